From an optimization exercise on the open Yosys and OpenROAD flow, aimed at small area; shortcuts taken in it are not production practice.
At most, simulation tests tie the RTL to the original design; equivalence was not proved.
Order is by start time. A run may have started before the one above it ended, and the first run may already hold edits.
The series may have gaps, and a smaller design here may also do less where the tests do not look.
Function not checked in run 1: the RTL went through the layout flow alone.
In runs 8 to 14, 16 and 17 the design's own scripts or RTL, not TritonCTS, make the clock network.
The clock port is modelled as an ideal driver, which makes a skipped or thinned clock tree look cheaper than it is; a real chip needs a root buffer or a tree.

==> flow/design.v <==
module counter_1000(clk,rst,clkout,statechange);
input clk,rst;
output clkout;
output [1:0] statechange;
reg clkout;
reg [9:0] flag1;
reg [1:0] statechange;
always @(posedge clk) 
begin   
    if(rst)
        begin
            flag1<=0;
            clkout<=1'b1;
        end
	else if(flag1<500) 
		begin
			flag1<=flag1+1;
			clkout<=1'b1;
		end 
	else if(flag1<1000)
		begin
			flag1<=flag1+1;
			clkout<=1'b0;
        end
    else if(flag1==1000)
        begin
            flag1<=0;
            clkout<=1'b1;
		end
end
always @(posedge clk)
begin 
    if(rst)
        statechange <= 0;
    else if(flag1==1000)
    begin
        if(statechange<3)
            statechange <= statechange + 1;
        else
            statechange <= 0;
    end
end
endmodule
module TrigSignal(clk_1m,rst,trig);
input clk_1m,rst;
output trig;
reg trig;
reg [16:0]flag1;
always @(posedge clk_1m) 
begin   
    if(rst)
        begin
            flag1<=0;
            trig<=1'b0;
        end
	else if(flag1<15) 
		begin
			flag1<=flag1+1;
			trig<=1'b1;
		end 
	else if(flag1<100000)
		begin
			flag1<=flag1+1;
			trig<=1'b0;
        end
    else if(flag1==100000)
        begin
            flag1<=0;
            trig<=1'b0;
		end
end
endmodule 
module PosCounter(clk_1m,rst,echo,dis_count);
input clk_1m,rst,echo;
output [19:0] dis_count;
reg [19:0] dis_count;
reg [19:0] count;
reg [19:0] countfinal;
always@(posedge clk_1m)
begin 
    if(rst)
    begin
        dis_count <= 0;
        count <= 0;
        countfinal <= 0;
    end
    else if(echo == 1'b1)
    begin
        count <= count+1;
        countfinal <= count;
    end
    else 
    begin
        dis_count <= countfinal *120 >> 6;
        count <= 0;
    end
end 
endmodule  
module Showdigit(in,LED_activating_counter,out1,out2);
input [19:0] in;
input [1:0] LED_activating_counter;
output reg [6:0] out1;
output reg [3:0] out2;
reg [3:0] outnumber;
always @(*)
begin
    case(LED_activating_counter)
    2'b00: 
    begin
        out2 = 4'b0111; 
        outnumber = (in / 10000)%10; 
    end
    2'b01: 
    begin
        out2 = 4'b1011; 
        outnumber = (in / 1000)%10; 
    end
    2'b10: 
    begin
        out2 = 4'b1101; 
        outnumber = ((in / 100)%10); 
    end
    2'b11: 
    begin
        out2 = 4'b1110; 
        outnumber = ((in / 10)%10); 
    end
    default: begin out2 = 4'b1111; outnumber = 4'b0000; end
    endcase
end
always@(*)
begin
    case(outnumber)
    4'b0000: out1 = 7'b0000001;  
    4'b0001: out1 = 7'b1001111;  
    4'b0010: out1 = 7'b0010010;  
    4'b0011: out1 = 7'b0000110;  
    4'b0100: out1 = 7'b1001100;  
    4'b0101: out1 = 7'b0100100;  
    4'b0110: out1 = 7'b0100000;  
    4'b0111: out1 = 7'b0001111;  
    4'b1000: out1 = 7'b0000000;  
    4'b1001: out1 = 7'b0000100;  
    default: out1 = 7'b0000001;  
    endcase
end
endmodule  
module Top(clk, rst, Trig, Echo, distance, sel);
input clk, rst, Echo;
output Trig;
output [6:0] distance;
output [3:0] sel;
wire [19:0] dis;
wire [1:0] state;
wire clk_1k;
counter_1000 u3(.clk(clk), .rst(rst), .clkout(clk_1k), .statechange(state));
TrigSignal u1(.clk_1m(clk), .rst(rst), .trig(Trig));
PosCounter u2(.clk_1m(clk), .rst(rst), .echo(Echo), .dis_count(dis));
Showdigit u4(.in(dis),.LED_activating_counter(state),.out1(distance[6:0]),.out2(sel[3:0]));
endmodule  
==> flow/run.sh <==
#!/bin/bash
# synth_recipe.tcl (not shown) runs the flow's synth.tcl, then flattens the netlist and writes it again
# the make line also repeats each setting of config.mk as NAME=value (left out here)
make -C /OpenROAD-flow-scripts/flow DESIGN_CONFIG=/design/flow/config.mk WORK_HOME=/design/flow/orfs CLKGATE_MAP_FILE= SYNTH_SCRIPT=/design/flow/synth_recipe.tcl finish
==> flow/config.mk <==
export PLATFORM = sky130hd
export DESIGN_NAME = Top
export DESIGN_NICKNAME = Top
export VERILOG_FILES = /design/flow/design.v
export SDC_FILE = /design/flow/constraint.sdc
export NUM_CORES = 4
export LEC_CHECK = 0
export CAP_MARGIN = 20
export CORE_MARGIN = 2
export CORE_UTILIZATION = 40
export PLACE_DENSITY = 0.6
export SLEW_MARGIN = 20
==> flow/constraint.sdc <==
create_clock -name core_clock -period 1000.0 [get_ports {clk}]
set_input_delay 200.0000 -clock core_clock [delete_from_list [all_inputs] [get_ports {clk}]]
set_output_delay 200.0000 -clock core_clock [all_outputs]
set_load 0.01 [all_outputs]
==> results of run 1 <==
-- metal layers --
metal | up-vias | GRT usage | routed length (µm)
met4 | 0 | 0.0574 | 1970
met2 | 783 | 0.372 | 38600
met3 | 120 | 0.0262 | 4730
li1 | 15200 | - | -
met5 | - | 0 | 0
met1 | 14300 | 0.325 | 42200
-- kinds of logic (layout without fill, tap and decap cells) --
group,after synthesis,count (layout),synth area share
simple gates,1636,1636,0.283
xor+xnor,232,232,0.0710
fa+ha+maj,370,370,0.171
other cells,1,11,0.000131
mux,126,126,0.0465
buf+inv,298,209,0.0410
compound gates,1318,1318,0.325
flops,90,90,0.0628
-- worst max-delay path: cells and delay by family, from the launching register on --
| kind | cells | cell delay (ns) |
|---|---|---|
| muxes | 8 | 2.22 |
| adders and majority gates | 32 | 10.21 |
| AOI/OAI and AO/OA | 245 | 54.99 |
| and+or+nand+nor | 109 | 27.66 |
| buffers and inverters | 31 | 5.75 |
| DFF | 1 | 0.38 |
-- through the flow --
| step | hold slack, ns | setup WS [ns] | util | area (µm²) |
|---|---|---|---|---|
| 2_1_floorplan | 0.425 | 707.48 | - | 28800 |
| 3_3_place_gp | 0.442 | 702.31 | 0.418 | 29800 |
| 3_5_place_dp | 0.448 | 700.32 | 0.418 | 29800 |
| 4_1_cts | 0.469 | 699.52 | 0.422 | 30100 |
| 5_1_grt | 0.490 | 689.74 | 0.422 | 30100 |
| 6_report | 0.463 | 698.25 | 0.422 | 30100 |
-- how the worst max path moves through the flow --
stage | end | depth (start not counted)
after global routing | distance[1] | 428
after global placement | distance[1] | 418
after CTS | distance[1] | 423
after detailed placement | distance[1] | 424
after floorplan | distance[1] | 449
final | distance[1] | 425
-- synth_stat cells, types with 25 or more instances --
master    instances  share of area
nand3_1         125          0.022
o21bai_1         30         0.0078
nand2b_1         38         0.0083
a21o_1           56          0.015
a31oi_1          45         0.0098
o31ai_1         135          0.035
nor4_1           26         0.0057
o21ai_0         166          0.029
o211ai_1         46          0.012
or2_2            37         0.0081
a211oi_1         47          0.012
dfxtp_1          90          0.063
and3_1           44         0.0096
and2_1           39         0.0085
nor2b_1          25         0.0054
o21a_1          177          0.046
a21oi_1         282          0.049
nor3_1          242          0.042
mux2i_1          79          0.028
mux2_2           40          0.016
or3_1            57          0.012
xnor2_1         146          0.045
clkbuf_1        123          0.016
fa_1             37          0.026
nand2_1         376          0.049
inv_1           130          0.017
nor2_1          441          0.058
xor2_1           85          0.026
nand4_1          61          0.013
ha_1            329           0.14
-- area by class of cell --
cell class	count	share of cell area
sequential	90	0.0599
clock inverter	5	0.00158
timing repair buffer	61	0.0161
multi-input combinational	3693	0.858
inverter	132	0.0166
tap	950	0.0395
clock buffer	11	0.00807
-- sequential cells by signal, summed over array words and instances (netlist names) --
signal / flops
u2.count: 20
u2.dis_count: 20
u2.countfinal: 20
u3.statechange: 2
u3.flag1: 10
u1.flag1: 17
u1.trig: 1
==> summary.md, run 1 <==
| Metric | Value |
|---|---|
| Status | timing/DRC/antenna clean |
| Vias in the first global route | 27900 |
| Initial antenna violation count | 0 |
| Initial Util | 0.403 |
| Die X | 272 µm |
| Asr flop ratio synth | 0 |
| Critical Path AT | 101.75 ns |
| Synth Register Bits | 90 |
| Num ports | 15 |
| Largest stage delay, worst path | 0.80 ns |
| Relative slew slack | 0.297 |
| # H-tree levels | 3 |
| First-pass GRT wire length | 145000 µm |
| Commonest cells after routing, fill and taps aside | nor2_1 (440), nand2_1 (376), ha_1 (329) |
| Final GP Congestion | slightly above 0.9 |
| Routed Antenna Nets | 0 |
| Largest net degree at the start of global routing | 67 |
| Critical hold path startpoint | u2.count[0]$_SDFF_PP0_ |
| Row count | 98 |
| HPWL Detailed | 68500 µm |
| Core box area | 71200 µm² |
| Final hold vios | 0 |
| CP endpoint kind | output pin |
| Clock buffer depth | 2 |
| Area of the die | ~74000 µm² |
| Setup Buffers After CTS | 0 |
| TritonCTS clock tree | yes |
| Final Max Tran Viols | 0 |
| # diodes | 0 |
| CP max-delay cell | and3_1 |
| Syn. warnings | 4 |
| Tcrit/Tclk final | 0.302 |
| Layout cells sized above 1 | 0.0611 |
| Hold Path Class | reg2reg |
| Filler cell count | 7397 |
| Register area share after synthesis | 0.0628 |
| Critical Path Start Type | flop |
| Drt wl/cell | 17.7 µm |
| DRC | 0 |
| Commonest non-fill, non-tap cell in the layout | nor2_1 |
| Number of library cell types mapped by synthesis | 131 |
| R2R depth | 27 |
| Worst Hold Path EP | u2.count[0]$_SDFF_PP0_ |
| Netlist Area Pre-Place | 28700 µm² |
| Area delta synth->final | 4.76% |
| DRC marker count from the first detailed-route iteration | roughly 2400 |
| Clock transition at path regs | around 0.090 ns |
| First-pass DRT Iterations | 6 |
| Tot GR Track Use | 0.231 |
| Critical Path RT | 800.00 ns |
| Most common flop cell mapped by yosys | dfxtp_1 |
| Root buffer cell | clkbuf_16 |
| Port bufs | 14 |
| Reg-to-reg endpoint | u2.dis_count[19]$_SDFFE_PP0N_ |
| Kind of critical path | reg2out |
| Number of flops mapped to enable cells by yosys | 0 |
| Vias | 30500 |
| Min cycle time layout | 301.75 ns |
| Vias per cell | roughly 6.2 |
| Crit path top cell by count | o21a_1 |
| Die Y | ~270 µm |
| Post-Place Cells | 4926 |
| Setup_tns | 0 ns |
| Final setup viols | 0 |
| Worst-skew pair later-pin latency | 0.37 ns |
| Flop-to-flop setup slack | 994.59 ns |
| Worst Max-Slew Pin Slew | 1.05 ns |
| Cts repair resizes | 0 |
| Max-Cap Viols | 0 |
| Avg Inst Size Synth | 7.05 µm² |
| Crit Reg-Reg Startpoint | u2.countfinal[1]$_SDFFE_PP0P_ |
| CTS Sinks | 90 |
| Routed wire length | roughly 88000 µm |
| Launch point of the worst path | u3.statechange[0]$_SDFFE_PP0P_ |
| Syn Inst Count | 4071 |
| CTS Buf Count | 9 |
| Max FO, Critical Path | 30 |
| Total gr overflow | 0 |
| FF/Latch Area | 1800 µm² |
| Fmax | 3.31 MHz |
| Clock skew | 0.0161 ns |
| Hold Buf Count CTS | 0 |
| Fin cells | 4942 |
| RSZ-0062 raised after global routing | false |
| Hold depth | 1 |
| Final #Nets | between 4000 and 5000 |
| Area of the multi-input gates | 25800 µm² |
Power of run 1 is not shown: the default activity estimate is doubtful for this run.
==> run 2, diff against run 1 <==
==> flow/design.v (replaced) <==
module counter_1000(clk,rst,statechange);
input clk,rst;
output reg [1:0] statechange;
reg [9:0] flag1;
wire last = &flag1[9:5] & flag1[3];
always @(posedge clk)
begin
    if (rst | last)
        flag1 <= 10'd0;
    else
        flag1 <= flag1 + 1'b1;
end
always @(posedge clk)
begin
    if (rst)
        statechange <= 2'd0;
    else if (last)
        statechange <= statechange + 1'b1;
end
endmodule
module TrigSignal(clk_1m,rst,trig);
input clk_1m,rst;
output trig;
reg [16:0] flag1;
wire last = flag1[16] & flag1[15] & flag1[10] & flag1[9] & flag1[7] & flag1[5];
always @(posedge clk_1m)
begin
    if (rst | last)
        flag1 <= 17'd0;
    else
        flag1 <= flag1 + 1'b1;
end
assign trig = ~(|flag1[16:4]) & (|flag1[3:0]);
endmodule
module PosCounter(clk_1m,rst,echo,dis_count);
input clk_1m,rst,echo;
output reg [15:0] dis_count;
reg [3:0] c16;
reg w;
reg [3:0] d1, d2, d3, d4, hk;
wire idle = d1[3] & d1[1];
wire e0 = ~w & hk[3] & hk[1] & d4[2] & d3[3] & d2[2] & d2[0] & (&d1[2:0]) & c16[3];
wire e1 = w & hk[3] & hk[0] & d4[0] & (&d3[2:0]) & d2[2] & d2[0] & c16[0];
wire ez = e0 | e1;
wire [31:0] ctab = 32'h21088420;
wire cy1 = ctab[{w, c16}];
wire cy2 = cy1 & d1[3] & d1[0];
wire cy3 = cy2 & d2[3] & d2[0];
wire cy4 = cy3 & d3[3] & d3[0];
wire cy5 = cy4 & d4[3] & d4[0];
always @(posedge clk_1m)
begin
    if (rst | ~echo)
    begin
        c16 <= 4'hf; w <= 1'b1;
        d1 <= 4'hf; d2 <= 4'hf; d3 <= 4'hf; d4 <= 4'hf; hk <= 4'hf;
    end
    else
    begin
        c16 <= c16 + 1'b1;
        w <= e0 | (w & ~e1);
        d1 <= ez ? 4'd0 : cy1 ? (cy2 ? 4'd0 : d1 + 1'b1) : d1;
        d2 <= ez ? 4'd0 : cy2 ? (cy3 ? 4'd0 : d2 + 1'b1) : d2;
        d3 <= ez ? 4'd0 : cy3 ? (cy4 ? 4'd0 : d3 + 1'b1) : d3;
        d4 <= ez ? 4'd0 : cy4 ? (cy5 ? 4'd0 : d4 + 1'b1) : d4;
        hk <= ez ? 4'd0 : hk + cy5;
    end
end
always @(posedge clk_1m)
begin
    if (rst)
        dis_count <= 16'd0;
    else if (~echo & ~idle)
        dis_count <= {d4, d3, d2, d1};
end
endmodule  
module Showdigit(in,LED_activating_counter,out1,out2);
input [15:0] in;
input [1:0] LED_activating_counter;
output reg [6:0] out1;
output reg [3:0] out2;
reg [3:0] outnumber;
always @(*)
begin
    case(LED_activating_counter)
    2'b00: begin out2 = 4'b0111; outnumber = in[15:12]; end
    2'b01: begin out2 = 4'b1011; outnumber = in[11:8]; end
    2'b10: begin out2 = 4'b1101; outnumber = in[7:4]; end
    default: begin out2 = 4'b1110; outnumber = in[3:0]; end
    endcase
end
always@(*)
begin
    case(outnumber)
    4'b0000: out1 = 7'b0000001;  
    4'b0001: out1 = 7'b1001111;  
    4'b0010: out1 = 7'b0010010;  
    4'b0011: out1 = 7'b0000110;  
    4'b0100: out1 = 7'b1001100;  
    4'b0101: out1 = 7'b0100100;  
    4'b0110: out1 = 7'b0100000;  
    4'b0111: out1 = 7'b0001111;  
    4'b1000: out1 = 7'b0000000;  
    4'b1001: out1 = 7'b0000100;  
    default: out1 = 7'b0000001;
    endcase
end
endmodule  
module Top(clk, rst, Trig, Echo, distance, sel);
input clk, rst, Echo;
output Trig;
output [6:0] distance;
output [3:0] sel;
wire [15:0] dis;
wire [1:0] state;
counter_1000 u3(.clk(clk), .rst(rst), .statechange(state));
TrigSignal u1(.clk_1m(clk), .rst(rst), .trig(Trig));
PosCounter u2(.clk_1m(clk), .rst(rst), .echo(Echo), .dis_count(dis));
Showdigit u4(.in(dis),.LED_activating_counter(state),.out1(distance[6:0]),.out2(sel[3:0]));
endmodule  
==> summary.md, run 2 <==
| Metric | Value |
|---|---|
| Final setup viols | 0 (unchanged) |
| HPWL Detailed | 4910 µm (-93%) |
| Critical Path AT | 2.75 ns (-99.00 ns) |
| Initial antenna violation count | 0 (unchanged) |
| Area contributors post-synth | dfxtp_1 (42%), ha_1 (9.0%), nor2_1 (5.8%) |
| Largest stage delay, worst path | 0.56 ns (-0.24 ns) |
| Final GP Congestion | 0.817 (-11%) |
| Netlist Area Pre-Place | 3340 µm² (-88%) |
| Cell family with most CP delay | buffers and inverters |
| Routed wire length | 6790 µm (-92%) |
| Most frequent cells after synthesis | dfxtp_1 (70), nor2_1 (52), nand2_1 (51) |
| DRC | 0 (unchanged) |
| Avg Inst Size Synth | 8.53 µm² (+21%) |
| Count leader, synth | dfxtp_1 |
| Vias in the first global route | 2498 (-91%) |
| Status | timing/DRC/antenna clean |
| DRC marker count from the first detailed-route iteration | 94 (-96%) |
| Commonest non-fill, non-tap cell in the layout | dfxtp_1 |
| # H-tree levels | 3 (unchanged) |
| Clock skew | 0.0177 ns (+0.00158 ns) |
| First-pass GRT wire length | 11700 µm (-92%) |
| Number of library cell types mapped by synthesis | 43 (-67%) |
| Hold Buf Count CTS | 0 (unchanged) |
| Asr flop ratio synth | 0 (unchanged) |
| Clock transition at path regs | 0.07 ns (-0.02 ns) |
| CTS Buf Count | 9 (unchanged) |
| # diodes | 0 (unchanged) |
| RSZ-0062 raised after global routing | false |
| Top cell type's share of synthesized area | 0.419 (+0.276) |
| Core box area | 8180 µm² (-89%) |
| Port bufs | 14 (unchanged) |
| Fmax | 4.93 MHz (+49%) |
| Buf/Inv on CP | 3 (-90%) |
| Clock buffer depth | 2 (unchanged) |
| CTS Sinks | 70 (-22%) |
| Hold Path Class | reg2reg |
| FF/Latch Area | 1400 µm² (-22%) |
| Largest net degree at the start of global routing | 25 (-63%) |
| CP endpoint kind | output pin |
| Critical Path RT | 800.00 ns (about the same) |
| Critical-path cell list | inv_1, ha_1, a222oi_1, a21oi_1, inv_1, ha_1, mux2i_1, o22ai_1, clkdlybuf4s50_1 |
| Die Y | 95.4 µm (-65%) |
| Top flop regs | u1.flag1 x17, u2.dis_count x16, u3.flag1 x10 |
| Worst-skew pair later-pin latency | 0.34 ns (-0.03 ns) |
| Setup Buffers After CTS | 0 (unchanged) |
| Area of the die | 9110 µm² (-88%) |
| Worst Max-Slew Pin Slew | 0.976 ns (-0.0753 ns) |
| Relative slew slack | 0.349 (+0.0519) |
| Synth Register Bits | 70 (-22%) |
| Reg with most FFs | u1.flag1 |
| Vias per cell | 5.17 (-16%) |
| Max FO, Critical Path | 5 (-83%) |
| Placed cell area | 3600 µm² (-88%) |
| Final hold vios | 0 (unchanged) |
| Syn. warnings | 4 (unchanged) |
| Num ports | 15 (unchanged) |
| Layout cells sized above 1 | 0.0601 (-0.00103) |
| Setup_tns | 0 ns (unchanged) |
| Tcrit/Tclk final | 0.203 (-0.0990) |
| Final #Nets | 438 (-90%) |
| Max-Cap Viols | 0 (unchanged) |
| Row count | 33 (-66%) |
| TritonCTS clock tree | yes |
| Filler cell count | 814 (-89%) |
| First-pass DRT Iterations | 4 (-2) |
| Final Cell Area | 3810 µm² (-87%) |
| Die X | 95.4 µm (-65%) |
| Number of flops mapped to enable cells by yosys | 0 (unchanged) |
| Commonest cells after routing, fill and taps aside | dfxtp_1 (70), nor2_1 (52), nand2_1 (51) |
| Tot GR Track Use | 0.162 (-0.0685) |
| Area of the multi-input gates | 1850 µm² (-93%) |
| Drt wl/cell | 13.0 µm (-26%) |
| Root buffer cell | clkbuf_8 |
| Area delta synth->final | 14.1% |
| Syn Inst Count | 392 (-90%) |
| Most common flop cell mapped by yosys | dfxtp_1 |
| Register area share after synthesis | 0.419 (+0.356) |
| Routed Antenna Nets | 0 (unchanged) |
| Cts repair resizes | 0 (unchanged) |
| Kind of critical path | reg2out |
| Largest register FFs | 17 |
| Critical Path Start Type | flop |
| Vias | 2695 (-91%) |
| Final Max Tran Viols | 0 (unchanged) |
| Initial Util | 0.409 (+0.00606) |
| Min cycle time layout | 202.75 ns (-99.00 ns) |
| Total gr overflow | 0 (unchanged) |
| CP max-delay cell | clkdlybuf4s50_1 |
| Post-synth top area cell | dfxtp_1 |
==> run 2: path summary, 6_finish.rpt <==
| kind | cells past startpoint | slack [ns] | startpoint | endpoint |
|---|---|---|---|---|
| worst min-delay path | 2 | 0.45 | u3.flag1[9]$_SDFF_PP0_ | u3.flag1[9]$_SDFF_PP0_ |
| worst max register to register | 9 | 997.54 | u2.c16[0]$_SDFF_PP1_ | u2.hk[2]$_SDFF_PP1_ |
| worst min register to register | 2 | 0.45 | u3.flag1[9]$_SDFF_PP0_ | u3.flag1[9]$_SDFF_PP0_ |
| worst max-delay path | 9 | 797.25 | u3.statechange[0]$_SDFFE_PP0P_ | distance[2] |
==> run 2: through the flow <==
| stage | utilization | hold slack, ns | cells | worst slack, ns |
|---|---|---|---|---|
| after floorplan | - | 0.416 | 392 | 798.28 |
| after global placement | 0.441 | 0.431 | 505 | 797.73 |
| after detailed placement | 0.441 | 0.437 | 505 | 797.64 |
| after CTS | 0.466 | 0.449 | 521 | 797.26 |
| after global routing | 0.467 | 0.474 | 521 | 797.07 |
| final | 0.467 | 0.448 | 521 | 797.25 |
==> run 2: per-layer routing <==
metal  vias to the layer above  track usage  part of all wire  routed length, µm
li1                       1395            -                 -                  -
met1                      1262        0.210              0.48               3280
met2                        32        0.266              0.48               3260
met3                         6       0.0356             0.028                190
met4                         0       0.0560             0.010                 68
met5                         -            0                 0                  0
==> run 2: worst register-to-register path, cell delays in order (launching register included) <==
cell and delay (ns):
dfxtp_1 0.37, ha_1 0.25, mux2_1 0.31, a221o_1 0.49, nand3_2 0.21, nor2_1 0.08, ha_1 0.20, ha_1 0.19
xnor2_1 0.15, o21ai_0 0.08
==> run 2: final cells by class <==
type | instances | share of cell area
well taps | 105 | 0.0344
flip-flops and latches | 70 | 0.367
multi-input cells | 296 | 0.485
inverters | 17 | 0.0167
repair buffers | 17 | 0.0426
clock buffers | 10 | 0.0361
clock inverters | 6 | 0.0180
==> run 2: cells by family after synthesis <==
group,synth area share
and+or+nand+nor,0.243
DFF,0.419
AOI/OAI and AO/OA,0.116
xor gates and xnor gates,0.0759
buffers and inverters,0.0292
adders and majority gates,0.0898
muxes,0.0273
Power of run 2 is not shown: the default activity estimate is doubtful for this run.
==> run 3, diff against run 2 <==
--- a/flow/design.v
+++ b/flow/design.v
@@ -1,17 +1,11 @@
 module counter_1000(clk,rst,statechange);
 input clk,rst;
 output reg [1:0] statechange;
-reg [9:0] flag1;
-wire last = &flag1[9:5] & flag1[3];
+reg [9:0] lf;
+wire last = lf == 10'h164;
 always @(posedge clk)
 begin
-    if (rst | last)
-        flag1 <= 10'd0;
-    else
-        flag1 <= flag1 + 1'b1;
-end
-always @(posedge clk)
-begin
+    lf <= (rst | last) ? 10'd0 : {lf[8:0], ~(lf[9] ^ lf[6])};
     if (rst)
         statechange <= 2'd0;
     else if (last)
@@ -20,17 +14,17 @@
 endmodule
 module TrigSignal(clk_1m,rst,trig);
 input clk_1m,rst;
-output trig;
-reg [16:0] flag1;
-wire last = flag1[16] & flag1[15] & flag1[10] & flag1[9] & flag1[7] & flag1[5];
+output reg trig;
+reg [16:0] lf;
+reg z;                  
+wire last = (lf[16:0] & 17'h1ffef) == 17'h0a8c7;
+wire clr  = rst | last;
 always @(posedge clk_1m)
 begin
-    if (rst | last)
-        flag1 <= 17'd0;
-    else
-        flag1 <= flag1 + 1'b1;
+    lf   <= clr ? 17'd0 : {lf[15:0], ~(lf[16] ^ lf[13])};
+    z    <= clr;
+    trig <= ~rst & (z | (trig & lf[0]));
 end
-assign trig = ~(|flag1[16:4]) & (|flag1[3:0]);
 endmodule
 module PosCounter(clk_1m,rst,echo,dis_count);
 input clk_1m,rst,echo;
@@ -41,30 +35,40 @@
 wire idle = d1[3] & d1[1];
 wire e0 = ~w & hk[3] & hk[1] & d4[2] & d3[3] & d2[2] & d2[0] & (&d1[2:0]) & c16[3];
 wire e1 = w & hk[3] & hk[0] & d4[0] & (&d3[2:0]) & d2[2] & d2[0] & c16[0];
-wire ez = e0 | e1;
+wire frc = rst | ~echo;       
+wire zc  = frc | idle;        
+wire zd  = zc | e0 | e1;      
 wire [31:0] ctab = 32'h21088420;
 wire cy1 = ctab[{w, c16}];
 wire cy2 = cy1 & d1[3] & d1[0];
 wire cy3 = cy2 & d2[3] & d2[0];
 wire cy4 = cy3 & d3[3] & d3[0];
 wire cy5 = cy4 & d4[3] & d4[0];
+function [3:0] binc;
+    input [3:0] d;
+    input ci;
+    begin
+        binc[0] = d[0] ^ ci;
+        binc[1] = d[1] ^ (ci & d[0] & ~d[3]);
+        binc[2] = d[2] ^ (ci & d[0] & d[1]);
+        binc[3] = (d[3] & ~(ci & d[0])) | (ci & d[0] & d[1] & d[2]);
+    end
+endfunction
+wire [3:0] n1 = binc(d1, cy1);
+wire [3:0] n2 = binc(d2, cy2);
+wire [3:0] n3 = binc(d3, cy3);
+wire [3:0] n4 = binc(d4, cy4);
+wire [3:0] nh = hk + cy5;
+wire [3:0] nc = c16 + 1'b1;
 always @(posedge clk_1m)
 begin
-    if (rst | ~echo)
-    begin
-        c16 <= 4'hf; w <= 1'b1;
-        d1 <= 4'hf; d2 <= 4'hf; d3 <= 4'hf; d4 <= 4'hf; hk <= 4'hf;
-    end
-    else
-    begin
-        c16 <= c16 + 1'b1;
-        w <= e0 | (w & ~e1);
-        d1 <= ez ? 4'd0 : cy1 ? (cy2 ? 4'd0 : d1 + 1'b1) : d1;
-        d2 <= ez ? 4'd0 : cy2 ? (cy3 ? 4'd0 : d2 + 1'b1) : d2;
-        d3 <= ez ? 4'd0 : cy3 ? (cy4 ? 4'd0 : d3 + 1'b1) : d3;
-        d4 <= ez ? 4'd0 : cy4 ? (cy5 ? 4'd0 : d4 + 1'b1) : d4;
-        hk <= ez ? 4'd0 : hk + cy5;
-    end
+    c16 <= zc ? 4'd0 : nc;
+    w   <= ~zc & (e0 | (w & ~e1));
+    d1  <= {frc | (~zd & n1[3]), ~zd & n1[2], frc | (~zd & n1[1]), ~zd & n1[0]};
+    d2  <= zd ? 4'd0 : n2;
+    d3  <= zd ? 4'd0 : n3;
+    d4  <= zd ? 4'd0 : n4;
+    hk  <= zd ? 4'd0 : nh;
 end
 always @(posedge clk_1m)
 begin
==> summary.md, run 3 <==
| Metric | Value |
|---|---|
| Critical Path Start Type | flop |
| Synth Register Bits | 72 (+2.9%) |
| CTS Buf Count | 9 (unchanged) |
| RSZ-0062 raised after global routing | false |
| Critical Path Stages | 8 (-1) |
| CTS Sinks | 72 (+2.9%) |
| R2R depth | 10 (+1) |
| Die X | 90.5 µm (-5.1%) |
| Drt wl/cell | 12.1 µm (-7.5%) |
| Final Max Tran Viols | 0 (unchanged) |
| Cts repair resizes | 0 (unchanged) |
| Cell family with most CP delay | compound AO/OA/AOI/OAI gates |
| Wl on met1 | 2790 µm (-15%) |
| Min cycle time layout | 202.99 ns (+0.240 ns) |
| Most common flop cell mapped by yosys | dfxtp_1 |
| # H-tree levels | 3 (unchanged) |
| Netlist Area Pre-Place | 3000 µm² (-10%) |
| Routed wire length | 5300 µm (-22%) |
| CP max-delay cell | clkdlybuf4s50_1 |
| First-pass DRT Iterations | 4 (unchanged) |
| Routed Antenna Nets | 0 (unchanged) |
| Layout cells sized above 1 | 0.0588 (-0.00127) |
| Clock skew | 0.00974 ns (-0.00797 ns) |
| Multiplexer share of the synthesized area | 0.0171 (-0.0102) |
| Tcrit/Tclk final | 0.203 (+0.000240) |
| Die Y | 90.5 µm (-5.1%) |
| Vias | 2090 (-22%) |
| Status | timing/DRC/antenna clean |
| Initial antenna violation count | 0 (unchanged) |
| Avg Inst Size Synth | 9.36 µm² (+9.7%) |
| Area contributors post-synth | dfxtp_1 (48%), ha_1 (9.6%), and2_1 (4.6%) |
| Top cell type's share of synthesized area | 0.481 (+0.0622) |
| Hold depth | 1 (-1) |
| Number of flops mapped to enable cells by yosys | 0 (unchanged) |
| Root buffer cell | clkbuf_8 |
| Placed cell area | 3220 µm² (-11%) |
| Critical Path RT | 800.00 ns (about the same) |
| Final #Nets | 361 (-18%) |
| Asr flop ratio synth | 0 (unchanged) |
| Clock transition at path regs | 0.08 ns (about the same) |
| Worst-skew pair later-pin latency | 0.34 ns (about the same) |
| Worst hold slack | 0.426 ns (-0.0225 ns) |
| Final setup viols | 0 (unchanged) |
| Clock buffer depth | 2 (unchanged) |
| Vias per cell | 4.76 (-8.0%) |
| Met2 WL | 2190 µm (-33%) |
| CP endpoint kind | output pin |
| Final hold vios | 0 (unchanged) |
| HPWL Detailed | 3720 µm (-24%) |
| Core box area | 7250 µm² (-11%) |
| Top flop regs | u1.lf x17, u2.dis_count x16, u3.lf x10 |
| Most frequent cells after synthesis | dfxtp_1 (72), nand2_1 (36), a21oi_1 (26) |
| Hold Buf Count CTS | 0 (unchanged) |
| Final GP Congestion | 0.786 (-3.9%) |
| Total gr overflow | 0 (unchanged) |
| DRC | 0 (unchanged) |
| Reg with most FFs | u1.lf |
| Max FO, Critical Path | 5 (unchanged) |
| Max-Cap Viols | 0 (unchanged) |
| Vias in the first global route | 2012 (-19%) |
| Syn. warnings | 4 (unchanged) |
| Largest net degree at the start of global routing | 32 (+28%) |
| Tot GR Track Use | 0.142 (-0.0200) |
| Kind of critical path | reg2out |
| Row count | 31 (-6.1%) |
| Highest routed layer | met4 |
| Area delta synth->final | 13.7% |
| Syn Inst Count | 320 (-18%) |
| Register area share after synthesis | 0.481 (+0.0622) |
| Commonest cells after routing, fill and taps aside | dfxtp_1 (72), nand2_1 (36), a21oi_1 (26) |
| Setup_tns | 0 ns (unchanged) |
| Largest family of logic cells by synthesized area | simple AND/OR/NAND/NOR gates |
| Post-synthesis compound-gate area fraction | 0.0894 (-0.0262) |
| Relative slew slack | 0.381 (+0.0318) |
| Post-synthesis xor/xnor area fraction | 0.0292 (-0.0467) |
| Setup Buffers After CTS | 0 (unchanged) |
| Area of the die | 8200 µm² (-10%) |
| First-pass GRT wire length | 9350 µm (-20%) |
| Hold Path Class | reg2reg |
| DRC marker count from the first detailed-route iteration | 111 (+18%) |
| TritonCTS clock tree | yes |
| Largest register FFs | 17 (unchanged) |
| Initial Util | 0.413 (+0.00388) |
| Largest stage delay, worst path | 0.55 ns (about the same) |
| Synth Area in Simple Gates | 0.246 (+0.00328) |
| Count leader, synth | dfxtp_1 |
| Critical-path cell list | inv_1, ha_1, a222oi_1, a21oi_1, ha_1, or2_2, a21oi_1, clkdlybuf4s50_1 |
| Routed wl met3 | 216 µm (+14%) |
| Worst Max-Slew Pin Slew | 0.929 ns (-0.0477 ns) |
| Fmax | 4.93 MHz (-0.12%) |
| # diodes | 0 (unchanged) |
| Buf/Inv on CP | 2 (-1) |
| Num ports | 15 (unchanged) |
| Adder-Cell Fraction of Synth Area | 0.0961 (+0.00629) |
| Port bufs | 14 (unchanged) |
| Final Cell Area | 3410 µm² (-11%) |
| Number of library cell types mapped by synthesis | 42 (-2.3%) |
| Post-synth top area cell | dfxtp_1 |
| Critical Path AT | 2.99 ns (+0.24 ns) |
| Commonest non-fill, non-tap cell in the layout | dfxtp_1 |
==> run 3: kinds of logic after synthesis <==
logic type                 count (synthesis)
DFF                                       72
adders and majority gates                 23
AOI/OAI and AO/OA                         44
and+or+nand+nor                          136
muxes                                      5
xor gates and xnor gates                  10
buffers and inverters                     30
==> run 3: layout make-up <==
cell class              count  area, µm²
well taps                  99        124
clock buffers              11        131
multi-input cells         218       1430
inverters                  19       71.3
flip-flops and latches     72       1440
clock inverters             5       57.6
fillers                   719       3850
repair buffers             15        148
==> run 3: through the flow <==
stage                     utilization  instances  setup slack, ns
after detailed placement        0.444        423           797.43
after global routing            0.470        439           796.75
after CTS                       0.470        439           797.03
after global placement          0.444        423           797.48
after floorplan                     -        320           798.05
final                           0.470        439           797.01
==> run 3: per-layer routing <==
layer | vias to the layer above | track usage
met3 | 8 | 0.0384
li1 | 1103 | -
met5 | - | 0
met4 | 0 | 0.0692
met1 | 943 | 0.192
met2 | 36 | 0.208
==> run 3: worst register-to-register path: stages (launching register included) <==
cell	delay, ns
dfxtp_1	0.44
inv_1	0.10
ha_1	0.20
nand3b_1	0.08
o21ai_0	0.11
o2111ai_1	0.37
inv_1	0.09
ha_1	0.22
and2_1	0.16
ha_1	0.27
nor3b_1	0.13
==> run 3: path summary, 6_finish.rpt <==
check | slack (ns) | start | endpoint
setup reg to reg | 997.65 | u2.c16[0]$_SDFF_PP0_ | u2.d2[2]$_SDFF_PN0_
hold / removal | 0.43 | u1.lf[4]$_SDFF_PP0_ | u1.lf[5]$_SDFF_PP0_
setup / recovery | 797.01 | u3.statechange[1]$_SDFFE_PP0P_ | distance[3]
hold reg to reg | 0.43 | u1.lf[4]$_SDFF_PP0_ | u1.lf[5]$_SDFF_PP0_
Power of run 3 is not shown: the default activity estimate is doubtful for this run.
==> run 4, diff against run 3 <==
--- a/flow/config.mk
+++ b/flow/config.mk
@@ -8,5 +8,8 @@
 export CAP_MARGIN = 20
 export CORE_MARGIN = 2
 export CORE_UTILIZATION = 40
+export CTS_BUF_LIST = sky130_fd_sc_hd__clkbuf_16
+export CTS_CLUSTER_DIAMETER = 500
+export CTS_CLUSTER_SIZE = 100
 export PLACE_DENSITY = 0.6
 export SLEW_MARGIN = 20
==> summary.md, run 4 <==
| Metric | Value |
|---|---|
| Grt met3 use | 0.0409 (+0.00250) |
| Setup_tns | 0 ns (unchanged) |
| Top flop regs | u1.lf x17, u2.dis_count x16, u3.lf x10 |
| Met1 Resource Use GR | 0.192 (unchanged) |
| Count leader, synth | dfxtp_1 |
| Synth Register Bits | 72 (unchanged) |
| RSZ-0062 raised after global routing | false |
| First-pass GRT wire length | 9440 µm (+0.96%) |
| Critical Path AT | 2.96 ns (-0.03 ns) |
| Worst-skew pair later-pin latency | 0.32 ns (-0.02 ns) |
| Met2 usage | 0.214 (+0.00560) |
| Register area share after synthesis | 0.481 (unchanged) |
| Status | timing/DRC/antenna clean |
| Final GP Congestion | 0.786 (unchanged) |
| TritonCTS clock tree | yes |
| Setup Buffers After CTS | 0 (unchanged) |
| Clock buffer depth | 2 (unchanged) |
| Initial antenna violation count | 0 (unchanged) |
| Min cycle time layout | 202.97 ns (-0.0220 ns) |
| Critical Path Start Type | flop |
| Fmax | 4.93 MHz (about the same) |
| Final hold vios | 0 (unchanged) |
| Num ports | 15 (unchanged) |
| Clock skew | 0.00971 ns (-0.0000242 ns) |
| Routed Antenna Nets | 0 (unchanged) |
| Total gr overflow | 0 (unchanged) |
| CTS Sinks | 72 (unchanged) |
| First-pass DRT Iterations | 4 (unchanged) |
| Hold Buf Count CTS | 0 (unchanged) |
| Reg with most FFs | u1.lf |
| Netlist Area Pre-Place | 3000 µm² (unchanged) |
| Max FO, Critical Path | 5 (unchanged) |
| Routed wire length | 5290 µm (about the same) |
| Clock transition at path regs | 0.06 ns (-0.02 ns) |
| Vias in the first global route | 2017 (+0.25%) |
| Number of flops mapped to enable cells by yosys | 0 (unchanged) |
| Row count | 31 (unchanged) |
| Vias per cell | 4.77 (+0.19%) |
| # H-tree levels | 3 (unchanged) |
| Initial Util | 0.413 (unchanged) |
| Worst hold slack | 0.425 ns (-0.000806 ns) |
| Worst Max-Slew Pin Slew | 0.919 ns (-0.00949 ns) |
| CP endpoint kind | output pin |
| Die X | 90.5 µm (unchanged) |
| Number of library cell types mapped by synthesis | 42 (unchanged) |
| Die Y | 90.5 µm (unchanged) |
| Area of the die | 8200 µm² (unchanged) |
| Grt peak-use layer | met2 |
| Vias | 2094 (+0.19%) |
| Largest register FFs | 17 (unchanged) |
| Avg Inst Size Synth | 9.36 µm² (unchanged) |
| Largest net degree at the start of global routing | 32 (unchanged) |
| Kind of critical path | reg2out |
| Commonest non-fill, non-tap cell in the layout | dfxtp_1 |
| Final #Nets | 361 (unchanged) |
| Layout cells sized above 1 | 0.0588 (unchanged) |
| Relative slew slack | 0.387 (+0.00633) |
| Filler cell count | 704 (-2.1%) |
| Syn Inst Count | 320 (unchanged) |
| HPWL Detailed | 3720 µm (unchanged) |
| Root buffer cell | clkbuf_16 |
| Cts repair resizes | 0 (unchanged) |
| Area of the multi-input gates | 1430 µm² (unchanged) |
| DRC | 0 (unchanged) |
| Tot GR Track Use | 0.141 (-0.00106) |
| Commonest cells after routing, fill and taps aside | dfxtp_1 (72), nand2_1 (36), a21oi_1 (26) |
| Max-Cap Viols | 0 (unchanged) |
| Critical Path RT | 800.00 ns (about the same) |
| Area contributors post-synth | dfxtp_1 (48%), ha_1 (9.6%), and2_1 (4.6%) |
| Hold Path Class | reg2reg |
| Top cell type's share of synthesized area | 0.481 (unchanged) |
| Port bufs | 14 (unchanged) |
| Most common flop cell mapped by yosys | dfxtp_1 |
| CTS Buf Count | 9 (unchanged) |
| Syn. warnings | 4 (unchanged) |
| FF/Latch Area | 1440 µm² (unchanged) |
| DRC marker count from the first detailed-route iteration | 113 (+1.8%) |
| Area delta synth->final | 17.1% |
| Tcrit/Tclk final | 0.203 (about the same) |
| Most frequent cells after synthesis | dfxtp_1 (72), nand2_1 (36), a21oi_1 (26) |
| Final setup viols | 0 (unchanged) |
| Core box area | 7250 µm² (unchanged) |
| Asr flop ratio synth | 0 (unchanged) |
| Final Max Tran Viols | 0 (unchanged) |
| # diodes | 0 (unchanged) |
| Post-synth top area cell | dfxtp_1 |
| Drt wl/cell | 12.1 µm (about the same) |
-- run 4: cell counts after synthesis --
No cell type changed its count.
-- run 4: kinds of logic after synthesis --
group                      Yosys count  synth area share
and+or+nand+nor                    136             0.246
xor gates and xnor gates            10            0.0292
AOI/OAI and AO/OA                   44            0.0894
adders and majority gates           23            0.0961
muxes                                5            0.0171
DFF                                 72             0.481
buffers and inverters               30            0.0405
-- run 4: worst max-delay path, stage by stage (launching register included) --
cell and delay, ns:
dfxtp_1 0.39, inv_1 0.08, ha_1 0.23, a222oi_1 0.40, a21oi_1 0.21, ha_1 0.35, or2_2 0.30, a21oi_1 0.14
clkdlybuf4s50_1 0.55
-- run 4: metal layers --
layer / vias to the layer above / share of wire
li1: 1105 / -
met1: 957 / 0.53
met2: 30 / 0.42
met3: 2 / 0.039
met4: 0 / 0.0072
met5: - / 0
-- run 4: stage by stage --
stage	std cells	area [µm²]	utilization	setup slack, ns
finish	439	3510	0.484	797.04
global route	439	3510	0.484	796.78
CTS	439	3510	0.484	797.06
detailed placement	423	3220	0.444	797.43
global placement	423	3220	0.444	797.48
floorplan	320	3000	-	798.05
-- run 4: path summary, 6_finish.rpt --
kind                                                startpoint                  end  slack [ns]  cells past startpoint
worst min register to register             u1.lf[4]$_SDFF_PP0_  u1.lf[5]$_SDFF_PP0_        0.42                      1
worst max-delay path            u3.statechange[1]$_SDFFE_PP0P_          distance[3]      797.04                      8
worst min-delay path                       u1.lf[4]$_SDFF_PP0_  u1.lf[5]$_SDFF_PP0_        0.42                      1
worst max register to register            u2.c16[0]$_SDFF_PP0_  u2.d2[2]$_SDFF_PN0_      997.65                     10
-- run 4: area by class of cell --
cell class              instances  share of cell area
clock buffers                   9              0.0642
inverters                      19              0.0203
clock inverters                 7              0.0186
well taps                      99              0.0353
flip-flops and latches         72               0.411
repair buffers                 15              0.0421
multi-input cells             218               0.408
Power of run 4 is not shown: the default activity estimate is doubtful for this run.
==> run 5, diff against run 4 <==
==> flow/flow/run.sh (new file) <==
#!/bin/bash
# Own layout flow: the standard synthesis, then an area re-mapping of the
# gates between its registers (registers untouched), then the standard ORFS
# steps with small port buffers and a single-level clock tree.
set -euo pipefail
W=$PWD
F=$W/flow
R=$W/orfs/results/$FLOW_PLATFORM/Top/base
YOSYS=$FLOW_HOME/../tools/install/yosys/bin/yosys
[[ -x $YOSYS ]] || YOSYS=yosys
export LIBFILE=$FLOW_HOME/platforms/$FLOW_PLATFORM/lib/sky130_fd_sc_hd__tt_025C_1v80.lib

# 1. standard synthesis (the standard flow's own script)
bash standard.sh "$R/1_2_yosys.v" > $W/synth_standard.log 2>&1
cp "$R/1_2_yosys.v" $W/standard_1_2_yosys.v

# 2. area re-mapping of the combinational logic
export IN_V=$W/standard_1_2_yosys.v OUT_V=$W/remapped.v ABC_SCRIPT=$F/area.abc
export ABC_DONT_USE="-dont_use sky130_fd_sc_hd__probe_p_8 -dont_use sky130_fd_sc_hd__probec_p_8 -dont_use sky130_fd_sc_hd__lpflow_*"
$YOSYS -c $F/remap.tcl > $W/remap_yosys.log 2>&1
cp $W/remapped.v "$R/1_2_yosys.v"

# 3. the rest of the standard flow
CTS="$(cat $F/cts_args.txt)"
bash standard.sh "BUFFER_PORTS_ARGS=-buffer_cell sky130_fd_sc_hd__buf_1" "CTS_ARGS=$CTS" finish > $W/layout.log 2>&1
==> flow/flow/area.abc (new file) <==
strash
&get -n
&deepsyn -T 60
&put
balance -l
resub -K 6 -l
rewrite -l
resub -K 6 -N 2 -l
refactor -l
resub -K 8 -l
balance -l
resub -K 8 -N 2 -l
rewrite -l
resub -K 10 -l
rewrite -z -l
resub -K 10 -N 2 -l
balance -l
resub -K 12 -l
refactor -z -l
resub -K 12 -N 2 -l
rewrite -z -l
balance -l
dch -f
amap
==> flow/flow/cts_args.txt (new file) <==
-sink_clustering_enable -sink_clustering_size 100 -sink_clustering_max_diameter 500 -buf_list sky130_fd_sc_hd__clkbuf_16 -root_buf sky130_fd_sc_hd__clkbuf_16 -dont_use_dummy_load -repair_clock_nets
==> flow/flow/remap.tcl (new file) <==
# Re-map the combinational logic of the standard synthesis netlist for area.
# Every flip-flop instance of the standard synthesis is kept as it is (same
# name, same cell); only the gates between them are re-synthesised by ABC.
yosys read_liberty -ignore_miss_func $::env(LIBFILE)
yosys blackbox sky130_fd_sc_hd__dfxtp_1
yosys read_verilog $::env(IN_V)
yosys hierarchy -top $::env(FLOW_TOP)
yosys flatten
yosys opt -purge
yosys abc -script $::env(ABC_SCRIPT) -liberty $::env(LIBFILE) {*}$::env(ABC_DONT_USE)
yosys opt_clean -purge
yosys hilomap -singleton -hicell sky130_fd_sc_hd__conb_1 HI -locell sky130_fd_sc_hd__conb_1 LO
yosys insbuf -buf sky130_fd_sc_hd__buf_1 A X
yosys opt_clean -purge
yosys write_verilog -noattr -nohex -nodec -selected $::env(OUT_V)
==> flow/standard.sh (new file) <==
#!/bin/bash
# synth_recipe.tcl (not shown) runs the flow's synth.tcl, then flattens the netlist and writes it again
# the make line also repeats each setting of config.mk as NAME=value (left out here)
make -C /OpenROAD-flow-scripts/flow DESIGN_CONFIG=/design/flow/config.mk WORK_HOME=/design/flow/orfs CLKGATE_MAP_FILE= SYNTH_SCRIPT=/design/flow/synth_recipe.tcl "${@:-finish}"
--- a/flow/config.mk
+++ b/flow/config.mk
@@ -8,8 +8,5 @@
 export CAP_MARGIN = 20
 export CORE_MARGIN = 2
 export CORE_UTILIZATION = 40
-export CTS_BUF_LIST = sky130_fd_sc_hd__clkbuf_16
-export CTS_CLUSTER_DIAMETER = 500
-export CTS_CLUSTER_SIZE = 100
 export PLACE_DENSITY = 0.6
 export SLEW_MARGIN = 20
removed: flow/run.sh
==> summary.md, run 5 <==
| Metric | Value |
|---|---|
| Status | timing/DRC/antenna clean |
| Vias | 2068 (-1.2%) |
| Total gr overflow | 0 (unchanged) |
| Num ports | 15 (unchanged) |
| Hold depth | 2 (+1) |
| Routed wire length | 4970 µm (-6.1%) |
| Clock transition at path regs | 0.05 ns (about the same) |
| Final GP Congestion | 0.755 (-3.9%) |
| Netlist Area Pre-Place | 2580 µm² (-14%) |
| R2R depth | 18 (+8) |
| TritonCTS clock tree | yes |
| Final Max Tran Viols | 0 (unchanged) |
| Syn Inst Count | 310 (-3.1%) |
| CTS Sinks | 72 (unchanged) |
| Initial Util | 0.411 (-0.00217) |
| Tcrit/Tclk final | 0.203 (-0.000318) |
| Worst-skew pair later-pin latency | 0.33 ns (about the same) |
| DRC | 0 (unchanged) |
| Top flop regs | u1.lf x17, u2.dis_count x16, u3.lf x10 |
| Initial antenna violation count | 0 (unchanged) |
| DRC marker count from the first detailed-route iteration | 89 (-21%) |
| Reg-to-reg endpoint | u2.hk[3]$_SDFF_PN0_ |
| Setup slack after layout | 797.35 ns (+0.318 ns) |
| DP Worst Slack | 797.54 ns (+0.115 ns) |
| CTS Buf Count | 9 (unchanged) |
| Final #Nets | 339 (-6.1%) |
| Crit Reg-Reg Startpoint | u2.c16[0]$_SDFF_PP0_ |
| Commonest cells after routing, fill and taps aside | dfxtp_1 (72), nor2_1 (57), clkinv_1 (42) |
| Critical Path Start Type | flop |
| Tot GR Track Use | 0.156 (+0.0156) |
| Routed Antenna Nets | 0 (unchanged) |
| Cts repair resizes | 0 (unchanged) |
| First-pass DRT Iterations | 4 (unchanged) |
| Setup_tns | 0 ns (unchanged) |
| Clock skew | 0.0108 ns (+0.00112 ns) |
| Layout cells sized above 1 | 0.0299 (-0.0289) |
| Final setup viols | 0 (unchanged) |
| Area of the die | 7100 µm² (-13%) |
| Relative slew slack | 0.399 (+0.0115) |
| Core box area | 6280 µm² (-13%) |
| Worst Hold Path EP | u1.lf[13]$_SDFF_PP0_ |
| Area delta synth->final | 14.8% |
| Setup Buffers After CTS | 0 (unchanged) |
| Drt wl/cell | 12.1 µm (+0.31%) |
| Critical Path RT | 800.00 ns (about the same) |
| Commonest non-fill, non-tap cell in the layout | dfxtp_1 |
| RSZ-0062 raised after global routing | false |
| Hold Path Class | reg2reg |
| Flop-to-flop setup slack | 996.85 ns (-0.80 ns) |
| CP endpoint kind | output pin |
| First-pass GRT wire length | 8760 µm (-7.2%) |
| Max FO, Critical Path | 6 (+1) |
| Row count | 29 (-6.5%) |
| Filler cell count | 625 (-11%) |
| Port bufs | 14 (unchanged) |
| Critical hold path startpoint | u1.lf[12]$_SDFF_PP0_ |
| Root buffer cell | clkbuf_16 |
| Largest net degree at the start of global routing | 20 (-38%) |
| Clock buffer depth | 2 (unchanged) |
| Kind of critical path | reg2out |
| Avg Inst Size Synth | 8.32 µm² (-11%) |
| Largest register FFs | 17 (unchanged) |
| Worst Max-Slew Pin Slew | 0.895 ns (-0.0241 ns) |
| Reg with most FFs | u1.lf |
| Syn. warnings | 4 (unchanged) |
| Vias per cell | 5.03 (+5.5%) |
| Critical Path AT | 2.65 ns (-0.31 ns) |
| # diodes | 0 (unchanged) |
| Die X | 84.3 µm (-6.9%) |
| # H-tree levels | 3 (unchanged) |
| Vias in the first global route | 1914 (-5.1%) |
| Hold Buf Count CTS | 0 (unchanged) |
| Max-Cap Viols | 0 (unchanged) |
| Min cycle time layout | 202.65 ns (-0.318 ns) |
| Final hold vios | 0 (unchanged) |
| HPWL Detailed | 3580 µm (-3.6%) |
| Die Y | 84.3 µm (-6.9%) |
| Fmax | 4.93 MHz (+0.16%) |
==> run 5: area by class of cell <==
class / count / area, µm² / area share
sequential: 72 / 1440 / 0.487
multi-input combinational: 196 / 980 / 0.331
clock buffer: 9 / 225 / 0.0761
inverter: 42 / 158 / 0.0533
tap: 77 / 96.3 / 0.0325
timing repair buffer: 15 / 60.1 / 0.0203
==> run 5: critical path, stage by stage (launching register included) <==
cell and delay [ns]:
dfxtp_1 0.41, clkinv_1 0.13, nand2_1 0.17, o22ai_1 0.09
a31oi_1 0.15, o21ai_0 0.17, nor2_1 0.17, nor2_1 0.08
a211o_1 0.31, o21ai_0 0.26, clkinv_1 0.12, nor2_1 0.11
buf_1 0.15
==> run 5: how the worst max path moves through the flow <==
stage                                        start                   to  slack (ns)
global placement                               rst     u2.d1[0]$_DFF_P_      797.69
global route        u3.statechange[1]$_SDFFE_PP0P_          distance[5]      796.99
floorplan           u3.statechange[1]$_SDFFE_PP0P_          distance[5]      797.87
detailed placement                             rst  u2.d2[1]$_SDFF_PN0_      797.54
finish              u3.statechange[1]$_SDFFE_PP0P_          distance[5]      797.35
CTS                 u3.statechange[1]$_SDFFE_PP0P_          distance[5]      797.36
==> run 5: stage by stage <==
step	cells	util	cell area (µm²)	hold slack, ns
2_1_floorplan	310	-	2580	0.397
3_3_place_gp	402	0.436	2740	0.411
3_5_place_dp	402	0.436	2740	0.414
4_1_cts	411	0.472	2960	0.423
5_1_grt	411	0.472	2960	0.444
6_report	411	0.472	2960	0.419
==> run 5: per-layer routing <==
| metal | GRT usage | share of wire | routed length, µm | up-vias |
|---|---|---|---|---|
| li1 | - | - | - | 1096 |
| met1 | 0.199 | 0.50 | 2460 | 926 |
| met2 | 0.239 | 0.44 | 2180 | 36 |
| met3 | 0.0472 | 0.042 | 207 | 10 |
| met4 | 0.0836 | 0.025 | 123 | 0 |
| met5 | 0 | 0 | 0 | - |
Power of run 5 is not shown: the default activity estimate is doubtful for this run.
==> run 6, diff against run 5 <==
--- a/flow/flow/run.sh
+++ b/flow/flow/run.sh
@@ -1,7 +1,7 @@
 #!/bin/bash
 # Own layout flow: the standard synthesis, then an area re-mapping of the
 # gates between its registers (registers untouched), then the standard ORFS
-# steps with small port buffers and a single-level clock tree.
+# steps with small port buffers and a single clock buffer.
 set -euo pipefail
 W=$PWD
 F=$W/flow
@@ -21,5 +21,5 @@
 cp $W/remapped.v "$R/1_2_yosys.v"
 
 # 3. the rest of the standard flow
-CTS="$(cat $F/cts_args.txt)"
-bash standard.sh "BUFFER_PORTS_ARGS=-buffer_cell sky130_fd_sc_hd__buf_1" "CTS_ARGS=$CTS" finish > $W/layout.log 2>&1
+export CLOCK_ROOT_BUF=$(cat $F/clock_buf.txt)
+bash standard.sh "BUFFER_PORTS_ARGS=-buffer_cell sky130_fd_sc_hd__buf_1" "PRE_CTS_TCL=$F/pre_cts.tcl" finish > $W/layout.log 2>&1
==> flow/flow/clock_buf.txt (new file) <==
sky130_fd_sc_hd__clkbuf_16
==> flow/flow/pre_cts.tcl (new file) <==
# Clock distribution for this small design: a single clock buffer at the
# centre of the core drives every register clock pin (all registers see the
# same clock), in place of TritonCTS's H-tree of leaf buffers.
set block [ord::get_db_block]
set core [$block getCoreArea]
set dbu [[ord::get_db_tech] getDbUnitsPerMicron]
set cx [expr {([$core xMin] + [$core xMax]) / 2.0 / $dbu}]
set cy [expr {([$core yMin] + [$core yMax]) / 2.0 / $dbu}]
insert_buffer -buffer_cell $::env(CLOCK_ROOT_BUF) -net clk -location [list $cx $cy] \
  -buffer_name clkbuf_root -net_name clk_root
global_connect
[$block findNet clk] setSigType CLOCK
[$block findNet clk_root] setSigType CLOCK
# the tree is complete: clock_tree_synthesis has nothing left to do
rename clock_tree_synthesis ""
proc clock_tree_synthesis {args} {
  puts "clock tree: single buffer clkbuf_root ($::env(CLOCK_ROOT_BUF))"
}
removed: flow/flow/cts_args.txt
==> summary.md, run 6 <==
| Metric | Value |
|---|---|
| Status | stopped before the end |
| Exit stage | clock tree synthesis |
| Error message | Error: cts.tcl, 6 invalid command name "NULL" |
| Final GP Congestion | 0.755 (unchanged) |
| Die Y | 84.3 µm (unchanged) |
| Syn Inst Count | 310 (unchanged) |
| Num ports | 15 (unchanged) |
| Initial Util | 0.411 (unchanged) |
| Port bufs | 14 (unchanged) |
| Netlist Area Pre-Place | 2580 µm² (unchanged) |
| Avg Inst Size Synth | 8.32 µm² (unchanged) |
| Syn. warnings | 4 (unchanged) |
| Die X | 84.3 µm (unchanged) |
| HPWL Detailed | 3580 µm (unchanged) |
| Post-Place Cells | 402 (unchanged) |
| Row count | 29 (unchanged) |
run 6: worst max-delay path by stage:
stage	start	cells after the start	slack, ns	end
floorplan	u3.statechange[1]$_SDFFE_PP0P_	11	797.87	distance[5]
global placement	rst	8	797.69	u2.d1[0]$_DFF_P_
detailed placement	rst	8	797.54	u2.d2[1]$_SDFF_PN0_
run 6: through the flow:
stage               worst slack (ns)  instance area (µm²)  hold WS (ns)
floorplan                     797.87                 2580         0.397
global placement              797.69                 2740         0.411
detailed placement            797.54                 2740         0.414
==> run 7, diff against run 6 <==
--- a/flow/flow/run.sh
+++ b/flow/flow/run.sh
@@ -1,7 +1,7 @@
 #!/bin/bash
 # Own layout flow: the standard synthesis, then an area re-mapping of the
 # gates between its registers (registers untouched), then the standard ORFS
-# steps with small port buffers and a single clock buffer.
+# steps with small port buffers and small clock buffers.
 set -euo pipefail
 W=$PWD
 F=$W/flow
@@ -21,5 +21,5 @@
 cp $W/remapped.v "$R/1_2_yosys.v"
 
 # 3. the rest of the standard flow
-export CLOCK_ROOT_BUF=$(cat $F/clock_buf.txt)
-bash standard.sh "BUFFER_PORTS_ARGS=-buffer_cell sky130_fd_sc_hd__buf_1" "PRE_CTS_TCL=$F/pre_cts.tcl" finish > $W/layout.log 2>&1
+CTS="$(cat $F/cts_args.txt)"
+bash standard.sh "BUFFER_PORTS_ARGS=-buffer_cell sky130_fd_sc_hd__buf_1" "CTS_ARGS=$CTS" finish > $W/layout.log 2>&1
==> flow/flow/cts_args.txt (new file) <==
-sink_clustering_enable -buf_list {sky130_fd_sc_hd__clkbuf_2 sky130_fd_sc_hd__clkbuf_4} -root_buf sky130_fd_sc_hd__clkbuf_8 -dont_use_dummy_load -repair_clock_nets
removed: flow/flow/clock_buf.txt
removed: flow/flow/pre_cts.tcl
==> summary.md, run 7 <==
| Metric | Value |
|---|---|
| Final #Nets | 339 |
| Hold Path Class | reg2reg |
| Syn Inst Count | 310 (unchanged) |
| Crit Reg-Reg Startpoint | u2.c16[0]$_SDFF_PP0_ |
| Critical Path Start Type | flop |
| Largest register FFs | 17 |
| First-pass DRT Iterations | 4 |
| Num ports | 15 (unchanged) |
| Worst-skew pair later-pin latency | 0.34 ns |
| Min cycle time layout | 202.67 ns |
| Drt wl/cell | about 12 µm |
| Commonest cells after routing, fill and taps aside | dfxtp_1 (72), nor2_1 (57), clkinv_1 (42) |
| Critical-path cell list | clkinv_1, nand2_1, o22ai_1, a31oi_1, o21ai_0, nor2_1, nor2_1, a211o_1, o21ai_0, clkinv_1, nor2_1, buf_1 |
| # diodes | 0 |
| CTS Sinks | 72 |
| Kind of critical path | reg2out |
| Port bufs | 14 (unchanged) |
| Tcrit/Tclk final | 0.203 |
| Final GP Congestion | 0.755 (unchanged) |
| Die X | 84.3 µm (unchanged) |
| Initial antenna violation count | 0 |
| Clock skew | 0.0170 ns |
| CP max-delay cell | dfxtp_1 |
| Reg with most FFs | u1.lf |
| Row count | 29 (unchanged) |
| Setup_tns | 0 ns |
| Commonest non-fill, non-tap cell in the layout | dfxtp_1 |
| First-pass GRT wire length | 8660 µm |
| Vias | between 2000 and 2500 |
| CTS Buf Count | 9 |
| DRC | 0 |
| Top flop regs | u1.lf x17, u2.dis_count x16, u3.lf x10 |
| Routed wire length | 4880 µm |
| Max FO, Critical Path | 6 |
| Root buffer cell | clkbuf_8 |
| Fmax | between 4 and 5 MHz |
| Met2 WL | 2100 µm |
| TritonCTS clock tree | yes |
| Cell family with most CP delay | compound AO/OA/AOI/OAI gates |
| DRC marker count from the first detailed-route iteration | 83 |
| Final Max Tran Viols | 0 |
| Core box area | about 6300 µm² |
| Clock buffer depth | 2 |
| Critical Path AT | 2.67 ns |
| Avg Inst Size Synth | 8.32 µm² (unchanged) |
| Setup Buffers After CTS | 0 |
| Highest routed layer | met4 |
| Launch point of the worst path | u3.statechange[1]$_SDFFE_PP0P_ |
| Area delta synth->final | 10.9% |
| Status | timing/DRC/antenna clean |
| Final setup viols | 0 |
| Wl on met1 | 2470 µm |
| Initial Util | 0.411 (unchanged) |
| Area of the die | 7100 µm² |
| Largest net degree at the start of global routing | 20 |
| # H-tree levels | 3 |
| Syn. warnings | 4 (unchanged) |
| Critical hold path startpoint | u1.lf[12]$_SDFF_PP0_ |
| Crit path top cell by count | nor2_1 |
| Worst Max-Slew Pin Slew | between 0.8 and 0.9 ns |
| Vias per cell | 5.02 |
| Netlist Area Pre-Place | 2580 µm² (unchanged) |
| Die Y | 84.3 µm (unchanged) |
| HPWL Detailed | 3580 µm (unchanged) |
| Routed wl met3 | 213 µm |
| Relative slew slack | 0.402 |
| RSZ-0062 raised after global routing | false |
| Clock transition at path regs | 0.07 ns |
| Largest stage delay, worst path | ~0.42 ns |
| Buf/Inv on CP | 3 |
| Cts repair resizes | 0 |
| Hold Buf Count CTS | 0 |
| CP endpoint kind | output pin |
| Final hold vios | 0 |
| Vias in the first global route | 1890 |
| Total gr overflow | 0 |
| Critical Path RT | approximately 800 ns |
| Routed Antenna Nets | 0 |
| Tot GR Track Use | 0.154 |
| Layout cells sized above 1 | 0.0299 |
| Max-Cap Viols | 0 |
[run 7: layout make-up]
cell class	instances	area, µm²
fill	631	3420
sequential	72	1440
multi-input combinational	196	980
inverter	42	158
clock buffer	9	124
tap	77	96.3
timing repair buffer	15	60.1
[run 7: final timing paths]
path | cells after the start | to | slack (ns)
setup reg to reg | 18 | u2.hk[3]$_SDFF_PN0_ | 996.91
hold reg to reg | 2 | u1.lf[13]$_SDFF_PP0_ | 0.42
hold / removal | 2 | u1.lf[13]$_SDFF_PP0_ | 0.42
setup / recovery | 12 | distance[5] | 797.33
[run 7: metrics by stage]
stage | worst slack, ns | hold slack [ns] | instance area (µm²) | util | cells
2_1_floorplan | 797.87 | 0.397 | 2580 | - | 310
3_3_place_gp | 797.69 | 0.411 | 2740 | 0.436 | 402
3_5_place_dp | 797.54 | 0.414 | 2740 | 0.436 | 402
4_1_cts | 797.33 | 0.424 | 2860 | 0.455 | 411
5_1_grt | 796.96 | 0.447 | 2860 | 0.455 | 411
6_report | 797.33 | 0.421 | 2860 | 0.455 | 411
[run 7: tightest hold or removal path, stage by stage, from the launching register on]
cell	delay (ns)
dfxtp_1	0.30
clkinv_1	0.05
nor2_1	0.04
[run 7: layer usage]
layer / GRT usage / vias to the layer above
met3: 0.0501 / 9
met2: 0.232 / 37
met1: 0.200 / 922
met4: 0.0704 / 0
met5: 0 / -
li1: - / 1094
Power of run 7 is not shown: the default activity estimate is doubtful for this run.
==> run 8, diff against run 7 <==
--- a/flow/design.v
+++ b/flow/design.v
@@ -1,29 +1,38 @@
-module counter_1000(clk,rst,statechange);
+module counter_1000(clk,rst,statechange,a_last);
 input clk,rst;
 output reg [1:0] statechange;
-reg [9:0] lf;
-wire last = lf == 10'h164;
+output a_last;
+localparam [3:0] PA = 4'ha;
+localparam [6:0] PB = 7'h2a;
+reg [3:0] qa;
+reg [6:0] qb;
+wire [3:0] a = qa ^ PA;
+wire [6:0] b = qb ^ PB;
+assign a_last = a[0] & a[1] & a[3];                     
+wire b_last = b[1] & b[2] & b[3] & b[5] & ~b[6];        
 always @(posedge clk)
 begin
-    lf <= (rst | last) ? 10'd0 : {lf[8:0], ~(lf[9] ^ lf[6])};
+    qa <= ((rst | a_last) ? 4'd0 : {a[2:0], ~(a[3] ^ a[0])}) ^ PA;
+    qb <= ((rst | b_last) ? 7'd0 : {b[5:0], ~(b[6] ^ b[0])}) ^ PB;
     if (rst)
         statechange <= 2'd0;
-    else if (last)
+    else if (a_last & b_last)
         statechange <= statechange + 1'b1;
 end
 endmodule
-module TrigSignal(clk_1m,rst,trig);
-input clk_1m,rst;
+module TrigSignal(clk_1m,rst,a_last,trig);
+input clk_1m,rst,a_last;
 output reg trig;
-reg [16:0] lf;
-reg z;                  
-wire last = (lf[16:0] & 17'h1ffef) == 17'h0a8c7;
-wire clr  = rst | last;
+localparam [13:0] P = 14'h2aaa;
+reg [13:0] q;
+reg z;
+wire [13:0] c = q ^ P;
+wire c_last = (c & 14'h3bbd) == 14'h0a88;
 always @(posedge clk_1m)
 begin
-    lf   <= clr ? 17'd0 : {lf[15:0], ~(lf[16] ^ lf[13])};
-    z    <= clr;
-    trig <= ~rst & (z | (trig & lf[0]));
+    q    <= ((rst | c_last) ? 14'd0 : {c[12:0], ~(c[13] ^ c[11] ^ c[3] ^ c[0])}) ^ P;
+    z    <= rst | (a_last & c_last);
+    trig <= ~rst & (z | (trig & ~(c[1] & c[12])));
 end
 endmodule
 module PosCounter(clk_1m,rst,echo,dis_count);
@@ -81,7 +90,7 @@
 module Showdigit(in,LED_activating_counter,out1,out2);
 input [15:0] in;
 input [1:0] LED_activating_counter;
-output reg [6:0] out1;
+output [6:0] out1;
 output reg [3:0] out2;
 reg [3:0] outnumber;
 always @(*)
@@ -93,22 +102,15 @@
     default: begin out2 = 4'b1110; outnumber = in[3:0]; end
     endcase
 end
-always@(*)
-begin
-    case(outnumber)
-    4'b0000: out1 = 7'b0000001;  
-    4'b0001: out1 = 7'b1001111;  
-    4'b0010: out1 = 7'b0010010;  
-    4'b0011: out1 = 7'b0000110;  
-    4'b0100: out1 = 7'b1001100;  
-    4'b0101: out1 = 7'b0100100;  
-    4'b0110: out1 = 7'b0100000;  
-    4'b0111: out1 = 7'b0001111;  
-    4'b1000: out1 = 7'b0000000;  
-    4'b1001: out1 = 7'b0000100;  
-    default: out1 = 7'b0000001;
-    endcase
-end
+wire A = outnumber[3], B = outnumber[2], C = outnumber[1], D = outnumber[0];
+wire sa = A | C | (B & D) | (~B & ~D);
+wire sb = ~B | (~C & ~D) | (C & D);
+wire sc = B | ~C | D;
+wire sd = A | (~B & ~D) | (~B & C) | (C & ~D) | (B & ~C & D);
+wire se = (~B & ~D) | (C & ~D);
+wire sf = A | (~C & ~D) | (B & ~C) | (B & ~D);
+wire sg = A | (~B & C) | (B & ~C) | (C & ~D);
+assign out1 = ~{sa, sb, sc, sd, se, sf, sg};    
 endmodule  
 module Top(clk, rst, Trig, Echo, distance, sel);
 input clk, rst, Echo;
@@ -117,8 +119,9 @@
 output [3:0] sel;
 wire [15:0] dis;
 wire [1:0] state;
-counter_1000 u3(.clk(clk), .rst(rst), .statechange(state));
-TrigSignal u1(.clk_1m(clk), .rst(rst), .trig(Trig));
+wire a_last;
+counter_1000 u3(.clk(clk), .rst(rst), .statechange(state), .a_last(a_last));
+TrigSignal u1(.clk_1m(clk), .rst(rst), .a_last(a_last), .trig(Trig));
 PosCounter u2(.clk_1m(clk), .rst(rst), .echo(Echo), .dis_count(dis));
 Showdigit u4(.in(dis),.LED_activating_counter(state),.out1(distance[6:0]),.out2(sel[3:0]));
 endmodule  
--- a/flow/flow/run.sh
+++ b/flow/flow/run.sh
@@ -1,7 +1,7 @@
 #!/bin/bash
 # Own layout flow: the standard synthesis, then an area re-mapping of the
 # gates between its registers (registers untouched), then the standard ORFS
-# steps with small port buffers and small clock buffers.
+# steps with small port buffers and a two-level clock tree of small buffers.
 set -euo pipefail
 W=$PWD
 F=$W/flow
@@ -21,5 +21,5 @@
 cp $W/remapped.v "$R/1_2_yosys.v"
 
 # 3. the rest of the standard flow
-CTS="$(cat $F/cts_args.txt)"
-bash standard.sh "BUFFER_PORTS_ARGS=-buffer_cell sky130_fd_sc_hd__buf_1" "CTS_ARGS=$CTS" finish > $W/layout.log 2>&1
+source $F/clock.cfg
+bash standard.sh "BUFFER_PORTS_ARGS=-buffer_cell sky130_fd_sc_hd__buf_1" "PRE_CTS_TCL=$F/pre_cts.tcl" finish > $W/layout.log 2>&1
==> flow/flow/clock.cfg (new file) <==
# clock tree: root buffer, leaf buffer, number of leaf buffers
export CLOCK_ROOT_BUF=sky130_fd_sc_hd__clkbuf_4
export CLOCK_LEAF_BUF=sky130_fd_sc_hd__clkbuf_4
export CLOCK_LEAVES=8
==> flow/flow/pre_cts.tcl (new file) <==
# Clock distribution for this small design, in place of TritonCTS: a root
# clock buffer at the centre of the registers drives a few leaf clock
# buffers, each placed at the centre of a group of nearby registers (k-means
# on register positions, at most cap registers per group) and driving that group's clock pins. Every register
# is two buffers from the clock port.
set block [ord::get_db_block]
set db [ord::get_db]
set root_master [$db findMaster $::env(CLOCK_ROOT_BUF)]
set leaf_master [$db findMaster $::env(CLOCK_LEAF_BUF)]
set nleaf $::env(CLOCK_LEAVES)
set clknet [$block findNet clk]

set sinks {}
foreach it [$clknet getITerms] {
  set loc [[$it getInst] getLocation]
  lappend sinks [list $it [lindex $loc 0] [lindex $loc 1]]
}
set n [llength $sinks]

# k-means, seeded with sinks spread along x
set sorted [lsort -real -index 1 $sinks]
set cent {}
for {set k 0} {$k < $nleaf} {incr k} {
  set s [lindex $sorted [expr {int(($k + 0.5) * $n / $nleaf)}]]
  lappend cent [list [lindex $s 1] [lindex $s 2]]
}
# capacitated k-means: each leaf drives at most cap registers
set cap [expr {($n + $nleaf - 1) / $nleaf + 1}]
for {set iter 0} {$iter < 30} {incr iter} {
  set pairs {}
  set i 0
  foreach s $sinks {
    for {set k 0} {$k < $nleaf} {incr k} {
      set c [lindex $cent $k]
      lappend pairs [list [expr {abs([lindex $s 1] - [lindex $c 0]) + abs([lindex $s 2] - [lindex $c 1])}] $i $k]
    }
    incr i
  }
  set pairs [lsort -real -index 0 $pairs]
  set owner [lrepeat $n -1]
  set fill [lrepeat $nleaf 0]
  foreach p $pairs {
    lassign $p d i k
    if {[lindex $owner $i] >= 0 || [lindex $fill $k] >= $cap} continue
    lset owner $i $k
    lset fill $k [expr {[lindex $fill $k] + 1}]
  }
  set groups {}
  for {set k 0} {$k < $nleaf} {incr k} { lappend groups {} }
  for {set i 0} {$i < $n} {incr i} {
    set k [lindex $owner $i]
    lset groups $k [concat [lindex $groups $k] [list [lindex $sinks $i]]]
  }
  set newcent {}
  for {set k 0} {$k < $nleaf} {incr k} {
    set g [lindex $groups $k]
    if {[llength $g] == 0} { lappend newcent [lindex $cent $k]; continue }
    set sx 0; set sy 0
    foreach s $g { set sx [expr {$sx + [lindex $s 1]}]; set sy [expr {$sy + [lindex $s 2]}] }
    lappend newcent [list [expr {$sx / [llength $g]}] [expr {$sy / [llength $g]}]]
  }
  set cent $newcent
}

proc place_new {block master name x y} {
  set inst [odb::dbInst_create $block $master $name]
  $inst setLocation [expr {int($x)}] [expr {int($y)}]
  $inst setPlacementStatus PLACED
  return $inst
}

# root buffer at the centre of the leaf buffers
set sx 0; set sy 0; set nl 0
for {set k 0} {$k < $nleaf} {incr k} {
  if {[llength [lindex $groups $k]] == 0} continue
  set c [lindex $cent $k]
  set sx [expr {$sx + [lindex $c 0]}]; set sy [expr {$sy + [lindex $c 1]}]; incr nl
}
set root [place_new $block $root_master clkbuf_root [expr {$sx / $nl}] [expr {$sy / $nl}]]
set rootnet [odb::dbNet_create $block clk_root]
$rootnet setSigType CLOCK
[$root findITerm A] connect $clknet
[$root findITerm X] connect $rootnet

for {set k 0} {$k < $nleaf} {incr k} {
  set g [lindex $groups $k]
  if {[llength $g] == 0} continue
  set c [lindex $cent $k]
  set leaf [place_new $block $leaf_master clkbuf_leaf_$k [lindex $c 0] [lindex $c 1]]
  set net [odb::dbNet_create $block clk_leaf_$k]
  $net setSigType CLOCK
  [$leaf findITerm A] connect $rootnet
  [$leaf findITerm X] connect $net
  foreach s $g {
    set it [lindex $s 0]
    $it disconnect
    $it connect $net
  }
  puts "clock leaf $k: [llength $g] registers"
}
global_connect
$clknet setSigType CLOCK

# the tree is complete: clock_tree_synthesis has nothing left to do
rename clock_tree_synthesis ""
proc clock_tree_synthesis {args} {
  puts "clock_tree_synthesis skipped: clock buffers already inserted"
}
removed: flow/flow/cts_args.txt
==> summary.md, run 8 <==
| Metric | Value |
|---|---|
| Core box area | 5960 µm² (-5.1%) |
| CP endpoint kind | output pin |
| Syn. warnings | 4 (unchanged) |
| Kind of critical path | reg2out |
| Fmax | 4.94 MHz (+0.11%) |
| Die Y | 82.7 µm (-1.8%) |
| Routed wire length | 4770 µm (-2.2%) |
| Top flop regs | u2.dis_count x16, u1.q x14, u3.qb x7 |
| Met1 Resource Use GR | 0.194 (-0.00633) |
| Vias | 1954 (-5.2%) |
| First-pass GRT wire length | 7710 µm (-11%) |
| Met2 usage | 0.227 (-0.00418) |
| Grt met3 use | 0.0196 (-0.0306) |
| Critical Path AT | 2.44 ns (-0.23 ns) |
| Final Max Tran Viols | 0 (unchanged) |
| Vias in the first global route | 1691 (-11%) |
| Hold Buf Count CTS | 0 (unchanged) |
| Vias per cell | 5.05 (+0.64%) |
| Num ports | 15 (unchanged) |
| Reg-to-reg endpoint | u2.hk[3]$_SDFF_PN0_ |
| Crit Reg-Reg Startpoint | u2.c16[0]$_SDFF_PP0_ |
| First-pass DRT Iterations | 4 (unchanged) |
| Reg with most FFs | u2.dis_count |
| Area delta synth->final | 8.93% |
| Critical Path RT | 800.00 ns (about the same) |
| Grt peak-use layer | met2 |
| Clock skew | 0.0228 ns (+0.00579 ns) |
| Drt wl/cell | 12.3 µm (+3.8%) |
| Initial antenna violation count | 0 (unchanged) |
| Die X | 82.7 µm (-1.8%) |
| Clock transition at path regs | 0.10 ns (+0.03 ns) |
| Final GP Congestion | 0.763 (+0.98%) |
| Worst-skew pair later-pin latency | 0.42 ns (+0.08 ns) |
| Commonest non-fill, non-tap cell in the layout | dfxtp_1 |
| # diodes | 0 (unchanged) |
| Setup_tns | 0 ns (unchanged) |
| Final Core Density | 0.454 (-0.00188) |
| Total gr overflow | 0 (unchanged) |
| Worst Max-Slew Pin Slew | 0.948 ns (+0.0581 ns) |
| Area of the die | 6850 µm² (-3.6%) |
| Final #Nets | 317 (-6.5%) |
| Largest register FFs | 16 (-1) |
| Layout cells sized above 1 | 0.0321 (+0.00211) |
| Cts repair resizes | 0 (unchanged) |
| R2R depth | 16 (-2) |
| RSZ-0062 raised after global routing | false |
| Max FO, Critical Path | 5 (-1) |
| Final Cell Area | 2700 µm² (-5.5%) |
| Hold depth | 1 (-1) |
| Hold Path Class | reg2reg |
| Largest net degree at the start of global routing | 18 (-10%) |
| Critical hold path startpoint | u1.q[6]$_SDFF_PP0_ |
| Commonest cells after routing, fill and taps aside | dfxtp_1 (70), nor2_1 (55), clkinv_1 (36) |
| Max-Cap Viols | 0 (unchanged) |
| HPWL Detailed | 3520 µm (-1.9%) |
| Final setup viols | 0 (unchanged) |
| Status | timing/DRC/antenna clean |
| Syn Inst Count | 288 (-7.1%) |
| Initial Util | 0.416 (+0.00558) |
| Worst Hold Path EP | u1.q[7]$_DFF_P_ |
| Tcrit/Tclk final | 0.202 (-0.000228) |
| Tot GR Track Use | 0.139 (-0.0147) |
| Relative slew slack | 0.363 (-0.0390) |
| Final hold vios | 0 (unchanged) |
| Critical Path Start Type | flop |
| DRC | 0 (unchanged) |
| DRC marker count from the first detailed-route iteration | 84 (+1.2%) |
| Min cycle time layout | 202.44 ns (-0.228 ns) |
| Setup Buffers After CTS | 0 (unchanged) |
| Avg Inst Size Synth | 8.61 µm² (+3.5%) |
| Placed cell area | 2630 µm² (-3.7%) |
| Netlist Area Pre-Place | 2480 µm² (-3.8%) |
| Row count | 28 (-3.4%) |
| Routed Antenna Nets | 0 (unchanged) |
| Flop-to-flop setup slack | 996.95 ns (+0.04 ns) |
| Port bufs | 14 (unchanged) |
[run 8: cell types whose count changed in the layout (fill, tap and decap cells not counted), moves of 4 or more]
cell and delta:
a32o_1 +5, clkbuf_4 +9, o21ai_0 -17, nand3_1 -6, clkinv_1 -6, nand2_1 +5
a21oi_1 +4, nor2b_1 -11, clkbuf_8 -9, nor3_1 +5
[run 8: layout make-up]
| type | count | area (µm²) |
|---|---|---|
| multi-input combinational | 182 | 943 |
| fill | 609 | 3250 |
| tap | 75 | 93.8 |
| timing repair buffer | 15 | 60.1 |
| inverter | 36 | 135 |
| buffer | 9 | 67.6 |
| sequential | 70 | 1400 |
[run 8: critical path, cell delays in order, from the launching register on]
cell and delay, ns:
dfxtp_1 0.39, clkinv_1 0.17, nand2_1 0.18, o22ai_1 0.10, a31oi_1 0.13, o21ai_0 0.17
a21boi_0 0.34, nor2b_1 0.20, nor3_1 0.08, nor2b_1 0.13, buf_1 0.13
[run 8: how the worst max path moves through the flow]
stage / start / depth (start not counted) / end
2_1_floorplan: u3.statechange[1]$_SDFFE_PP0P_ / 8 / distance[6]
3_3_place_gp: rst / 7 / u2.d1[1]$_DFF_P_
3_5_place_dp: rst / 7 / u2.d3[2]$_SDFF_PN0_
4_1_cts: rst / 7 / u2.d3[2]$_SDFF_PN0_
5_1_grt: u3.statechange[0]$_SDFFE_PP0P_ / 9 / distance[6]
6_report: u3.statechange[0]$_SDFFE_PP0P_ / 10 / distance[6]
[run 8: per-layer routing]
metal  routed length [µm]  part of all wire  vias to the layer above
li1                     -                 -                     1049
met1                 2470              0.52                      870
met2                 2030              0.42                       28
met3                  190             0.040                        7
met4                   85             0.018                        0
met5                    0                 0                        -
[run 8: per-stage QoR]
stage | std cells | setup WS (ns) | hold slack, ns
detailed placement | 378 | 797.62 | 0.351
global route | 387 | 797.28 | 0.393
floorplan | 288 | 798.10 | 0.343
CTS | 387 | 797.64 | 0.351
global placement | 378 | 797.66 | 0.345
finish | 387 | 797.56 | 0.371
Power of run 8 is not shown: the default activity estimate is doubtful for this run.
==> run 9, diff against run 8 <==
--- a/flow/flow/pre_cts.tcl
+++ b/flow/flow/pre_cts.tcl
@@ -1,8 +1,9 @@
 # Clock distribution for this small design, in place of TritonCTS: a root
 # clock buffer at the centre of the registers drives a few leaf clock
-# buffers, each placed at the centre of a group of nearby registers (k-means
-# on register positions, at most cap registers per group) and driving that group's clock pins. Every register
-# is two buffers from the clock port.
+# buffers. Each leaf buffer sits at the centre of a group of nearby
+# registers (k-means on register positions, at most cap registers per group)
+# and drives that group's clock pins. Every register is two buffers from the
+# clock port.
 set block [ord::get_db_block]
 set db [ord::get_db]
 set root_master [$db findMaster $::env(CLOCK_ROOT_BUF)]
==> summary.md, run 9 <==
| Metric | Value |
|---|---|
| Setup slack after layout | 797.56 ns (unchanged) |
| RSZ-0062 raised after global routing | false |
| Largest net degree at the start of global routing | 18 (unchanged) |
| Clock transition at path regs | 0.10 ns (about the same) |
| Critical Path Start Type | flop |
| Commonest non-fill, non-tap cell in the layout | dfxtp_1 |
| First-pass GRT wire length | 7710 µm (unchanged) |
| Critical Path RT | 800.00 ns (about the same) |
| Critical Path AT | 2.44 ns (about the same) |
| Num ports | 15 (unchanged) |
| Vias per cell | 5.05 (unchanged) |
| Largest register FFs | 16 (unchanged) |
| Drt wl/cell | 12.3 µm (unchanged) |
| Area delta synth->final | 8.93% (unchanged) |
| Initial Util | 0.416 (unchanged) |
| Hold Buf Count CTS | 0 (unchanged) |
| Commonest cells after routing, fill and taps aside | dfxtp_1 (70), nor2_1 (55), clkinv_1 (36) |
| CP endpoint kind | output pin |
| Avg Inst Size Synth | 8.61 µm² (unchanged) |
| Die X | 82.7 µm (unchanged) |
| Worst-skew pair later-pin latency | 0.42 ns (about the same) |
| Final setup viols | 0 (unchanged) |
| Layout cells sized above 1 | 0.0321 (unchanged) |
| Final Max Tran Viols | 0 (unchanged) |
| Initial antenna violation count | 0 (unchanged) |
| Syn Inst Count | 288 (unchanged) |
| Final hold vios | 0 (unchanged) |
| Final GP Congestion | 0.763 (unchanged) |
| Fmax | 4.94 MHz (unchanged) |
| Reg with most FFs | u2.dis_count |
| Final #Nets | 317 (unchanged) |
| Worst hold slack | 0.371 ns (unchanged) |
| Setup_tns | 0 ns (unchanged) |
| DP Worst Slack | 797.62 ns (unchanged) |
| HPWL Detailed | 3520 µm (unchanged) |
| Core box area | 5960 µm² (unchanged) |
| Cts repair resizes | 0 (unchanged) |
| Netlist Area Pre-Place | 2480 µm² (unchanged) |
| Final Core Density | 0.454 (unchanged) |
| Port bufs | 14 (unchanged) |
| Tot GR Track Use | 0.139 (unchanged) |
| Vias | 1954 (unchanged) |
| Max FO, Critical Path | 5 (unchanged) |
| Routed Antenna Nets | 0 (unchanged) |
| DRC marker count from the first detailed-route iteration | 84 (unchanged) |
| Status | timing/DRC/antenna clean |
| Vias in the first global route | 1691 (unchanged) |
| Relative slew slack | 0.363 (unchanged) |
| Worst Max-Slew Pin Slew | 0.948 ns (unchanged) |
| Kind of critical path | reg2out |
| Min cycle time layout | 202.44 ns (unchanged) |
| Total gr overflow | 0 (unchanged) |
| Clock skew | 0.0228 ns (unchanged) |
| Syn. warnings | 4 (unchanged) |
| Routed wire length | 4770 µm (unchanged) |
| Hold depth | 1 (unchanged) |
| Row count | 28 (unchanged) |
| Tcrit/Tclk final | 0.202 (unchanged) |
| DRC | 0 (unchanged) |
| Area of the die | 6850 µm² (unchanged) |
| Die Y | 82.7 µm (unchanged) |
| Setup Buffers After CTS | 0 (unchanged) |
| # diodes | 0 (unchanged) |
| Top flop regs | u2.dis_count x16, u1.q x14, u3.qb x7 |
| Max-Cap Viols | 0 (unchanged) |
| R2R depth | 16 (unchanged) |
| First-pass DRT Iterations | 4 (unchanged) |
| Hold Path Class | reg2reg |
run 9: cell counts in the layout (fill, tap and decap cells not counted):
No cell type changed its count.
run 9: final cells by class:
type | count | area (µm²)
timing repair buffer | 15 | 60.1
buffer | 9 | 67.6
inverter | 36 | 135
sequential | 70 | 1400
tap | 75 | 93.8
multi-input combinational | 182 | 943
fill | 609 | 3250
run 9: through the flow:
stage          cell area (µm²)  cells
2_1_floorplan             2480    288
3_3_place_gp              2630    378
3_5_place_dp              2630    378
4_1_cts                   2700    387
5_1_grt                   2700    387
6_report                  2700    387
run 9: layer usage:
metal / part of all wire / GRT usage / routed length (µm) / vias up
met2: 0.42 / 0.227 / 2030 / 28
met4: 0.018 / 0.0328 / 85 / 0
met3: 0.040 / 0.0196 / 190 / 7
li1: - / - / - / 1049
met1: 0.52 / 0.194 / 2470 / 870
met5: 0 / 0 / 0 / -
run 9: final timing paths:
path / from / end / slack [ns]
max: u3.statechange[0]$_SDFFE_PP0P_ / distance[6] / 797.56
min: u1.q[6]$_SDFF_PP0_ / u1.q[7]$_DFF_P_ / 0.37
max reg2reg: u2.c16[0]$_SDFF_PP0_ / u2.hk[3]$_SDFF_PN0_ / 996.95
min reg2reg: u1.q[6]$_SDFF_PP0_ / u1.q[7]$_DFF_P_ / 0.37
run 9: worst max-delay path, cell delays in order, from the launching register on:
cell	delay, ns
dfxtp_1	0.39
clkinv_1	0.17
nand2_1	0.18
o22ai_1	0.10
a31oi_1	0.13
o21ai_0	0.17
a21boi_0	0.34
nor2b_1	0.20
nor3_1	0.08
nor2b_1	0.13
buf_1	0.13
Power of run 9 is not shown: the default activity estimate is doubtful for this run.
==> run 10, diff against run 9 <==
==> flow/flow/clock.cfg (replaced) <==
# clock tree: root buffer, leaf buffer, number of leaf buffers
export CLOCK_ROOT_BUF=sky130_fd_sc_hd__clkbuf_4
export CLOCK_LEAF_BUF=sky130_fd_sc_hd__clkbuf_4
export CLOCK_LEAVES=7
--- a/flow/config.mk
+++ b/flow/config.mk
@@ -7,6 +7,6 @@
 export LEC_CHECK = 0
 export CAP_MARGIN = 20
 export CORE_MARGIN = 2
-export CORE_UTILIZATION = 40
-export PLACE_DENSITY = 0.6
+export CORE_UTILIZATION = 70
+export PLACE_DENSITY = 0.85
 export SLEW_MARGIN = 20
==> summary.md, run 10 <==
| Metric | Value |
|---|---|
| Largest net degree at the start of global routing | 18 (unchanged) |
| Setup_tns | 0 ns (unchanged) |
| Vias per cell | 5.68 (+13%) |
| Die Y | 63.5 µm (-23%) |
| Hold Path Class | reg2reg |
| Core box area | 3360 µm² (-44%) |
| Relative slew slack | 0.408 (+0.0446) |
| CP max-delay cell | dfxtp_1 |
| Max FO, Critical Path | 5 (unchanged) |
| RSZ-0062 raised after global routing | false |
| Netlist Area Pre-Place | 2480 µm² (unchanged) |
| Initial antenna violation count | 0 (unchanged) |
| Tcrit/Tclk final | 0.202 (about the same) |
| HPWL Detailed | 3540 µm (+0.63%) |
| Worst-skew pair later-pin latency | 0.39 ns (-0.03 ns) |
| Min cycle time layout | 202.42 ns (-0.0220 ns) |
| Hold Buf Count CTS | 0 (unchanged) |
| Final setup viols | 0 (unchanged) |
| Tot GR Track Use | 0.254 (+0.115) |
| Fmax | 4.94 MHz (about the same) |
| Initial Util | 0.737 (+0.321) |
| Final GP Congestion | 0.837 (+9.7%) |
| Clock skew | 0.0248 ns (+0.00204 ns) |
| Top flop regs | u2.dis_count x16, u1.q x14, u3.qb x7 |
| Critical Path Start Type | flop |
| Commonest non-fill, non-tap cell in the layout | dfxtp_1 |
| Critical Path AT | 2.42 ns (-0.02 ns) |
| Num ports | 15 (unchanged) |
| Kind of critical path | reg2out |
| Reg with most FFs | u2.dis_count |
| Worst Max-Slew Pin Slew | 0.881 ns (-0.0665 ns) |
| DRC marker count from the first detailed-route iteration | 125 (+49%) |
| Critical Path RT | 800.00 ns (about the same) |
| Crit path top cell by count | nor2b_1 |
| Routed Antenna Nets | 0 (unchanged) |
| Final hold vios | 0 (unchanged) |
| Drt wl/cell | 13.0 µm (+5.8%) |
| Row count | 21 (-25%) |
| Area of the die | 4030 µm² (-41%) |
| # diodes | 0 (unchanged) |
| Port bufs | 14 (unchanged) |
| First-pass DRT Iterations | 4 (unchanged) |
| Final Max Tran Viols | 0 (unchanged) |
| Critical-path cell list | clkinv_1, nand2_1, o22ai_1, a31oi_1, o21ai_0, a21boi_0, nor2b_1, nor3_1, nor2b_1, buf_1 |
| Syn Inst Count | 288 (unchanged) |
| CP endpoint kind | output pin |
| Status | timing/DRC/antenna clean |
| Largest register FFs | 16 (unchanged) |
| Area delta synth->final | 7.16% |
| Cts repair resizes | 0 (unchanged) |
| First-pass GRT wire length | 8610 µm (+12%) |
| Avg Inst Size Synth | 8.61 µm² (unchanged) |
| Setup Buffers After CTS | 0 (unchanged) |
| Final #Nets | 316 (-0.32%) |
| Max-Cap Viols | 0 (unchanged) |
| DRC | 0 (unchanged) |
| Largest stage delay, worst path | 0.39 ns (about the same) |
| Clock transition at path regs | 0.10 ns (about the same) |
| Total gr overflow | 0 (unchanged) |
| Die X | 63.5 µm (-23%) |
| Commonest cells after routing, fill and taps aside | dfxtp_1 (70), nor2_1 (55), clkinv_1 (36) |
| Layout cells sized above 1 | 0.0289 (-0.00311) |
| Routed wire length | 4660 µm (-2.4%) |
| Vias | 2028 (+3.8%) |
| Vias in the first global route | 1941 (+15%) |
| Syn. warnings | 4 (unchanged) |
==> run 10: changes by cell type in the layout (fill, tap and decap cells not counted), sizes merged <==
cell,delta
clkbuf,-1
==> run 10: worst max-delay path, delay by kind of cell (launching register included) <==
kind	cells	cell delay, ns
simple gates	4	0.61
flops	1	0.39
buf+inv	2	0.28
compound gates	4	0.74
==> run 10: worst paths after layout <==
path	start	to	slack (ns)	depth (start not counted)
max	u3.statechange[0]$_SDFFE_PP0P_	distance[6]	797.58	10
min	u3.qb[4]$_SDFF_PP0_	u3.qb[5]$_DFF_P_	0.37	1
max reg2reg	u2.c16[0]$_SDFF_PP0_	u2.hk[3]$_SDFF_PN0_	996.93	16
min reg2reg	u3.qb[4]$_SDFF_PP0_	u3.qb[5]$_DFF_P_	0.37	1
==> run 10: area by class of cell <==
type	count	area, µm²
plain buffers	8	60.1
fillers	254	706
inverters	36	135
multi-input cells	182	943
flip-flops and latches	70	1400
well taps	46	57.6
repair buffers	15	60.1
==> run 10: through the flow <==
step / setup WS, ns / hold slack [ns] / std cells / cell area (µm²) / util
after floorplan: 798.10 / 0.343 / 288 / 2480 / -
after global placement: 797.82 / 0.345 / 349 / 2600 / 0.772
after detailed placement: 797.81 / 0.353 / 349 / 2600 / 0.772
after CTS: 797.81 / 0.351 / 357 / 2660 / 0.790
after global routing: 797.33 / 0.397 / 357 / 2660 / 0.790
final: 797.58 / 0.370 / 357 / 2660 / 0.790
==> run 10: metal layers <==
layer | up-vias | part of all wire | global-route usage
li1 | 1052 | - | -
met1 | 927 | 0.47 | 0.356
met2 | 39 | 0.46 | 0.432
met3 | 10 | 0.044 | 0.0268
met4 | 0 | 0.018 | 0.0435
met5 | - | 0 | 0
Power of run 10 is not shown: the default activity estimate is doubtful for this run.
==> run 11, diff against run 10 <==
==> flow/flow/clock.cfg (replaced) <==
# clock tree: root buffer, leaf buffer, number of leaf buffers
export CLOCK_ROOT_BUF=sky130_fd_sc_hd__clkbuf_2
export CLOCK_LEAF_BUF=sky130_fd_sc_hd__clkbuf_4
export CLOCK_LEAVES=6
==> summary.md, run 11 <==
| Metric | Value |
|---|---|
| Top flop regs | u2.dis_count x16, u1.q x14, u3.qb x7 |
| Worst-skew pair later-pin latency | 0.43 ns (+0.04 ns) |
| Commonest cells after routing, fill and taps aside | dfxtp_1 (70), nor2_1 (55), clkinv_1 (36) |
| Layout cells sized above 1 | 0.0258 (-0.00313) |
| Routed wire length | 4600 µm (-1.3%) |
| Setup_tns | 0 ns (unchanged) |
| Buf/Inv on CP | 2 (unchanged) |
| Num ports | 15 (unchanged) |
| Clock skew | 0.0292 ns (+0.00444 ns) |
| Row count | 21 (unchanged) |
| DRC marker count from the first detailed-route iteration | 124 (-0.80%) |
| Largest register FFs | 16 (unchanged) |
| Max-Cap Viols | 0 (unchanged) |
| Final hold vios | 0 (unchanged) |
| Commonest non-fill, non-tap cell in the layout | dfxtp_1 |
| Area of the die | 4030 µm² (unchanged) |
| Status | timing/DRC/antenna clean |
| Relative slew slack | 0.417 (+0.00902) |
| Largest stage delay, worst path | 0.40 ns (about the same) |
| Crit path top cell by count | nor2b_1 |
| HPWL Detailed | 3540 µm (unchanged) |
| CP endpoint kind | output pin |
| Max FO, Critical Path | 5 (unchanged) |
| Reg with most FFs | u2.dis_count |
| Vias in the first global route | 1932 (-0.46%) |
| Hold Path Class | reg2reg |
| Routed Antenna Nets | 0 (unchanged) |
| Min cycle time layout | 202.46 ns (+0.0460 ns) |
| Fmax | 4.94 MHz (about the same) |
| Hold Buf Count CTS | 0 (unchanged) |
| Initial Util | 0.737 (unchanged) |
| Final #Nets | 315 (-0.32%) |
| Total gr overflow | 0 (unchanged) |
| Worst Max-Slew Pin Slew | 0.868 ns (-0.0134 ns) |
| Avg Inst Size Synth | 8.61 µm² (unchanged) |
| Core box area | 3360 µm² (unchanged) |
| DRC | 0 (unchanged) |
| Die Y | 63.5 µm (unchanged) |
| Vias | 2021 (-0.35%) |
| Final Max Tran Viols | 0 (unchanged) |
| Critical-path cell list | clkinv_1, nand2_1, o22ai_1, a31oi_1, o21ai_0, a21boi_0, nor2b_1, nor3_1, nor2b_1, buf_1 |
| Critical Path AT | 2.46 ns (+0.04 ns) |
| Critical Path RT | 800.00 ns (about the same) |
| Area delta synth->final | 6.76% |
| First-pass GRT wire length | 8530 µm (-0.96%) |
| Critical Path Start Type | flop |
| Syn Inst Count | 288 (unchanged) |
| Final setup viols | 0 (unchanged) |
| Cell family with most CP delay | compound AO/OA/AOI/OAI gates |
| Cts repair resizes | 0 (unchanged) |
| # diodes | 0 (unchanged) |
| Tcrit/Tclk final | 0.202 (about the same) |
| Drt wl/cell | 12.9 µm (-1.0%) |
| Die X | 63.5 µm (unchanged) |
| First-pass DRT Iterations | 4 (unchanged) |
| Tot GR Track Use | 0.252 (-0.00200) |
| Final GP Congestion | 0.837 (unchanged) |
| Largest net degree at the start of global routing | 18 (unchanged) |
| Kind of critical path | reg2out |
| RSZ-0062 raised after global routing | false |
| Setup Buffers After CTS | 0 (unchanged) |
| Vias per cell | 5.68 (about the same) |
| Netlist Area Pre-Place | 2480 µm² (unchanged) |
| Syn. warnings | 4 (unchanged) |
| Port bufs | 14 (unchanged) |
| Clock transition at path regs | 0.12 ns (+0.02 ns) |
| Initial antenna violation count | 0 (unchanged) |
| CP max-delay cell | dfxtp_1 |
==> run 11: final timing paths <==
| path | startpoint | end | slack, ns | cells past startpoint |
|---|---|---|---|---|
| worst max-delay path | u3.statechange[0]$_SDFFE_PP0P_ | distance[6] | 797.54 | 10 |
| worst min-delay path | u3.qb[4]$_SDFF_PP0_ | u3.qb[5]$_DFF_P_ | 0.37 | 1 |
| worst max register to register | u2.c16[0]$_SDFF_PP0_ | u2.hk[3]$_SDFF_PN0_ | 996.92 | 16 |
| worst min register to register | u3.qb[4]$_SDFF_PP0_ | u3.qb[5]$_DFF_P_ | 0.37 | 1 |
==> run 11: final cells by class <==
cell class	instances	area [µm²]
Buffer	7	50.0
Fill cell	254	716
Inverter	36	135
Multi-Input combinational cell	182	943
Sequential cell	70	1400
Tap cell	46	57.6
Timing Repair Buffer	15	60.1
==> run 11: layer usage <==
metal	GRT usage	vias up	wire (µm)
met3	0.0196	9	171
met1	0.357	921	2210
met4	0.0489	0	83
met5	0	-	0
li1	-	1054	-
met2	0.426	37	2130
==> run 11: metrics by stage <==
stage	setup slack, ns	area, µm²	utilization	hold slack, ns	instances
2_1_floorplan	798.10	2480	-	0.343	288
3_3_place_gp	797.82	2600	0.772	0.345	349
3_5_place_dp	797.81	2600	0.772	0.353	349
4_1_cts	797.81	2650	0.787	0.351	356
5_1_grt	797.28	2650	0.787	0.398	356
6_report	797.54	2650	0.787	0.370	356
Power of run 11 is not shown: the default activity estimate is doubtful for this run.
==> run 12, diff against run 11 <==
==> flow/flow/clock.cfg (replaced) <==
# clock tree: root buffer, leaf buffer, number of leaf buffers
export CLOCK_ROOT_BUF=sky130_fd_sc_hd__clkbuf_2
export CLOCK_LEAF_BUF=sky130_fd_sc_hd__clkbuf_4
export CLOCK_LEAVES=7
--- a/flow/config.mk
+++ b/flow/config.mk
@@ -5,8 +5,9 @@
 export SDC_FILE = /design/flow/constraint.sdc
 export NUM_CORES = 4
 export LEC_CHECK = 0
-export CAP_MARGIN = 20
+export CAP_MARGIN = 0
 export CORE_MARGIN = 2
 export CORE_UTILIZATION = 70
+export GPL_TIMING_DRIVEN = 0
 export PLACE_DENSITY = 0.85
-export SLEW_MARGIN = 20
+export SLEW_MARGIN = 0
==> summary.md, run 12 <==
| Metric | Value |
|---|---|
| Status | timing/DRC/antenna clean |
| Largest stage delay, worst path | 0.45 ns (+0.05 ns) |
| Die Y | 63.5 µm (unchanged) |
| Total gr overflow | 0 (unchanged) |
| Area delta synth->final | 6.76% (unchanged) |
| Initial antenna violation count | 0 (unchanged) |
| R2R depth | 16 (unchanged) |
| Worst-skew pair later-pin latency | 0.45 ns (+0.02 ns) |
| Layout cells sized above 1 | 0.0258 (unchanged) |
| Die X | 63.5 µm (unchanged) |
| Tot GR Track Use | 0.239 (-0.0135) |
| First-pass GRT wire length | 7970 µm (-6.6%) |
| Drt wl/cell | 13.0 µm (+0.61%) |
| Met1 Resource Use GR | 0.317 (-0.0397) |
| Met2 usage | 0.417 (-0.00921) |
| Final Max Tran Viols | 0 (unchanged) |
| Worst Max-Slew Pin Slew | 1.12 ns (+0.254 ns) |
| DRC marker count from the first detailed-route iteration | 96 (-23%) |
| HPWL Detailed | 3430 µm (-3.1%) |
| Largest register FFs | 16 (unchanged) |
| Syn. warnings | 4 (unchanged) |
| Routed Antenna Nets | 0 (unchanged) |
| Crit path top cell by count | nor2b_1 |
| # diodes | 0 (unchanged) |
| Avg Inst Size Synth | 8.61 µm² (unchanged) |
| Min cycle time layout | 202.46 ns (-0.00200 ns) |
| Filler cell count | 269 (+5.9%) |
| Kind of critical path | reg2out |
| Critical Path RT | 800.00 ns (about the same) |
| Core box area | 3360 µm² (unchanged) |
| Port bufs | 14 (unchanged) |
| Final setup viols | 0 (unchanged) |
| Final GP Congestion | 0.838 (+0.19%) |
| Final #Nets | 315 (unchanged) |
| Hold depth | 1 (unchanged) |
| Commonest non-fill, non-tap cell in the layout | dfxtp_1 |
| Clock skew | 0.0167 ns (-0.0126 ns) |
| Grt peak-use layer | met2 |
| Top flop regs | u2.dis_count x16, u1.q x14, u3.qb x7 |
| Largest net degree at the start of global routing | 18 (unchanged) |
| Row count | 21 (unchanged) |
| RSZ-0062 raised after global routing | false |
| Clock transition at path regs | 0.11 ns (about the same) |
| Hold Buf Count CTS | 0 (unchanged) |
| Relative slew slack | 0.243 (-0.174) |
| Final hold vios | 0 (unchanged) |
| Vias per cell | 5.65 (-0.40%) |
| Fmax | 4.94 MHz (about the same) |
| First-pass DRT Iterations | 4 (unchanged) |
| Initial Util | 0.737 (unchanged) |
| DRC | 0 (unchanged) |
| Setup_tns | 0 ns (unchanged) |
| Max FO, Critical Path | 7 (+2) |
| Critical Path AT | 2.46 ns (about the same) |
| CP endpoint kind | output pin |
| Syn Inst Count | 288 (unchanged) |
| Vias in the first global route | 1893 (-2.0%) |
| Area of the die | 4030 µm² (unchanged) |
| Routed wire length | 4620 µm (+0.61%) |
| Vias | 2013 (-0.40%) |
| Num ports | 15 (unchanged) |
| Hold Path Class | reg2reg |
| Max-Cap Viols | 0 (unchanged) |
| Setup Buffers After CTS | 0 (unchanged) |
| Tcrit/Tclk final | 0.202 (about the same) |
| Cts repair resizes | 0 (unchanged) |
| CP max-delay cell | dfxtp_1 |
| Critical Path Start Type | flop |
| Netlist Area Pre-Place | 2480 µm² (unchanged) |
| Reg with most FFs | u2.dis_count |
| Critical-path cell list | clkinv_1, nand2_1, o22ai_1, a31oi_1, o21ai_0, a21boi_0, nor2b_1, nor3_1, nor2b_1, buf_1 |
| Commonest cells after routing, fill and taps aside | dfxtp_1 (70), nor2_1 (55), clkinv_1 (36) |
| Grt met3 use | 0.0321 (+0.0125) |
-- run 12: final timing paths --
kind,startpoint,end,slack (ns)
max reg2reg,u2.c16[0]$_SDFF_PP0_,u2.hk[3]$_SDFF_PN0_,996.97
max,u3.statechange[1]$_SDFFE_PP0P_,distance[6],797.54
min,u3.qb[4]$_SDFF_PP0_,u3.qb[5]$_DFF_P_,0.37
min reg2reg,u3.qb[4]$_SDFF_PP0_,u3.qb[5]$_DFF_P_,0.37
-- run 12: layout make-up --
| class | instances | area, µm² | share of cell area |
|---|---|---|---|
| Buffer | 8 | 57.6 | 0.0217 |
| Timing Repair Buffer | 14 | 52.6 | 0.0198 |
| Tap cell | 46 | 57.6 | 0.0217 |
| Sequential cell | 70 | 1400 | 0.529 |
| Inverter | 36 | 135 | 0.0510 |
| Multi-Input combinational cell | 182 | 943 | 0.356 |
-- run 12: critical path: cells and delay by family (launching register included) --
kind,cells,cell delay (ns)
DFF,1,0.45
AOI/OAI and AO/OA,4,0.73
and+or+nand+nor,4,0.60
buffers and inverters,2,0.24
-- run 12: through the flow --
stage	setup WS, ns	area (µm²)	hold WS (ns)	util	instances
5_1_grt	797.26	2650	0.382	0.787	356
3_3_place_gp	797.76	2590	0.346	0.770	348
6_report	797.54	2650	0.369	0.787	356
2_1_floorplan	798.10	2480	0.343	-	288
3_5_place_dp	797.65	2590	0.347	0.770	348
4_1_cts	797.66	2650	0.349	0.787	356
-- run 12: routing by layer --
layer  wire length (µm)  share of wire
met1               2200           0.48
met2               2140           0.46
met3                207          0.045
met4                 70          0.015
met5                  0              0
Power of run 12 is not shown: the default activity estimate is doubtful for this run.
==> run 13, diff against run 12 <==
--- a/flow/design.v
+++ b/flow/design.v
@@ -42,12 +42,12 @@
 reg w;
 reg [3:0] d1, d2, d3, d4, hk;
 wire idle = d1[3] & d1[1];
-wire e0 = ~w & hk[3] & hk[1] & d4[2] & d3[3] & d2[2] & d2[0] & (&d1[2:0]) & c16[3];
-wire e1 = w & hk[3] & hk[0] & d4[0] & (&d3[2:0]) & d2[2] & d2[0] & c16[0];
+wire e0 = ~w & hk[3] & hk[1] & hk[0] & d4[2] & d3[3] & d2[2] & d2[0] & (&d1[2:0]) & ~c16[2];
+wire e1 = w & hk[3] & hk[2] & d4[0] & (&d3[2:0]) & d2[2] & d2[0] & ~c16[2];
 wire frc = rst | ~echo;       
 wire zc  = frc | idle;        
 wire zd  = zc | e0 | e1;      
-wire [31:0] ctab = 32'h21088420;
+wire [31:0] ctab = 32'h44100908;
 wire cy1 = ctab[{w, c16}];
 wire cy2 = cy1 & d1[3] & d1[0];
 wire cy3 = cy2 & d2[3] & d2[0];
@@ -67,8 +67,8 @@
 wire [3:0] n2 = binc(d2, cy2);
 wire [3:0] n3 = binc(d3, cy3);
 wire [3:0] n4 = binc(d4, cy4);
-wire [3:0] nh = hk + cy5;
-wire [3:0] nc = c16 + 1'b1;
+wire [3:0] nh = cy5 ? {hk[2:0], ~(hk[3] ^ hk[0])} : hk;
+wire [3:0] nc = {c16[2:0], c16[3] ^ c16[2] ^ ~(|c16[2:0])};
 always @(posedge clk_1m)
 begin
     c16 <= zc ? 4'd0 : nc;
==> summary.md, run 13 <==
| Metric | Value |
|---|---|
| Initial Util | 0.730 (-0.00707) |
| Die X | 63.2 µm (-0.45%) |
| Hold Buf Count CTS | 0 (unchanged) |
| Worst-skew pair later-pin latency | 0.45 ns (about the same) |
| Cts repair resizes | 0 (unchanged) |
| Buf/Inv on CP | 2 (unchanged) |
| DRC | 0 (unchanged) |
| Hold Path Class | reg2reg |
| RSZ-0062 raised after global routing | false |
| Min cycle time layout | 202.52 ns (+0.0650 ns) |
| Commonest cells after routing, fill and taps aside | dfxtp_1 (70), nor2_1 (47), clkinv_1 (39) |
| Syn Inst Count | 290 (+0.69%) |
| Final Cell Area | 2620 µm² (-0.90%) |
| DRC marker count from the first detailed-route iteration | 103 (+7.3%) |
| Cell family with most CP delay | compound AO/OA/AOI/OAI gates |
| Avg Inst Size Synth | 8.47 µm² (-1.6%) |
| # diodes | 0 (unchanged) |
| Num ports | 15 (unchanged) |
| Placed cell area | 2570 µm² (-0.92%) |
| Relative slew slack | 0.229 (-0.0132) |
| Layout cells sized above 1 | 0.0256 (-0.000165) |
| Reg with most FFs | u2.dis_count |
| Commonest non-fill, non-tap cell in the layout | dfxtp_1 |
| Top flop regs | u2.dis_count x16, u1.q x14, u3.qb x7 |
| Total gr overflow | 0 (unchanged) |
| Crit path top cell by count | nor2b_1 |
| Netlist Area Pre-Place | 2460 µm² (-0.96%) |
| Clock transition at path regs | 0.09 ns (-0.02 ns) |
| Row count | 21 (unchanged) |
| Vias in the first global route | 1805 (-4.6%) |
| Post-Place Cells | 350 (+0.57%) |
| Vias per cell | 5.57 (-1.5%) |
| CP max-delay cell | dfxtp_1 |
| Max FO, Critical Path | 5 (-2) |
| Final Max Tran Viols | 0 (unchanged) |
| Area of the die | 4000 µm² (-0.90%) |
| Syn. warnings | 4 (unchanged) |
| Largest register FFs | 16 (unchanged) |
| Critical Path AT | 2.52 ns (+0.06 ns) |
| Fin cells | 358 (+0.56%) |
| CP endpoint kind | output pin |
| Critical Path RT | 800.00 ns (about the same) |
| Critical-path cell list | clkinv_1, nand2_1, o22ai_1, a31oi_1, o21ai_0, a21boi_0, nor2b_1, nor3_1, nor2b_1, buf_1 |
| Initial antenna violation count | 0 (unchanged) |
| Port bufs | 14 (unchanged) |
| Routed wire length | 4560 µm (-1.5%) |
| Max-Cap Viols | 0 (unchanged) |
| Final Core Density | 0.780 (-0.00707) |
| Final #Nets | 317 (+0.63%) |
| Filler cell count | 255 (-5.2%) |
| First-pass DRT Iterations | 6 (+2) |
| Vias | 1994 (-0.94%) |
| Drt wl/cell | 12.7 µm (-2.0%) |
| Setup Buffers After CTS | 0 (unchanged) |
| Critical Path Start Type | flop |
| Core box area | 3360 µm² (unchanged) |
| Kind of critical path | reg2out |
| Routed Antenna Nets | 0 (unchanged) |
| Die Y | 63.2 µm (-0.45%) |
| HPWL Detailed | 3410 µm (-0.65%) |
| Fmax | 4.94 MHz (about the same) |
| Clock skew | 0.0132 ns (-0.00350 ns) |
| Tcrit/Tclk final | 0.203 (about the same) |
| Tot GR Track Use | 0.234 (-0.00444) |
| Worst Max-Slew Pin Slew | 1.15 ns (+0.0257 ns) |
| Largest net degree at the start of global routing | 14 (-4) |
| Final setup viols | 0 (unchanged) |
| Final hold vios | 0 (unchanged) |
| Final GP Congestion | 0.855 (+2.0%) |
| First-pass GRT wire length | 7860 µm (-1.4%) |
| Area delta synth->final | 6.83% (about the same) |
| Largest stage delay, worst path | 0.35 ns (-0.10 ns) |
| Status | timing/DRC/antenna clean |
| Setup_tns | 0 ns (unchanged) |
==> run 13: worst paths after layout <==
kind                                        from                    end  slack [ns]  cells past startpoint
hold reg to reg              u3.qb[4]$_SDFF_PP0_       u3.qb[5]$_DFF_P_        0.37                      1
setup / recovery  u3.statechange[0]$_SDFFE_PP0P_            distance[6]      797.48                     10
setup reg to reg            u2.c16[1]$_SDFF_PP0_  u2.hk[1]$_SDFFE_PN0P_      996.62                     13
hold / removal               u3.qb[4]$_SDFF_PP0_       u3.qb[5]$_DFF_P_        0.37                      1
==> run 13: through the flow <==
stage	setup WS, ns	hold slack, ns
after floorplan	798.13	0.343
after global placement	797.57	0.343
after detailed placement	797.61	0.348
after CTS	797.58	0.350
after global routing	797.22	0.378
final	797.48	0.373
==> run 13: area by class of cell <==
| class | instances | area (µm²) | area share |
|---|---|---|---|
| Buffer | 8 | 57.6 | 0.0219 |
| Inverter | 39 | 146 | 0.0558 |
| Multi-Input combinational cell | 181 | 908 | 0.346 |
| Sequential cell | 70 | 1400 | 0.534 |
| Tap cell | 46 | 57.6 | 0.0219 |
| Timing Repair Buffer | 14 | 52.6 | 0.0200 |
==> run 13: metal layers <==
| layer | GRT usage | vias to the layer above | wire length (µm) |
|---|---|---|---|
| met5 | 0 | - | 0 |
| met4 | 0.0353 | 0 | 73 |
| met3 | 0.0268 | 10 | 204 |
| met2 | 0.408 | 51 | 2100 |
| met1 | 0.322 | 887 | 2170 |
| li1 | - | 1046 | - |
Power of run 13 is not shown: the default activity estimate is doubtful for this run.
==> run 14, diff against run 13 <==
--- a/flow/flow/run.sh
+++ b/flow/flow/run.sh
@@ -14,11 +14,26 @@
 bash standard.sh "$R/1_2_yosys.v" > $W/synth_standard.log 2>&1
 cp "$R/1_2_yosys.v" $W/standard_1_2_yosys.v
 
-# 2. area re-mapping of the combinational logic
-export IN_V=$W/standard_1_2_yosys.v OUT_V=$W/remapped.v ABC_SCRIPT=$F/area.abc
+# 2. area re-mapping of the combinational logic: ABC runs with a few random
+#    seeds in parallel; the smallest netlist is kept
+export IN_V=$W/standard_1_2_yosys.v
 export ABC_DONT_USE="-dont_use sky130_fd_sc_hd__probe_p_8 -dont_use sky130_fd_sc_hd__probec_p_8 -dont_use sky130_fd_sc_hd__lpflow_*"
-$YOSYS -c $F/remap.tcl > $W/remap_yosys.log 2>&1
-cp $W/remapped.v "$R/1_2_yosys.v"
+SEEDS="0 1 2 3"
+for s in $SEEDS; do
+  sed "s/^&deepsyn.*/\&deepsyn -T 45 -S $s/" $F/area.abc > $W/area_$s.abc
+  OUT_V=$W/remapped_$s.v ABC_SCRIPT=$W/area_$s.abc $YOSYS -c $F/remap.tcl > $W/remap_yosys_$s.log 2>&1 &
+done
+wait
+best=""; best_area=""
+for s in $SEEDS; do
+  a=$($YOSYS -p "read_liberty -lib $LIBFILE; read_verilog $W/remapped_$s.v; hierarchy -top $FLOW_TOP; stat -liberty $LIBFILE" 2>&1 | tee $W/remap_stat_$s.log | awk "/Chip area for module/ {print \$NF}" || true)
+  echo "seed $s: area $a" >> $W/remap_choice.log
+  if [[ -n "$a" ]] && { [[ -z "$best" ]] || awk -v x="$a" -v y="$best_area" 'BEGIN{exit !(x < y)}'; }; then
+    best=$s; best_area=$a
+  fi
+done
+echo "kept seed $best ($best_area)" >> $W/remap_choice.log
+cp $W/remapped_$best.v "$R/1_2_yosys.v"
 
 # 3. the rest of the standard flow
 source $F/clock.cfg
==> summary.md, run 14 <==
| Metric | Value |
|---|---|
| Die X | 63.2 µm (unchanged) |
| Critical Path RT | 800.00 ns (about the same) |
| First-pass DRT Iterations | 6 (unchanged) |
| Critical-path cell list | clkinv_1, nand2_1, o22ai_1, a31oi_1, o21ai_0, a21boi_0, nor2b_1, nor3_1, nor2b_1, buf_1 |
| Tcrit/Tclk final | 0.203 (unchanged) |
| Max-Cap Viols | 0 (unchanged) |
| Initial Util | 0.730 (unchanged) |
| Hold Path Class | reg2reg |
| Final Cell Area | 2620 µm² (unchanged) |
| Avg Inst Size Synth | 8.47 µm² (unchanged) |
| Vias in the first global route | 1805 (unchanged) |
| Reg with most FFs | u2.dis_count |
| Placed cell area | 2570 µm² (unchanged) |
| Top flop regs | u2.dis_count x16, u1.q x14, u3.qb x7 |
| Initial antenna violation count | 0 (unchanged) |
| Vias per cell | 5.57 (unchanged) |
| Max FO, Critical Path | 5 (unchanged) |
| Critical Path Start Type | flop |
| CP endpoint kind | output pin |
| Core box area | 3360 µm² (unchanged) |
| Kind of critical path | reg2out |
| Die Y | 63.2 µm (unchanged) |
| Vias | 1994 (unchanged) |
| Min cycle time layout | 202.52 ns (unchanged) |
| Setup Buffers After CTS | 0 (unchanged) |
| Worst Max-Slew Pin Slew | 1.15 ns (unchanged) |
| Worst-skew pair later-pin latency | 0.45 ns (about the same) |
| Status | timing/DRC/antenna clean |
| First-pass GRT wire length | 7860 µm (unchanged) |
| Final setup viols | 0 (unchanged) |
| Drt wl/cell | 12.7 µm (unchanged) |
| Cts repair resizes | 0 (unchanged) |
| DRC marker count from the first detailed-route iteration | 103 (unchanged) |
| # diodes | 0 (unchanged) |
| Worst hold slack | 0.373 ns (unchanged) |
| Total gr overflow | 0 (unchanged) |
| Area of the die | 4000 µm² (unchanged) |
| Commonest cells after routing, fill and taps aside | dfxtp_1 (70), nor2_1 (47), clkinv_1 (39) |
| Relative slew slack | 0.229 (unchanged) |
| Largest stage delay, worst path | 0.35 ns (about the same) |
| Final GP Congestion | 0.855 (unchanged) |
| Critical Path AT | 2.52 ns (about the same) |
| Clock transition at path regs | 0.09 ns (about the same) |
| Syn Inst Count | 290 (unchanged) |
| Clock skew | 0.0132 ns (unchanged) |
| CP max-delay cell | dfxtp_1 |
| Netlist Area Pre-Place | 2460 µm² (unchanged) |
| Row count | 21 (unchanged) |
| Area delta synth->final | 6.83% (unchanged) |
| Syn. warnings | 4 (unchanged) |
| RSZ-0062 raised after global routing | false |
| Routed Antenna Nets | 0 (unchanged) |
| Fin cells | 358 (unchanged) |
| Largest net degree at the start of global routing | 14 (unchanged) |
| Tot GR Track Use | 0.234 (unchanged) |
| Commonest non-fill, non-tap cell in the layout | dfxtp_1 |
| HPWL Detailed | 3410 µm (unchanged) |
| Crit path top cell by count | nor2b_1 |
| Routed wire length | 4560 µm (unchanged) |
| Port bufs | 14 (unchanged) |
| Largest register FFs | 16 (unchanged) |
| Final hold vios | 0 (unchanged) |
| Layout cells sized above 1 | 0.0256 (unchanged) |
| Fmax | 4.94 MHz (unchanged) |
| Final Max Tran Viols | 0 (unchanged) |
| Final #Nets | 317 (unchanged) |
| Num ports | 15 (unchanged) |
| Hold Buf Count CTS | 0 (unchanged) |
| Post-Place Cells | 350 (unchanged) |
| DRC | 0 (unchanged) |
| Setup_tns | 0 ns (unchanged) |
==> run 14: worst paths after layout <==
check	startpoint	to	slack, ns	cells after the start
hold reg to reg	u3.qb[4]$_SDFF_PP0_	u3.qb[5]$_DFF_P_	0.37	1
setup reg to reg	u2.c16[1]$_SDFF_PP0_	u2.hk[1]$_SDFFE_PN0P_	996.62	13
setup / recovery	u3.statechange[0]$_SDFFE_PP0P_	distance[6]	797.48	10
hold / removal	u3.qb[4]$_SDFF_PP0_	u3.qb[5]$_DFF_P_	0.37	1
==> run 14: area by class of cell <==
class,instances,area (µm²)
buffer,8,57.6
fill,255,739
inverter,39,146
multi-input combinational,181,908
sequential,70,1400
tap,46,57.6
timing repair buffer,14,52.6
==> run 14: worst max-delay path: cells and delay by family, from the launching register on <==
family | cells | cell delay (ns)
compound gates | 4 | 0.81
flops | 1 | 0.35
buf+inv | 2 | 0.28
simple gates | 4 | 0.65
==> run 14: routing by layer <==
metal	global-route usage	vias up	routed length, µm
met1	0.322	887	2170
li1	-	1046	-
met2	0.408	51	2100
met4	0.0353	0	73
met3	0.0268	10	204
met5	0	-	0
==> run 14: through the flow <==
step           setup slack (ns)   util
2_1_floorplan            798.13      -
3_3_place_gp             797.57  0.763
3_5_place_dp             797.61  0.763
4_1_cts                  797.58  0.780
5_1_grt                  797.22  0.780
6_report                 797.48  0.780
Power of run 14 is not shown: the default activity estimate is doubtful for this run.
==> run 15, diff against run 14 <==
==> flow/flow/run.sh (replaced) <==
#!/bin/bash
# Own layout flow: the standard synthesis, then an area re-mapping of the
# gates between its registers (registers untouched), then the standard ORFS
# steps with small port buffers and a two-level clock tree of small buffers.
set -euo pipefail
W=$PWD
F=$W/flow
R=$W/orfs/results/$FLOW_PLATFORM/Top/base
YOSYS=$FLOW_HOME/../tools/install/yosys/bin/yosys
[[ -x $YOSYS ]] || YOSYS=yosys
export LIBFILE=$FLOW_HOME/platforms/$FLOW_PLATFORM/lib/sky130_fd_sc_hd__tt_025C_1v80.lib

# 1. standard synthesis (the standard flow's own script)
bash standard.sh "$R/1_2_yosys.v" > $W/synth_standard.log 2>&1
cp "$R/1_2_yosys.v" $W/standard_1_2_yosys.v

# 2. area re-mapping of the combinational logic
export IN_V=$W/standard_1_2_yosys.v OUT_V=$W/remapped.v ABC_SCRIPT=$F/area.abc
export ABC_DONT_USE="-dont_use sky130_fd_sc_hd__probe_p_8 -dont_use sky130_fd_sc_hd__probec_p_8 -dont_use sky130_fd_sc_hd__lpflow_*"
$YOSYS -c $F/remap.tcl > $W/remap_yosys.log 2>&1
cp $W/remapped.v "$R/1_2_yosys.v"

# 3. the rest of the standard flow
source $F/clock.cfg
bash standard.sh "BUFFER_PORTS_ARGS=-buffer_cell sky130_fd_sc_hd__buf_1" "PRE_CTS_TCL=$F/pre_cts.tcl" finish > $W/layout.log 2>&1
==> flow/flow/clock.cfg (replaced) <==
# clock tree: root buffer, leaf buffer, number of leaf buffers
export CLOCK_ROOT_BUF=sky130_fd_sc_hd__clkbuf_2
export CLOCK_LEAF_BUF=sky130_fd_sc_hd__clkbuf_4
export CLOCK_LEAVES=6
--- a/flow/config.mk
+++ b/flow/config.mk
@@ -7,7 +7,7 @@
 export LEC_CHECK = 0
 export CAP_MARGIN = 0
 export CORE_MARGIN = 2
-export CORE_UTILIZATION = 70
+export CORE_UTILIZATION = 85
 export GPL_TIMING_DRIVEN = 0
-export PLACE_DENSITY = 0.85
+export PLACE_DENSITY = 0.92
 export SLEW_MARGIN = 0
==> summary.md, run 15 <==
| Metric | Value |
|---|---|
| Die X | 57.8 µm (-8.7%) |
| Status | stopped before the end |
| Initial Util | 0.891 (+0.160) |
| Die Y | 57.8 µm (-8.7%) |
| Avg Inst Size Synth | 8.47 µm² (unchanged) |
| Syn. warnings | 4 (unchanged) |
| Port bufs | 14 (unchanged) |
| Num ports | 15 (unchanged) |
| Error message | [ERROR GPL-0301] Utilization 101.435 % exceeds 100%. |
| Syn Inst Count | 290 (unchanged) |
| Row count | 19 (-9.5%) |
| Exit stage | global placement |
| Netlist Area Pre-Place | 2460 µm² (unchanged) |
==> run 16, diff against run 15 <==
--- a/flow/flow/run.sh
+++ b/flow/flow/run.sh
@@ -14,11 +14,35 @@
 bash standard.sh "$R/1_2_yosys.v" > $W/synth_standard.log 2>&1
 cp "$R/1_2_yosys.v" $W/standard_1_2_yosys.v
 
-# 2. area re-mapping of the combinational logic
-export IN_V=$W/standard_1_2_yosys.v OUT_V=$W/remapped.v ABC_SCRIPT=$F/area.abc
+# 2. area re-mapping of the combinational logic: ABC runs with two mappers
+#    (amap, &nf) and a few random seeds, four at a time; the smallest
+#    netlist is kept
+export IN_V=$W/standard_1_2_yosys.v
 export ABC_DONT_USE="-dont_use sky130_fd_sc_hd__probe_p_8 -dont_use sky130_fd_sc_hd__probec_p_8 -dont_use sky130_fd_sc_hd__lpflow_*"
-$YOSYS -c $F/remap.tcl > $W/remap_yosys.log 2>&1
-cp $W/remapped.v "$R/1_2_yosys.v"
+RUNS=""
+for m in amap nf; do
+  for s in 0 1 2 3; do
+    sed "s/^&deepsyn.*/\&deepsyn -T 45 -S $s/" $F/area_$m.abc > $W/area_${m}_$s.abc
+    RUNS="$RUNS ${m}_$s"
+  done
+done
+n=0
+for r in $RUNS; do
+  OUT_V=$W/remapped_$r.v ABC_SCRIPT=$W/area_$r.abc $YOSYS -c $F/remap.tcl > $W/remap_yosys_$r.log 2>&1 &
+  n=$((n + 1))
+  if (( n % 4 == 0 )); then wait; fi
+done
+wait
+best=""; best_area=""
+for r in $RUNS; do
+  a=$($YOSYS -p "read_liberty -lib $LIBFILE; read_verilog $W/remapped_$r.v; hierarchy -top $FLOW_TOP; stat -liberty $LIBFILE" 2>&1 | tee $W/remap_stat_$r.log | awk "/Chip area for module/ {print \$NF}" || true)
+  echo "$r: area $a" >> $W/remap_choice.log
+  if [[ -n "$a" ]] && { [[ -z "$best" ]] || awk -v x="$a" -v y="$best_area" 'BEGIN{exit !(x < y)}'; }; then
+    best=$r; best_area=$a
+  fi
+done
+echo "kept $best ($best_area)" >> $W/remap_choice.log
+cp $W/remapped_$best.v "$R/1_2_yosys.v"
 
 # 3. the rest of the standard flow
 source $F/clock.cfg
==> flow/flow/area_amap.abc (new file) <==
strash
&get -n
&deepsyn -T 45
&put
balance -l
resub -K 6 -l
rewrite -l
resub -K 6 -N 2 -l
refactor -l
resub -K 8 -l
balance -l
resub -K 8 -N 2 -l
rewrite -l
resub -K 10 -l
rewrite -z -l
resub -K 10 -N 2 -l
balance -l
resub -K 12 -l
refactor -z -l
resub -K 12 -N 2 -l
rewrite -z -l
balance -l
dch -f
amap
==> flow/flow/area_nf.abc (new file) <==
strash
&get -n
&deepsyn -T 45
&put
balance -l
resub -K 6 -l
rewrite -l
resub -K 6 -N 2 -l
refactor -l
resub -K 8 -l
balance -l
resub -K 8 -N 2 -l
rewrite -l
resub -K 10 -l
rewrite -z -l
resub -K 10 -N 2 -l
balance -l
resub -K 12 -l
refactor -z -l
resub -K 12 -N 2 -l
rewrite -z -l
balance -l
&get -n
&dch -f
&nf -R 1000
&put
==> flow/flow/clock.cfg (replaced) <==
# clock tree: root buffer, leaf buffer, number of leaf buffers
export CLOCK_ROOT_BUF=sky130_fd_sc_hd__clkbuf_2
export CLOCK_LEAF_BUF=sky130_fd_sc_hd__clkbuf_4
export CLOCK_LEAVES=7
--- a/flow/config.mk
+++ b/flow/config.mk
@@ -7,7 +7,7 @@
 export LEC_CHECK = 0
 export CAP_MARGIN = 0
 export CORE_MARGIN = 2
-export CORE_UTILIZATION = 85
+export CORE_UTILIZATION = 70
 export GPL_TIMING_DRIVEN = 0
-export PLACE_DENSITY = 0.92
+export PLACE_DENSITY = 0.85
 export SLEW_MARGIN = 0
removed: flow/flow/area.abc
==> summary.md, run 16 <==
| Metric | Value |
|---|---|
| Vias | 1866 |
| Routed wire length | roughly 4400 µm |
| Syn Inst Count | 255 (-12%) |
| Post-Place Cells | 315 |
| # diodes | 0 |
| Netlist Area Pre-Place | 2440 µm² (-0.61%) |
| Routed Antenna Nets | 0 |
| Fin cells | 323 |
| Port bufs | 14 (unchanged) |
| Largest net degree at the start of global routing | 20 |
| Reg with most FFs | u2.dis_count |
| Final setup viols | 0 |
| Fmax | slightly below 5 MHz |
| Die Y | 63.1 µm (+9.2%) |
| Num ports | 15 (unchanged) |
| Hold Path Class | reg2reg |
| Die X | 63.1 µm (+9.2%) |
| DRC | 0 |
| Vias per cell | ~5.8 |
| First-pass DRT Iterations | 4 |
| Core box area | approximately 3300 µm² |
| Final Max Tran Viols | 0 |
| R2R depth | 9 |
| Worst-skew pair later-pin latency | about 0.43 ns |
| Clock transition at path regs | approximately 0.1 ns |
| First-pass GRT wire length | just under 8000 µm |
| Tot GR Track Use | 0.233 |
| Avg Inst Size Synth | 9.57 µm² (+13%) |
| Max-Cap Viols | 0 |
| Setup Buffers After CTS | 0 |
| DRC marker count from the first detailed-route iteration | 88 |
| Max FO, Critical Path | 9 |
| Cts repair resizes | 0 |
| Largest register FFs | 16 |
| CP endpoint kind | output pin |
| Relative slew slack | 0.411 |
| Drt wl/cell | ~14 µm |
| Commonest non-fill, non-tap cell in the layout | dfxtp_1 |
| Row count | 21 (+2) |
| Final #Nets | 282 |
| Kind of critical path | reg2out |
| Tcrit/Tclk final | 0.202 |
| Setup_tns | 0 ns |
| Area delta synth->final | 7.07% |
| Total gr overflow | 0 |
| Critical Path AT | 2.25 ns |
| Initial Util | 0.732 (-0.159) |
| HPWL Detailed | around 3200 µm |
| Area of the die | 3980 µm² |
| Top flop regs | u2.dis_count x16, u1.q x14, u3.qb x7 |
| Final hold vios | 0 |
| Critical Path RT | 800.00 ns |
| Commonest cells after routing, fill and taps aside | dfxtp_1 (70), nor2_1 (35), a21oi_1 (26) |
| Status | timing/DRC/antenna clean |
| Min cycle time layout | between 200 and 250 ns |
| RSZ-0062 raised after global routing | false |
| Critical Path Start Type | flop |
| Layout cells sized above 1 | 0.0361 |
| Initial antenna violation count | 0 |
| Worst Max-Slew Pin Slew | 0.880 ns |
| Vias in the first global route | approximately 1700 |
| Syn. warnings | 4 (unchanged) |
| Final GP Congestion | 0.784 |
| Clock skew | 0.0153 ns |
| Hold Buf Count CTS | 0 |
| Hold depth | 1 |
[run 16: worst max-delay path: stages (launching register included)]
cell and delay [ns]:
dfxtp_1 0.50, or2_0 0.25, o22ai_1 0.10, nor2_1 0.29
a21oi_1 0.16, nor2b_1 0.18, nor4_1 0.16, buf_1 0.18
[run 16: layer usage]
| metal | GRT usage | part of all wire | vias to the layer above |
|---|---|---|---|
| li1 | - | - | 974 |
| met5 | 0 | 0 | - |
| met1 | 0.340 | 0.50 | 843 |
| met3 | 0.0196 | 0.042 | 7 |
| met4 | 0.0361 | 0.015 | 0 |
| met2 | 0.387 | 0.45 | 42 |
[run 16: per-stage QoR]
step	utilization	hold WS, ns	cell area [µm²]	setup slack [ns]
2_1_floorplan	-	0.343	2440	798.26
3_3_place_gp	0.765	0.344	2550	797.55
3_5_place_dp	0.766	0.350	2560	797.64
4_1_cts	0.783	0.347	2610	797.64
5_1_grt	0.783	0.400	2610	797.51
6_report	0.783	0.374	2610	797.75
[run 16: layout make-up]
type	count	area, µm²
buffer	8	57.6
fill	233	723
inverter	5	18.8
multi-input combinational	180	1030
sequential	70	1400
tap	46	57.6
timing repair buffer	14	52.6
[run 16: final timing paths]
path | endpoint | slack, ns | start
worst max-delay path | distance[6] | 797.75 | u3.statechange[0]$_SDFFE_PP0P_
worst min-delay path | u1.q[11]$_DFF_P_ | 0.37 | u1.q[10]$_SDFF_PP0_
worst max register to register | u2.hk[1]$_SDFFE_PN0P_ | 997.11 | u2.c16[1]$_SDFF_PP0_
worst min register to register | u1.q[11]$_DFF_P_ | 0.37 | u1.q[10]$_SDFF_PP0_
Power of run 16 is not shown: the default activity estimate is doubtful for this run.
==> run 17, diff against run 16 <==
--- a/flow/flow/run.sh
+++ b/flow/flow/run.sh
@@ -15,12 +15,12 @@
 cp "$R/1_2_yosys.v" $W/standard_1_2_yosys.v
 
 # 2. area re-mapping of the combinational logic: ABC runs with two mappers
-#    (amap, &nf) and a few random seeds, four at a time; the smallest
-#    netlist is kept
+#    (amap, &nf; &nf also after a second resynthesis pass) and a few random
+#    seeds, four at a time; the smallest netlist is kept
 export IN_V=$W/standard_1_2_yosys.v
 export ABC_DONT_USE="-dont_use sky130_fd_sc_hd__probe_p_8 -dont_use sky130_fd_sc_hd__probec_p_8 -dont_use sky130_fd_sc_hd__lpflow_*"
 RUNS=""
-for m in amap nf; do
+for m in amap nf nf2; do
   for s in 0 1 2 3; do
     sed "s/^&deepsyn.*/\&deepsyn -T 45 -S $s/" $F/area_$m.abc > $W/area_${m}_$s.abc
     RUNS="$RUNS ${m}_$s"
==> flow/flow/area_nf2.abc (new file) <==
strash
&get -n
&deepsyn -T 45
&put
balance -l
resub -K 6 -l
rewrite -l
resub -K 6 -N 2 -l
refactor -l
resub -K 8 -l
balance -l
resub -K 8 -N 2 -l
rewrite -l
resub -K 10 -l
rewrite -z -l
resub -K 10 -N 2 -l
balance -l
resub -K 12 -l
refactor -z -l
resub -K 12 -N 2 -l
rewrite -z -l
balance -l
balance -l
resub -K 6 -l
rewrite -l
resub -K 6 -N 2 -l
refactor -l
resub -K 8 -l
balance -l
resub -K 8 -N 2 -l
rewrite -l
resub -K 10 -l
rewrite -z -l
resub -K 10 -N 2 -l
balance -l
resub -K 12 -l
refactor -z -l
resub -K 12 -N 2 -l
rewrite -z -l
balance -l
&get -n
&dch -f
&nf -R 1000
&put
==> summary.md, run 17 <==
| Metric | Value |
|---|---|
| Status | timing/DRC/antenna clean |
| Final Core Density | 0.783 (about the same) |
| Final #Nets | 282 (unchanged) |
| Commonest cells after routing, fill and taps aside | dfxtp_1 (70), nor2_1 (35), a21oi_1 (26) |
| Largest net degree at the start of global routing | 20 (unchanged) |
| CP max-delay cell | dfxtp_1 |
| Netlist Area Pre-Place | 2440 µm² (-0.10%) |
| Commonest non-fill, non-tap cell in the layout | dfxtp_1 |
| Final hold vios | 0 (unchanged) |
| Critical Path RT | 800.00 ns (about the same) |
| RSZ-0062 raised after global routing | false |
| Layout cells sized above 1 | 0.0361 (unchanged) |
| Cell family with most CP delay | simple AND/OR/NAND/NOR gates |
| Cts repair resizes | 0 (unchanged) |
| Largest register FFs | 16 (unchanged) |
| Max FO, Critical Path | 9 (unchanged) |
| Kind of critical path | reg2out |
| Hold Buf Count CTS | 0 (unchanged) |
| Critical Path Start Type | flop |
| Row count | 21 (unchanged) |
| Vias per cell | 5.84 (+1.0%) |
| DRC | 0 (unchanged) |
| Reg with most FFs | u2.dis_count |
| Final GP Congestion | 0.773 (-1.5%) |
| Die Y | 63.0 µm (about the same) |
| Total gr overflow | 0 (unchanged) |
| Tcrit/Tclk final | 0.202 (about the same) |
| Worst Max-Slew Pin Slew | 0.919 ns (+0.0386 ns) |
| Area delta synth->final | 7.08% (about the same) |
| Drt wl/cell | 13.2 µm (-3.0%) |
| Routed wire length | 4280 µm (-3.0%) |
| Fmax | 4.94 MHz (about the same) |
| CP endpoint kind | output pin |
| HPWL Detailed | 3090 µm (-2.5%) |
| Clock transition at path regs | 0.10 ns (about the same) |
| First-pass GRT wire length | 7620 µm (-1.7%) |
| Critical Path AT | 2.31 ns (+0.06 ns) |
| Relative slew slack | 0.385 (-0.0258) |
| Syn. warnings | 4 (unchanged) |
| Filler cell count | 246 (+5.6%) |
| Worst-skew pair later-pin latency | 0.45 ns (+0.02 ns) |
| Initial Util | 0.731 (-0.000750) |
| Largest stage delay, worst path | 0.48 ns (-0.02 ns) |
| Hold Path Class | reg2reg |
| # diodes | 0 (unchanged) |
| First-pass DRT Iterations | 4 (unchanged) |
| Final setup viols | 0 (unchanged) |
| Min cycle time layout | 202.32 ns (+0.0670 ns) |
| Vias in the first global route | 1799 (+4.7%) |
| Final Max Tran Viols | 0 (unchanged) |
| Routed Antenna Nets | 0 (unchanged) |
| Vias | 1885 (+1.0%) |
| Die X | 63.0 µm (about the same) |
| Setup Buffers After CTS | 0 (unchanged) |
| Area of the multi-input gates | 1020 µm² (-0.24%) |
| Clock skew | 0.0259 ns (+0.0106 ns) |
| Setup_tns | 0 ns (unchanged) |
| Port bufs | 14 (unchanged) |
| DRC marker count from the first detailed-route iteration | 148 (+68%) |
| Max-Cap Viols | 0 (unchanged) |
| Avg Inst Size Synth | 9.56 µm² (-0.10%) |
| Num ports | 15 (unchanged) |
| Post-Place Cells | 315 (unchanged) |
| FF/Latch Area | 1400 µm² (unchanged) |
| Buf/Inv on CP | 1 (unchanged) |
| Initial antenna violation count | 0 (unchanged) |
| Top flop regs | u2.dis_count x16, u1.q x14, u3.qb x7 |
| Core box area | 3340 µm² (unchanged) |
| Fin cells | 323 (unchanged) |
| Critical-path cell list | or2_0, o22ai_1, nor2_1, a21oi_1, nor2b_1, nor4_1, buf_1 |
| Syn Inst Count | 255 (unchanged) |
| Area of the die | 3970 µm² (-0.11%) |
| Tot GR Track Use | 0.226 (-0.00650) |
==> run 17: final timing paths <==
kind,start,end,slack (ns),depth (start not counted)
hold reg to reg,u3.qb[4]$_SDFF_PP0_,u3.qb[5]$_DFF_P_,0.36,1
setup / recovery,u3.statechange[0]$_SDFFE_PP0P_,distance[6],797.69,7
hold / removal,u3.qb[4]$_SDFF_PP0_,u3.qb[5]$_DFF_P_,0.36,1
setup reg to reg,u2.c16[1]$_SDFF_PP0_,u2.hk[2]$_SDFFE_PN0P_,997.23,9
==> run 17: through the flow <==
stage          hold WS, ns  setup WS, ns  area (µm²)
6_report             0.364        797.69        2610
5_1_grt              0.387        797.48        2610
4_1_cts              0.351        797.53        2610
3_5_place_dp         0.352        797.52        2550
3_3_place_gp         0.346        797.62        2550
2_1_floorplan        0.343        798.26        2440
==> run 17: routing by layer <==
layer  vias up  wire length (µm)  global-route usage
met5         -                 0                   0
met3        10               192              0.0216
met4         0                83              0.0389
met1       860              2140               0.329
met2        43              1860               0.372
li1        972                 -                   -
==> run 17: final cells by class <==
type / instances / share of cell area
well taps: 46 / 0.0220
multi-input cells: 180 / 0.392
repair buffers: 14 / 0.0201
flip-flops and latches: 70 / 0.537
plain buffers: 8 / 0.0220
inverters: 5 / 0.00719
Power of run 17 is not shown: the default activity estimate is doubtful for this run.

[re-timing with driven ports]
No port has a modelled driver above. Below, the same layouts with a new extraction and two added sets of constraints. Step 1 assumes that a clkbuf_16 drives the clock port and a buf_2 every other input. Step 2, shift: input delay + t, output delay - t, t = (earliest + latest rising clock arrival at the registers) / 2. This alone moves slack from input paths to output paths. Slacks: ideal / step 1 / step 2; pairs: ideal / step 1.
run | t (ns) | setup slack, ns | worst slew at a driven data input, ns
run 1 | 0.414 | 698.254 / 698.201 / 698.615 | 0.02
run 2 | 0.363 | 797.253 / 797.221 / 797.584 | 0.03
run 3 | 0.364 | 797.013 / 796.984 / 797.348 | 0.03
run 4 | 0.348 | 797.035 / 797.003 / 797.351 | 0.03
run 5 | 0.357 | 797.353 / 797.318 / 797.532 | 0.04
run 7 | 0.363 | 797.334 / 797.304 / 797.527 | 0.04
run 8 | 0.435 | 797.562 / 797.535 / 797.681 | 0.03
run 9 | 0.435 | 797.562 / 797.535 / 797.681 | 0.03
run 10 | 0.398 | 797.584 / 797.562 / 797.779 | 0.03
run 11 | 0.438 | 797.538 / 797.515 / 797.809 | 0.03
run 12 | 0.463 | 797.540 / 797.521 / 797.642 | 0.03
run 13 | 0.467 | 797.475 / 797.452 / 797.550 | 0.04
run 14 | 0.467 | 797.475 / 797.452 / 797.550 | 0.04
run 16 | 0.450 | 797.752 / 797.728 / 797.652 | 0.03
run 17 | 0.460 | 797.685 / 797.664 / 797.718 | 0.03
After both steps every run listed still meets setup and hold. For run 16, which loses most, drivers alone change the setup slack by -0.024 ns; drivers and shift together by -0.100 ns.
